What follows belongs to an exercise in optimizing a design on an open flow for small area; a production flow would make more cautious choices.
In this exercise RTL edits were held to simulation tests only and were not proved equivalent to the original.
Order is by start time. A run may have started before the one above it ended, and the first run may already hold edits.
Some runs may be left out. An edit can pass the tests and still lose a function that they never use.

## flow/config.mk

```make
export PLATFORM = sky130hd
export DESIGN_NAME = LeNet_Conv_C3_top
export DESIGN_NICKNAME = LeNet_Conv_C3_top
export VERILOG_FILES = /design/flow/design.v
export SDC_FILE = /design/flow/constraint.sdc
export NUM_CORES = 4
export LEC_CHECK = 0
export CAP_MARGIN = 20
export CORE_MARGIN = 2
export CORE_UTILIZATION = 40
export PLACE_DENSITY = 0.6
export SLEW_MARGIN = 20
```

## flow/constraint.sdc

```tcl
create_clock -name core_clock -period 8.0 [get_ports {i_sclk}]
set_input_delay 1.6000 -clock core_clock [delete_from_list [all_inputs] [get_ports {i_sclk}]]
set_output_delay 1.6000 -clock core_clock [all_outputs]
set_load 0.01 [all_outputs]
```

## flow/design.v

```verilog
module mult_8bs_4bs(
  input  wire              CLK,
  input  wire signed [7:0] A,
  input  wire signed [3:0] B,
  output reg  signed [11:0] P
);
always @(posedge CLK) P <= A * B;
endmodule
module fifo_3b_16d(
  input  wire       clk,
  input  wire       rst,
  input  wire [2:0] din,
  input  wire       wr_en,
  input  wire       rd_en,
  output reg  [2:0] dout,
  output wire       full,
  output wire       empty
);
reg [2:0] mem [0:15];
reg [3:0] wr_ptr, rd_ptr;
reg [4:0] count;
wire do_wr = wr_en && !full;
wire do_rd = rd_en && !empty;
assign full  = (count == 5'd16);
assign empty = (count == 5'd0);
always @(posedge clk) begin
  if (rst) begin
    wr_ptr <= 4'd0;
    rd_ptr <= 4'd0;
    count  <= 5'd0;
    dout   <= 3'd0;
  end else begin
    if (do_wr) wr_ptr <= wr_ptr + 4'd1;
    if (do_rd) begin
      rd_ptr <= rd_ptr + 4'd1;
      dout   <= mem[rd_ptr];
    end
    count <= count + {4'd0, do_wr} - {4'd0, do_rd};
  end
end
always @(posedge clk)
  if (do_wr) mem[wr_ptr] <= din;
endmodule
`timescale 1ns / 1ps
module Sigmoid#(
	parameter				WI = 16,
	parameter				WO = 1
)(
	input	wire				i_sclk,
	input	wire				i_rstn,
	input	wire				i_valid,
	input	wire signed[WI-1:0]		i_tdata,
	output	reg 				o_valid,
	output	reg [WO-1:0]			o_tdata
);
always@(posedge i_sclk)	o_valid <= i_valid;
always@(posedge i_sclk)
     if(!i_rstn)
     	o_tdata <= 'd0;
     else
	if(i_valid)
	begin
		if(i_tdata<0)	o_tdata <= 'd0;
		else		o_tdata <= 'd1;
	end
	else
	                       o_tdata <= o_tdata;
endmodule
`timescale 1ns / 1ps
module LeNet_Conv_C3#(
	parameter					WD = 3,
	parameter					WW = 8
)(		
	input	wire					i_sclk,
	input	wire					i_rstn,
	input	wire					i_vsync,
	input	wire					i_hsync,
	input	wire					i_valid,
	input	wire[WD-1:0]			        i_tdata,
	input	wire					i_W_en,
	input	wire[WW-1:0]			        i_Weight,
	input	wire[4:0]				i_W_addr,
	output	reg 					o_hsync,
	output	wire					o_valid,
	output	wire signed[WD+WW+5:0]	o_tdata
);
reg [7:0]	cnt_cols,cnt_rows;
reg [WD-1:0]	dat_1;
reg 		wr_en_1;
wire		rd_en_1;
wire[WD-1:0]	dat_2;
reg 		wr_en_2;
wire		rd_en_2;
wire[WD-1:0]	dat_3;
reg 		wr_en_3;
wire		rd_en_3;
wire[WD-1:0]	dat_4;
reg 		wr_en_4;
wire		rd_en_4;
wire[WD-1:0]	dat_5;
reg [WD:0]	dat_1_d1,dat_1_d2,dat_1_d3,dat_1_d4;
reg [WD:0]	dat_2_d1,dat_2_d2,dat_2_d3,dat_2_d4;
reg [WD:0]	dat_3_d1,dat_3_d2,dat_3_d3,dat_3_d4;
reg [WD:0]	dat_4_d1,dat_4_d2,dat_4_d3,dat_4_d4;
reg [WD:0]	dat_5_d1,dat_5_d2,dat_5_d3,dat_5_d4;
reg  signed[WW-1:0]		W_11,W_12,W_13,W_14,W_15;
reg  signed[WW-1:0]		W_21,W_22,W_23,W_24,W_25;
reg  signed[WW-1:0]		W_31,W_32,W_33,W_34,W_35;
reg  signed[WW-1:0]		W_41,W_42,W_43,W_44,W_45;
reg  signed[WW-1:0]		W_51,W_52,W_53,W_54,W_55;
wire signed[WD+WW:0]	M11,M12,M13,M14,M15;
wire signed[WD+WW:0]	M21,M22,M23,M24,M25;
wire signed[WD+WW:0]	M31,M32,M33,M34,M35;
wire signed[WD+WW:0]	M41,M42,M43,M44,M45;
wire signed[WD+WW:0]	M51,M52,M53,M54,M55;
reg [9:0]		sum_flag;
reg  signed[WD+WW+2:0]	sum_11,sum_12;
reg  signed[WD+WW+2:0]	sum_21,sum_22;
reg  signed[WD+WW+2:0]	sum_31,sum_32;
reg  signed[WD+WW+2:0]	sum_41,sum_42;
reg  signed[WD+WW+2:0]	sum_51,sum_52;
reg  signed[WD+WW+3:0]	sum_1,sum_2,sum_3,sum_4,sum_5;
reg  signed[WD+WW+4:0]	sum_t1,sum_t2;
reg  signed[WD+WW+5:0]	sum_5x5;
always@(posedge i_sclk)
	if(i_valid)		cnt_cols <= cnt_cols + 'd1;
	else			cnt_cols <= 'd1;
always@(posedge i_sclk)
	if(!i_rstn)		cnt_rows <= 'd0;
	else
	  if(i_vsync)		cnt_rows <= 'd0;
	  else 
	    if(i_hsync)		cnt_rows <= cnt_rows + 'd1;
	    else			cnt_rows <= cnt_rows;
always@(posedge i_sclk)	wr_en_1 <= i_valid;
always@(posedge i_sclk)	dat_1 <= i_tdata;
assign rd_en_1 = cnt_rows>1 ? i_valid:'d0;
assign rd_en_2 = cnt_rows>2 ? i_valid:'d0;
assign rd_en_3 = cnt_rows>3 ? i_valid:'d0;
assign rd_en_4 = cnt_rows>4 ? i_valid:'d0;
always@(posedge i_sclk)	wr_en_2 <= rd_en_1;
always@(posedge i_sclk)	wr_en_3 <= rd_en_2;
always@(posedge i_sclk)	wr_en_4 <= rd_en_3;
fifo_3b_16d fifo_3b_16d_r1(
  .clk(i_sclk),       
  .rst(i_vsync),       
  .din(dat_1),       
  .wr_en(wr_en_1),   
  .rd_en(rd_en_1),   
  .dout(dat_2),     
  .full(),     
  .empty()   
);
fifo_3b_16d fifo_3b_16d_r2(
  .clk(i_sclk),       
  .rst(i_vsync),       
  .din(dat_2),       
  .wr_en(wr_en_2),   
  .rd_en(rd_en_2),   
  .dout(dat_3),     
  .full(),     
  .empty()   
);
fifo_3b_16d fifo_3b_16d_r3(
  .clk(i_sclk),       
  .rst(i_vsync),       
  .din(dat_3),       
  .wr_en(wr_en_3),   
  .rd_en(rd_en_3),   
  .dout(dat_4),     
  .full(),     
  .empty()   
);
fifo_3b_16d fifo_3b_16d_r4(
  .clk(i_sclk),       
  .rst(i_vsync),       
  .din(dat_4),       
  .wr_en(wr_en_4),   
  .rd_en(rd_en_4),   
  .dout(dat_5),     
  .full(),     
  .empty()   
);
always@(posedge i_sclk)
	begin
		dat_1_d1 <= dat_1;
		dat_2_d1 <= dat_2;
		dat_3_d1 <= dat_3;
		dat_4_d1 <= dat_4;
		dat_5_d1 <= dat_5;
		dat_1_d2 <= dat_1_d1;
		dat_2_d2 <= dat_2_d1;
		dat_3_d2 <= dat_3_d1;
		dat_4_d2 <= dat_4_d1;
		dat_5_d2 <= dat_5_d1;
		dat_1_d3 <= dat_1_d2;
		dat_2_d3 <= dat_2_d2;
		dat_3_d3 <= dat_3_d2;
		dat_4_d3 <= dat_4_d2;
		dat_5_d3 <= dat_5_d2;
		dat_1_d4 <= dat_1_d3;
		dat_2_d4 <= dat_2_d3;
		dat_3_d4 <= dat_3_d3;
		dat_4_d4 <= dat_4_d3;
		dat_5_d4 <= dat_5_d3;
	end
always @(posedge i_sclk)
	if(!i_rstn)
	begin
		W_11 <= 'd0;
		W_12 <= 'd0;
		W_13 <= 'd0;
		W_14 <= 'd0;
		W_15 <= 'd0;
		W_21 <= 'd0;
		W_22 <= 'd0;
		W_23 <= 'd0;
		W_24 <= 'd0;
		W_25 <= 'd0;
		W_31 <= 'd0;
		W_32 <= 'd0;
		W_33 <= 'd0;
		W_34 <= 'd0;
		W_35 <= 'd0;
		W_41 <= 'd0;
		W_42 <= 'd0;
		W_43 <= 'd0;
		W_44 <= 'd0;
		W_45 <= 'd0;
		W_51 <= 'd0;
		W_52 <= 'd0;
		W_53 <= 'd0;
		W_54 <= 'd0;
		W_55 <= 'd0;
	end
	else if(i_W_en)
	begin
		case (i_W_addr)
		0 :	W_11 <= i_Weight;
		1 :     W_12 <= i_Weight;
		2 :     W_13 <= i_Weight;
		3 :     W_14 <= i_Weight;
		4 :     W_15 <= i_Weight;
		5 :     W_21 <= i_Weight;
		6 :     W_22 <= i_Weight;
		7 :     W_23 <= i_Weight;
		8 :     W_24 <= i_Weight;
		9 :     W_25 <= i_Weight;
		10:     W_31 <= i_Weight;
		11:     W_32 <= i_Weight;
		12:     W_33 <= i_Weight;
		13:     W_34 <= i_Weight;
		14:     W_35 <= i_Weight;
		15:     W_41 <= i_Weight;
		16:     W_42 <= i_Weight;
		17:     W_43 <= i_Weight;
		18:     W_44 <= i_Weight;
		19:     W_45 <= i_Weight;
		20:     W_51 <= i_Weight;
		21:     W_52 <= i_Weight;
		22:     W_53 <= i_Weight;
		23:     W_54 <= i_Weight;
		24:     W_55 <= i_Weight;
		endcase
	end
	else
	begin
		W_11 <= W_11;
		W_12 <= W_12;
		W_13 <= W_13;
		W_14 <= W_14;
		W_15 <= W_15;
		W_21 <= W_21;
		W_22 <= W_22;
		W_23 <= W_23;
		W_24 <= W_24;
		W_25 <= W_25;
		W_31 <= W_31;
		W_32 <= W_32;
		W_33 <= W_33;
		W_34 <= W_34;
		W_35 <= W_35;
		W_41 <= W_41;
		W_42 <= W_42;
		W_43 <= W_43;
		W_44 <= W_44;
		W_45 <= W_45;
		W_51 <= W_51;
		W_52 <= W_52;
		W_53 <= W_53;
		W_54 <= W_54;
		W_55 <= W_55;
	end
mult_8bs_4bs mult_8bs_4bs_M11(
  .CLK(i_sclk),   
  .A(W_11),       
  .B(dat_5_d4),       
  .P(M11)       
);
mult_8bs_4bs mult_8bs_4bs_M12(
  .CLK(i_sclk),   
  .A(W_12),       
  .B(dat_5_d3),       
  .P(M12)       
);
mult_8bs_4bs mult_8bs_4bs_M13(
  .CLK(i_sclk),   
  .A(W_13),       
  .B(dat_5_d2),       
  .P(M13)       
);
mult_8bs_4bs mult_8bs_4bs_M14(
  .CLK(i_sclk),   
  .A(W_14),       
  .B(dat_5_d1),       
  .P(M14)       
);
mult_8bs_4bs mult_8bs_4bs_M15(
  .CLK(i_sclk),   
  .A(W_15),       
  .B({1'b0,dat_5}),       
  .P(M15)       
);
mult_8bs_4bs mult_8bs_4bs_M21(
  .CLK(i_sclk),   
  .A(W_21),       
  .B(dat_4_d4),       
  .P(M21)       
);
mult_8bs_4bs mult_8bs_4bs_M22(
  .CLK(i_sclk),   
  .A(W_22),       
  .B(dat_4_d3),       
  .P(M22)       
);
mult_8bs_4bs mult_8bs_4bs_M23(
  .CLK(i_sclk),   
  .A(W_23),       
  .B(dat_4_d2),       
  .P(M23)       
);
mult_8bs_4bs mult_8bs_4bs_M24(
  .CLK(i_sclk),   
  .A(W_24),       
  .B(dat_4_d1),       
  .P(M24)       
);
mult_8bs_4bs mult_8bs_4bs_M25(
  .CLK(i_sclk),   
  .A(W_25),       
  .B({1'b0,dat_4}),       
  .P(M25)       
);
mult_8bs_4bs mult_8bs_4bs_M31(
  .CLK(i_sclk),   
  .A(W_31),       
  .B(dat_3_d4),       
  .P(M31)       
);
mult_8bs_4bs mult_8bs_4bs_M32(
  .CLK(i_sclk),   
  .A(W_32),       
  .B(dat_3_d3),       
  .P(M32)       
);
mult_8bs_4bs mult_8bs_4bs_M33(
  .CLK(i_sclk),   
  .A(W_33),       
  .B(dat_3_d2),       
  .P(M33)       
);
mult_8bs_4bs mult_8bs_4bs_M34(
  .CLK(i_sclk),   
  .A(W_34),       
  .B(dat_3_d1),       
  .P(M34)       
);
mult_8bs_4bs mult_8bs_4bs_M35(
  .CLK(i_sclk),   
  .A(W_35),       
  .B({1'b0,dat_3}),       
  .P(M35)       
);
mult_8bs_4bs mult_8bs_4bs_M41(
  .CLK(i_sclk),   
  .A(W_41),       
  .B(dat_2_d4),       
  .P(M41)       
);
mult_8bs_4bs mult_8bs_4bs_M42(
  .CLK(i_sclk),   
  .A(W_42),       
  .B(dat_2_d3),       
  .P(M42)       
);
mult_8bs_4bs mult_8bs_4bs_M43(
  .CLK(i_sclk),   
  .A(W_43),       
  .B(dat_2_d2),       
  .P(M43)       
);
mult_8bs_4bs mult_8bs_4bs_M44(
  .CLK(i_sclk),   
  .A(W_44),       
  .B(dat_2_d1),       
  .P(M44)       
);
mult_8bs_4bs mult_8bs_4bs_M45(
  .CLK(i_sclk),   
  .A(W_45),       
  .B({1'b0,dat_2}),       
  .P(M45)       
);
mult_8bs_4bs mult_8bs_4bs_M51(
  .CLK(i_sclk),   
  .A(W_51),       
  .B(dat_1_d4),       
  .P(M51)       
);
mult_8bs_4bs mult_8bs_4bs_M52(
  .CLK(i_sclk),   
  .A(W_52),       
  .B(dat_1_d3),       
  .P(M52)       
);
mult_8bs_4bs mult_8bs_4bs_M53(
  .CLK(i_sclk),   
  .A(W_53),       
  .B(dat_1_d2),       
  .P(M53)       
);
mult_8bs_4bs mult_8bs_4bs_M54(
  .CLK(i_sclk),   
  .A(W_54),       
  .B(dat_1_d1),       
  .P(M54)       
);
mult_8bs_4bs mult_8bs_4bs_M55(
  .CLK(i_sclk),   
  .A(W_55),       
  .B({1'b0,dat_1}),       
  .P(M55)       
);
always@(posedge i_sclk)
	if(!i_rstn)	sum_flag <= 'd0;
	else		sum_flag <= {sum_flag[8:0],rd_en_4};
always@(posedge i_sclk)
	if(!i_rstn)
	begin
		sum_11 <= 'd0;
		sum_12 <= 'd0;
		sum_21 <= 'd0;
		sum_22 <= 'd0;
		sum_31 <= 'd0;
		sum_32 <= 'd0;
		sum_41 <= 'd0;
		sum_42 <= 'd0;
		sum_51 <= 'd0;
		sum_52 <= 'd0;
		sum_1 <= 'd0;
		sum_2 <= 'd0;
		sum_3 <= 'd0;
		sum_4 <= 'd0;
		sum_5 <= 'd0;
		sum_t1 <= 'd0;
		sum_t2 <= 'd0;
		sum_5x5 <= 'd0;
	end
	else
	begin
	if(i_vsync)
	begin
		sum_11 <= 'd0;
		sum_12 <= 'd0;
		sum_21 <= 'd0;
		sum_22 <= 'd0;
		sum_31 <= 'd0;
		sum_32 <= 'd0;
		sum_41 <= 'd0;
		sum_42 <= 'd0;
		sum_51 <= 'd0;
		sum_52 <= 'd0;
		sum_1 <= 'd0;
		sum_2 <= 'd0;
		sum_3 <= 'd0;
		sum_4 <= 'd0;
		sum_5 <= 'd0;
		sum_t1 <= 'd0;
		sum_t2 <= 'd0;
		sum_5x5 <= 'd0;
	end
	else
	begin
		if(sum_flag[5])
		begin
			sum_11 <= M11 + M12;
			sum_12 <= M13 + M14 + M15;
			sum_21 <= M21 + M22;
			sum_22 <= M23 + M24 + M25;
			sum_31 <= M31 + M32;
			sum_32 <= M33 + M34 + M35;
			sum_41 <= M41 + M42;
			sum_42 <= M43 + M44 + M45;
			sum_51 <= M51 + M52;
			sum_52 <= M53 + M54 + M55;
		end
		else
		begin
			sum_11 <= sum_11;
			sum_12 <= sum_12;
			sum_21 <= sum_21;
			sum_22 <= sum_22;
			sum_31 <= sum_31;
			sum_32 <= sum_32;
			sum_41 <= sum_41;
			sum_42 <= sum_42;
			sum_51 <= sum_51;
			sum_52 <= sum_52;
		end
		sum_1 <= sum_11 + sum_12;
		sum_2 <= sum_21 + sum_22;
		sum_3 <= sum_31 + sum_32;
		sum_4 <= sum_41 + sum_42;
		sum_5 <= sum_51 + sum_52;
		sum_t1 <= sum_1 + sum_2;
		sum_t2 <= sum_3 + sum_4 + sum_5;
		sum_5x5 <= sum_t1 + sum_t2;
	end
	end
always@(posedge i_sclk)
	if(cnt_rows>3)	o_hsync <= i_hsync;
	else		o_hsync <= 'd0;
assign	o_valid = sum_flag[5]&sum_flag[9];
assign	o_tdata = sum_5x5;
endmodule
`timescale 1ns / 1ps
module LeNet_Conv_C3_top#(
	parameter				WD = 3,
	parameter				WW = 8,
	parameter				GP = 6
)(		
	input	wire				i_sclk,
	input	wire				i_rstn,
	input	wire				i_vsync,
	input	wire				i_hsync,
	input	wire				i_valid,
	input	wire[WD-1:0]			i_tdata_1,
	input	wire[WD-1:0]			i_tdata_2,
	input	wire[WD-1:0]			i_tdata_3,
	input	wire[WD-1:0]			i_tdata_4,
	input	wire[WD-1:0]			i_tdata_5,
	input	wire[WD-1:0]			i_tdata_6,
	input	wire[GP-1:0]			i_W_en,
	input	wire[WW-1:0]			i_Weight_1,
	input	wire[WW-1:0]			i_Weight_2,
	input	wire[WW-1:0]			i_Weight_3,
	input	wire[WW-1:0]			i_Weight_4,
	input	wire[WW-1:0]			i_Weight_5,
	input	wire[WW-1:0]			i_Weight_6,
	input	wire[4:0]			i_W_addr,
	input	wire signed[WW-1:0]		i_Bias,
	output	wire				o_hsync,
	output	wire				o_valid,
	output	wire				o_tdata
);
wire					C3_hsync;
wire					C3_valid;
wire signed[WD+WW+5:0]			C3_tdata[5:0];
reg  signed[WD+WW+8:0]			sum_1,sum_2;
reg 					sum_en;
reg 					C3_dat_en;
reg  signed[WD+WW+8:0]			C3_dat;
wire		C3_sigm_dat_en;
wire		C3_sigm_dat;
assign o_hsync = C3_hsync;
assign o_valid = C3_sigm_dat_en;
assign o_tdata = C3_sigm_dat;
LeNet_Conv_C3#(
	.WD			(WD),
	.WW			(WW)
)LeNet_Conv_C3_1(
	.i_sclk		(i_sclk),
	.i_rstn		(i_rstn),
	.i_vsync		(i_vsync),
	.i_hsync		(i_hsync),
	.i_valid		(i_valid),
	.i_tdata		(i_tdata_1),
	.i_W_en		(i_W_en[0]),
	.i_Weight		(i_Weight_1),
	.i_W_addr		(i_W_addr),
	.o_hsync		(C3_hsync),
	.o_valid		(C3_valid),
	.o_tdata		(C3_tdata[0])
);
LeNet_Conv_C3#(
	.WD			(WD),
	.WW			(WW)
)LeNet_Conv_C3_2(
	.i_sclk		(i_sclk),
	.i_rstn		(i_rstn),
	.i_vsync		(i_vsync),
	.i_hsync		(i_hsync),
	.i_valid		(i_valid),
	.i_tdata		(i_tdata_2),
	.i_W_en		(i_W_en[1]),
	.i_Weight		(i_Weight_2),
	.i_W_addr		(i_W_addr),
	.o_hsync		(),
	.o_valid		(),
	.o_tdata		(C3_tdata[1])
);
LeNet_Conv_C3#(
	.WD			(WD),
	.WW			(WW)
)LeNet_Conv_C3_3(
	.i_sclk		(i_sclk),
	.i_rstn		(i_rstn),
	.i_vsync		(i_vsync),
	.i_hsync		(i_hsync),
	.i_valid		(i_valid),
	.i_tdata		(i_tdata_3),
	.i_W_en		(i_W_en[2]),
	.i_Weight		(i_Weight_3),
	.i_W_addr		(i_W_addr),
	.o_hsync		(),
	.o_valid		(),
	.o_tdata		(C3_tdata[2])
);
LeNet_Conv_C3#(
	.WD			(WD),
	.WW			(WW)
)LeNet_Conv_C3_4(
	.i_sclk		(i_sclk),
	.i_rstn		(i_rstn),
	.i_vsync		(i_vsync),
	.i_hsync		(i_hsync),
	.i_valid		(i_valid),
	.i_tdata		(i_tdata_4),
	.i_W_en		(i_W_en[3]),
	.i_Weight		(i_Weight_4),
	.i_W_addr		(i_W_addr),
	.o_hsync		(),
	.o_valid		(),
	.o_tdata		(C3_tdata[3])
);
LeNet_Conv_C3#(
	.WD			(WD),
	.WW			(WW)
)LeNet_Conv_C3_5(
	.i_sclk		(i_sclk),
	.i_rstn		(i_rstn),
	.i_vsync		(i_vsync),
	.i_hsync		(i_hsync),
	.i_valid		(i_valid),
	.i_tdata		(i_tdata_5),
	.i_W_en		(i_W_en[4]),
	.i_Weight		(i_Weight_5),
	.i_W_addr		(i_W_addr),
	.o_hsync		(),
	.o_valid		(),
	.o_tdata		(C3_tdata[4])
);
LeNet_Conv_C3#(
	.WD			(WD),
	.WW			(WW)
)LeNet_Conv_C3_6(
	.i_sclk		(i_sclk),
	.i_rstn		(i_rstn),
	.i_vsync		(i_vsync),
	.i_hsync		(i_hsync),
	.i_valid		(i_valid),
	.i_tdata		(i_tdata_6),
	.i_W_en		(i_W_en[5]),
	.i_Weight		(i_Weight_6),
	.i_W_addr		(i_W_addr),
	.o_hsync		(),
	.o_valid		(),
	.o_tdata		(C3_tdata[5])
);
always@(posedge i_sclk)
	if(!i_rstn || i_vsync)
	begin
		sum_1 <= 'd0;
		sum_2 <= 'd0;
	end
	else 
	begin
	  if(C3_valid)
	  begin
		sum_1 <= C3_tdata[0] + C3_tdata[1] + C3_tdata[2];
		sum_2 <= C3_tdata[3] + C3_tdata[4] + C3_tdata[5];
	  end
	  else
	  begin
		sum_1 <= sum_1;
		sum_2 <= sum_2;	
	  end
	end
always@(posedge i_sclk)	sum_en <= C3_valid;
always@(posedge i_sclk)	C3_dat_en <= sum_en;
always@(posedge i_sclk)
	if(!i_rstn || i_vsync)	C3_dat <= 'd0;
	else 
	begin
	  if(sum_en)	        C3_dat <= sum_1 + sum_2 + i_Bias;
	  else 		C3_dat <= C3_dat;
	end
Sigmoid#(
	.WI 			(WD+WW+9)
)Sigmoid_C31(
	.i_sclk		(i_sclk),
	.i_rstn                (i_rstn),
	.i_valid		(C3_dat_en),
	.i_tdata		(C3_dat),
	.o_valid		(C3_sigm_dat_en),
	.o_tdata		(C3_sigm_dat)
);
endmodule
```

## flow/run.sh

```bash
#!/bin/bash
# synth_recipe.tcl (not shown) runs the flow's synth.tcl, then flattens the netlist and writes it again
# the make line also repeats each setting of config.mk as NAME=value (left out here)
make -C /OpenROAD-flow-scripts/flow DESIGN_CONFIG=/design/flow/config.mk WORK_HOME=/design/flow/orfs CLKGATE_MAP_FILE= SYNTH_SCRIPT=/design/flow/synth_recipe.tcl finish
```

==> run_results.csv, run 1 <==
group,metric,value,unit
synthesis,synth_compound_area_frac,0.113,
critical_path,endpoint_kind,"flip-flop",
placed_design,place_ws,2.78,ns
routing,wl,1000000,um
sta,setup_tns,0,ns
sta,fin_ws,3.77,ns
synthesis,synth_xor_area_frac,0.0589,
placed_design,port_buffers,92,
floorplanning,chipHeight,1020,um
global_route,grt_overflow,0,
run_status,status,"finished clean",
floorplanning,start_util,0.401,
clock_tree,cts_setup_buffers,0,
routing,dr.max_layer_used,"met5",
critical_path,start_kind,"flip-flop",
routing,wl_met1,465000,um
global_route,track_usage,0.189,
worst_hold_path,min_from,"C3_dat_en",
floorplanning,num_io_pins,93,
routing,drt-initial-drc-count,16300,
worst_hold_path,hold_path_class,"reg -> reg",
floorplanning,core_area,1030000,um2
clock_tree,worstSkewPairLatency,1.15,ns
routing,dr_total_vias,292000,
synthesis,syn_nets,50800,
synthesis,synth_top_family_by_area,"adder cells",
sta,hold_violations,0,
synthesis,synthFlopType,"dfxtp_1",
sta,max_freq,0.236,GHz
global_route,antenna_found_initial,63,
global_route,grt_pass1_wl,1590000,um
clock_tree,cts_root_buf,"clkbuf_16",
clock_tree,cts_buffers,759,
clock_tree,ctsHoldBuffers,0,
cells_and_area,area_growth,10.2,%
floorplanning,rows,372,
clock_tree,cts_tree,"yes",
routing,drc,0,
sta,slew-limit-headroom,0.233,
critical_path,path_max_fanout,3,
critical_path,cp.arrival,5.25,ns
cells_and_area,fin_util,0.442,
sta,slew_viol_final,0,
clock_tree,cts_resized,0,
synthesis,synth_simple_gate_area_frac,0.144,
sta,tightest_slew,1.14,ns
clock_tree,clkTransAtPathRegs,0.06,ns
floorplanning,die-width,1020,um
critical_path,r2r-end,"LeNet_Conv_C3_3.sum_42[12]",
sta,setup_viol,0,
sta,rsz0062_at_grt,"false",
synthesis,synth_edf_count,1152,
global_route,grt_pass1_vias,292000,
job,cap_violations,0,
worst_hold_path,whs_path_depth,0,
routing,routed-wl-met3,43200,um
sta,fin_crit_sh,0.529,
sta,skew,0.0973,ns
placed_design,gp_congestion,0.865,
cells_and_area,final_layout_size_suffix_gt1_frac,0.0455,
global_route,grt_max_degree,150,
synthesis,syn_area,411000,um2
placed_design,dp.final_hpwl,732000,um
critical_path,r2r_setup_slack,3.77,ns
routing,drtPass1Iterations,6,
synthesis,synthCells,43900,
synthesis,synth.area.mux_share,0.0328,
synthesis,syn_avg_cell_area,9.36,um2
floorplanning,die_area,1040000,um2
routing,wl_met2,458000,um
clock_tree,clock_path_buffers,5,
critical_path,worst-endpoint-required,9.02,ns
critical_path,timing.rr.start,"LeNet_Conv_C3_3.mult_8bs_4bs_M43.P[0]",
critical_path,startpoint,"LeNet_Conv_C3_3.mult_8bs_4bs_M43.P[0]",
routing,wl_per_cell,17.2,um
synthesis,seq_area_frac_synth,0.350,
synthesis,synth_fa_ha_area_frac,0.235,
synthesis,ys_ff_latch,6619,
clock_tree,cts_num_sinks,6619,
synthesis,async_reset_ff_frac,0,
synthesis,synth_cell_types,96,
routing,vias_per_cell,5.01,
routing,antenna_left,0,
clock_tree,h-tree-depth,6,
worst_hold_path,min_to,"Sigmoid_C31.o_valid",
cells_and_area,layout.nets,50800,
sta,hold_ws,0.388,ns
synthesis,yosys_warnings,5,
sta,fin_crit,4.23,ns
critical_path,worstRegToRegCells,17,
critical_path,crit_type,"reg -> reg",
[critical path, stage by stage, from the launching register on]
cell	delay, ns
dfxtp_1	0.37
ha_1	0.18
inv_1	0.06
fa_1	0.45
nor2b_1	0.13
o21ai_0	0.10
a21boi_0	0.28
o21ai_0	0.24
a2111oi_0	0.66
o21a_1	0.21
nor2_1	0.05
xnor2_1	0.30
ha_1	0.34
and3_1	0.19
a211oi_1	0.27
xnor2_1	0.11
mux2i_1	0.13
nor2_1	0.05
[worst max path at each step]
| stage | slack, ns | to |
|---|---|---|
| floorplan | 3.99 | LeNet_Conv_C3_5.fifo_3b_16d_r4.count[4] |
| CTS | 3.82 | LeNet_Conv_C3_3.sum_42[12] |
| global route | 3.38 | LeNet_Conv_C3_1.sum_12[12] |
| finish | 3.77 | LeNet_Conv_C3_3.sum_42[12] |
| detailed placement | 2.78 | LeNet_Conv_C3_4.fifo_3b_16d_r1.count[4] |
| global placement | 2.75 | LeNet_Conv_C3_4.fifo_3b_16d_r1.count[4] |
[kinds of logic after synthesis]
family | after synthesis
xor+xnor | 2766
buf+inv | 7231
fa+ha+maj | 6822
compound gates | 7261
simple gates | 12300
mux | 898
flops | 6619
[layout make-up]
class                           instances  area (um2)
Multi-Input combinational cell      30100      240000
Fill cell                           97000      572000
Clock buffer                         1001       21300
Antenna cell                           19        47.5
Timing Repair Buffer                  287        2580
Tap cell                            13700       17100
Sequential cell                      6619      144000
Inverter                             6122       23000
Clock inverter                        390        4980
[per-layer routing]
metal  vias to the layer above  global-route usage
met5                         -                   0
met4                        14              0.0577
met3                      1481              0.0220
li1                     146000                   -
met1                    140000               0.254
met2                      4812               0.318
[metrics by stage]
stage	cells	area (um2)
after floorplan	43900	411000
after global placement	56800	427000
after detailed placement	56800	427000
after CTS	58200	453000
after global routing	58200	453000
final	58200	453000
[synth_stat cells (135+ instances only)]
master,instances,area [um2]
nand4_1,135,845
o21a_1,256,1920
o21ai_0,1154,5780
nand3_1,1472,7370
dfxtp_1,5467,109000
nand2_1,3560,13400
a21boi_0,1257,9440
ha_1,5316,66500
clkbuf_1,956,3590
xnor2_1,1735,15200
a31oi_1,185,1160
and2_1,2693,16800
xor2_1,1031,9030
and3_1,172,1080
fa_1,1506,30100
nor2_1,2859,10700
nor3_1,501,2510
mux2i_1,537,5380
mux4_2,360,8110
nor2b_1,316,1980
edfxtp_1,1152,34600
inv_1,6116,23000
a21o_1,795,5970
nand2b_1,311,1950
a211oi_1,265,1990
a21oi_1,2300,11500
o21bai_1,413,3100
[layout by cell type (no fill, tap or decap), drive strengths merged, types with 316 or more instances in the layout]
cell type,instances
inv,6161
dfxtp,5467
ha,5316
nand2,3560
nor2,2859
and2,2693
a21oi,2303
xnor2,1735
fa,1506
nand3,1472
a21boi,1284
o21ai,1182
edfxtp,1152
xor2,1031
clkbuf,1001
a21o,795
mux2i,537
nor3,505
o21bai,413
mux4,360
nor2b,316
Power of run 1 is not shown: the default activity estimate is doubtful for this run.
## Run 2: large edit since run 1, in outline
flow/design.v: 718 -> 3991 lines; modules unchanged: 0
  c3_fa: new, 4 lines
  c3_ha: new, 4 lines
  c3_dot_ua: new, 1493 lines, not shown
  c3_dot_ub: new, 1495 lines, shown in part
  c3_dot_uf: new, 787 lines, not shown
  LeNet_Conv_C3_top: edited, 182 -> 207 lines
  removed: mult_8bs_4bs, fifo_3b_16d, Sigmoid, LeNet_Conv_C3
  code outside the modules changed too, not shown
==> module c3_fa as of run 2 <==
module c3_fa(input wire a, input wire b, input wire c, output wire s, output wire co);
assign s = a ^ b ^ c;
assign co = (a & b) | (c & (a ^ b));
endmodule
==> module c3_ha as of run 2 <==
module c3_ha(input wire a, input wire b, output wire s, output wire co);
assign s = a ^ b;
assign co = a & b;
endmodule
==> module c3_dot_ub as of run 2, first 9 of 1495 lines <==
module c3_dot_ub(
  input wire [239:0] w,
  input wire [239:0] v,
  input wire sel,
  input wire [89:0] x,
  input wire [17:0] a,
  output wire [17:0] c1,
  output wire [17:0] c2
);
==> module LeNet_Conv_C3_top as of run 2 <==
module LeNet_Conv_C3_top#(
	parameter				WD = 3,
	parameter				WW = 8,
	parameter				GP = 6
)(
	input	wire				i_sclk,
	input	wire				i_rstn,
	input	wire				i_vsync,
	input	wire				i_hsync,
	input	wire				i_valid,
	input	wire[WD-1:0]			i_tdata_1,
	input	wire[WD-1:0]			i_tdata_2,
	input	wire[WD-1:0]			i_tdata_3,
	input	wire[WD-1:0]			i_tdata_4,
	input	wire[WD-1:0]			i_tdata_5,
	input	wire[WD-1:0]			i_tdata_6,
	input	wire[GP-1:0]			i_W_en,
	input	wire[WW-1:0]			i_Weight_1,
	input	wire[WW-1:0]			i_Weight_2,
	input	wire[WW-1:0]			i_Weight_3,
	input	wire[WW-1:0]			i_Weight_4,
	input	wire[WW-1:0]			i_Weight_5,
	input	wire[WW-1:0]			i_Weight_6,
	input	wire[4:0]			i_W_addr,
	input	wire signed[WW-1:0]		i_Bias,
	output	wire				o_hsync,
	output	wire				o_valid,
	output	wire				o_tdata
);
reg [3:0]	rowc;		 
reg [3:0]	colc;		 
reg		hs_q;
always @(posedge i_sclk)
	if (!i_rstn || i_vsync)	rowc <= 4'd0;
	else if (i_hsync)	rowc <= rowc + 4'd1;
always @(posedge i_sclk)
	if (i_valid)	colc <= colc + 4'd1;
	else		colc <= 4'd0;
always @(posedge i_sclk)	hs_q <= i_hsync & (rowc >= 4'd4);
assign o_hsync = hs_q;
wire		trig = i_valid & (colc == 4'd3);	 
reg		mact;		 
reg [3:0]	mk;		 
reg		orow;		 
always @(posedge i_sclk)
	if (!i_rstn)		mact <= 1'b0;
	else if (trig)		mact <= 1'b1;
	else if (mk == 4'd15)	mact <= 1'b0;
always @(posedge i_sclk)
	if (trig)		mk <= 4'd1;
	else if (mact)		mk <= mk + 4'd1;
	else			mk <= 4'd0;
always @(posedge i_sclk)
	if (trig)	orow <= (rowc >= 4'd5);
wire		fpa = trig | (mact & ~mk[0]);		 
wire		fpb = mact & mk[0];			 
wire		fc0 = trig | (mact & (mk == 4'd1));	 
wire [2:0]	fcol = mk[3:1];				 
reg		s1, s2, s3;	 
reg [1:0]	sbi;		 
reg [2:0]	cab;		 
reg [2:0]	wix;		 
always @(posedge i_sclk) begin
	s1 <= fpb;
	s2 <= s1;
	s3 <= s2;
	if (fpb) begin
		sbi <= mk[2:1];
		cab <= mk[3:1];
	end
	wix <= cab;
end
reg		oact;		 
reg [2:0]	oc;		 
always @(posedge i_sclk)
	if (!i_rstn)				oact <= 1'b0;
	else if (mact && mk == 4'd9 && orow)	oact <= 1'b1;
	else if (oc == 3'd7)			oact <= 1'b0;
always @(posedge i_sclk)
	if (oact)	oc <= oc + 3'd1;
	else		oc <= 3'd0;
wire [47:0]	wt_in = {i_Weight_6, i_Weight_5, i_Weight_4, i_Weight_3, i_Weight_2, i_Weight_1};
wire [1199:0]	W;		 
genvar g, a, j;
generate
for (g = 0; g < 6; g = g + 1) begin : KG
	wire [7:0] wd = i_rstn ? wt_in[g*8 +: 8] : 8'd0;
	for (a = 0; a < 25; a = a + 1) begin : KA
		reg [7:0] w;
		wire we = !i_rstn || (i_W_en[g] && i_W_addr == a);
		always @(posedge i_sclk)
			if (we)	w <= wd;
		assign W[(g*25+a)*8 +: 8] = w;
	end
end
endgenerate
wire [17:0]	D0 = {i_tdata_6, i_tdata_5, i_tdata_4, i_tdata_3, i_tdata_2, i_tdata_1};
reg  [17:0]	D1, D2, D3, D4, D5, D6, D7;
always @(posedge i_sclk) begin
	D1 <= D0; D2 <= D1; D3 <= D2; D4 <= D3; D5 <= D4; D6 <= D5; D7 <= D6;
end
reg  [17:0]	tapd;
always @(*)
	case (fcol)
	3'd1: tapd = D1;
	3'd2: tapd = D2;
	3'd3: tapd = D3;
	3'd4: tapd = D4;
	3'd5: tapd = D5;
	3'd6: tapd = D6;
	default: tapd = D7;
	endcase
wire [17:0]	tap = fc0 ? D0 : tapd;
reg  [17:0]	S0, S1, S2, S3, S4;
always @(posedge i_sclk)
	if (fpb) begin
		if (fc0) begin
			S0 <= D4; S1 <= D3; S2 <= D2; S3 <= D1; S4 <= D0;
		end else begin
			S0 <= S1; S1 <= S2; S2 <= S3; S3 <= S4; S4 <= tap;
		end
	end
wire [89:0]	SW = {S4, S3, S2, S1, S0};	 
reg  [127:0]	A1;	 
reg  [135:0]	A2;	 
reg  [143:0]	A3;	 
reg  [143:0]	A4;	 
wire [15:0]	A1h = A1[127 -: 16];
wire [16:0]	A2h = A2[135 -: 17];
wire [17:0]	A3h = A3[143 -: 18];
wire [239:0]	WA1, WA2, WB1, WB2;
wire [89:0]	XAB;
generate
for (g = 0; g < 6; g = g + 1) begin : OPG
	for (j = 0; j < 5; j = j + 1) begin : OPJ
		assign XAB[(g*5+j)*3 +: 3] = SW[j*18 + g*3 +: 3];
		assign WA1[(g*5+j)*8 +: 8] = W[(g*25 +  0 + j)*8 +: 8];	 
		assign WA2[(g*5+j)*8 +: 8] = W[(g*25 + 10 + j)*8 +: 8];	 
		assign WB1[(g*5+j)*8 +: 8] = W[(g*25 +  5 + j)*8 +: 8];	 
		assign WB2[(g*5+j)*8 +: 8] = W[(g*25 + 15 + j)*8 +: 8];	 
	end
end
endgenerate
wire [16:0]	accA = s2 ? A2h : 17'h1ffff;		 
wire [17:0]	accB = s2 ? A3h : {{2{A1h[15]}}, A1h};
wire [17:0]	ca1, ca2, cb1, cb2;
reg  [17:0]	RA1, RA2, RB1, RB2;
c3_dot_ua UA (.w(WA2), .v(WA1), .sel(s2), .x(XAB), .a(accA), .c1(ca1), .c2(ca2));
c3_dot_ub UB (.w(WB2), .v(WB1), .sel(s2), .x(XAB), .a(accB), .c1(cb1), .c2(cb2));
always @(posedge i_sclk) begin
	RA1 <= ca1; RA2 <= ca2;
	RB1 <= cb1; RB2 <= cb2;
end
wire [17:0]	zA = RA1 + RA2 + 18'd1;
wire [17:0]	zB = RB1 + RB2 + 18'd1;
always @(posedge i_sclk) begin
	if (s2) begin
		A1 <= {A1[111:0], zA[15:0]};
		A2 <= {A2[118:0], zB[16:0]};
	end
	if (s3) begin
		A3 <= {A3[125:0], zA};
		A4[wix*18 +: 18] <= zB;
	end
end
localparam [59:0] GA = {4'd5,4'd5,4'd4,4'd4,4'd3,4'd3, 4'd2,4'd2,4'd2, 4'd1,4'd1,4'd1, 4'd0,4'd0,4'd0};
localparam [59:0] JA = {4'd1,4'd0,4'd1,4'd0,4'd1,4'd0, 4'd2,4'd1,4'd0, 4'd2,4'd1,4'd0, 4'd2,4'd1,4'd0};
localparam [59:0] GB = {4'd5,4'd5,4'd4,4'd4,4'd3,4'd3, 4'd5,4'd2,4'd2, 4'd4,4'd1,4'd1, 4'd3,4'd0,4'd0};
localparam [59:0] JB = {4'd4,4'd3,4'd4,4'd3,4'd4,4'd3, 4'd2,4'd4,4'd3, 4'd2,4'd4,4'd3, 4'd2,4'd4,4'd3};
wire [53:0]	XFA = fc0 ? {D1, D2, D3} : {S3, S2, S1};	 
wire [35:0]	XFB = fc0 ? {D1, D2} : {S4, S3};		 
wire [119:0]	WF1, WF2;
wire [44:0]	XF;
genvar m;
generate
for (m = 0; m < 15; m = m + 1) begin : FM
	localparam integer ga = GA[m*4 +: 4];
	localparam integer ja = JA[m*4 +: 4];
	localparam integer gb = GB[m*4 +: 4];
	localparam integer jb = JB[m*4 +: 4];
	assign WF1[m*8 +: 8] = W[(gb*25 + 20 + jb)*8 +: 8];
	assign WF2[m*8 +: 8] = W[(ga*25 + 20 + ja)*8 +: 8];
	if (jb == 4) begin : L
		assign XF[m*3 +: 3] = fpb ? tap[gb*3 +: 3] : XFA[ja*18 + ga*3 +: 3];
	end else begin : E
		assign XF[m*3 +: 3] = fpb ? XFB[(jb-2)*18 + gb*3 +: 3] : XFA[ja*18 + ga*3 +: 3];
	end
end
endgenerate
wire [7:0]	nbias = ~i_Bias;
wire [17:0]	A4r = A4[fcol*18 +: 18];
reg  [18:0]	RF1, RF2;
wire [18:0]	pF = fpb ? RF1 : {A4r[17], A4r};
wire [18:0]	qF = fpb ? RF2 : {{11{nbias[7]}}, nbias};
wire [18:0]	cf1, cf2;
c3_dot_uf UF (.w(WF1), .v(WF2), .sel(fpb), .x(XF), .p(pF), .q(qF), .c1(cf1), .c2(cf2));
always @(posedge i_sclk) begin
	RF1 <= cf1; RF2 <= cf2;
end
wire [18:0]	zF = RF1 + RF2 + 19'd1;		 
wire		sgn = zF[18];			 
reg [3:0]	SB;
always @(posedge i_sclk)
	if (s1)	SB[sbi] <= sgn;
assign o_valid = oact;
assign o_tdata = SB[oc[1:0]];
endmodule
--- a/flow/config.mk
+++ b/flow/config.mk
@@ -7,6 +7,7 @@
 export LEC_CHECK = 0
 export CAP_MARGIN = 20
 export CORE_MARGIN = 2
-export CORE_UTILIZATION = 40
-export PLACE_DENSITY = 0.6
+export CORE_UTILIZATION = 55
+export PLACE_DENSITY = 0.65
 export SLEW_MARGIN = 20
+export SYNTH_HIERARCHICAL = 1
==> run 2 against run 1 <==
  * Final area decreased by 69%
  * Die area decreased by 77%
  * Critical path depth increased by 3
  * Area after synthesis decreased by 69%
  * Sequential share of layout area increased by 11 points
  * Setup slack got worse by 3.4 ns
  * Synthesized cell count decreased by 79%
  * Non-clock buffer count increased by 280
  * Register-to-register slack got worse by 3.3 ns
  * Worst hold slack got worse by 0.043 ns
  * Critical endpoint is now RF1[4]
==> run_results.csv, run 2 <==
group,metric,value,unit
routing,drt-initial-drc-count,11800,
cells_and_area,final_cell_mix,"nand2_1 (2,172), edfxtp_1 (1,850), fa_1 (1,708), buf_4 (446), mux2_4 (380)",
cells_and_area,reg_top3,"KG.KA.w: 1200 flops, A3: 144 flops, A4: 144 flops",
worst_hold_path,whs_path_depth,0,
placed_design,dpl.cell_count,12400,
cells_and_area,largest_register,"KG.KA.w",
synthesis,synthFlopType,"edfxtp_1",
synthesis,yosysMostFrequentCell,"nand2_1",
clock_tree,cts_tree,"yes",
critical_path,endpoint_kind,"flip-flop",
clock_tree,cts_num_sinks,2110,
global_route,grt_max_degree,169,
clock_tree,cts_root_buf,"clkbuf_16",
sta,max_freq,0.130,GHz
sta,slew_viol_final,0,
worst_hold_path,hold_path_class,"reg -> reg",
placed_design,place_ws,-0.480,ns
clock_tree,cts_resized,0,
routing,drtPass1Iterations,7,
floorplanning,start_util,0.554,
synthesis,synth_top_area_frac,0.431,
floorplanning,num_io_pins,93,
placed_design,port_buffers,92,
run_status,status,"finished clean",
routing,vias_per_cell,6.27,
clock_tree,ctsHoldBuffers,0,
sta,hold_violations,0,
routing,wl,479000,um
routing,drc,0,
clock_tree,worstSkewPairLatency,0.93,ns
routing,wl_per_cell,37.2,um
synthesis,synthCells,9257,
sta,fin_crit,7.68,ns
sta,tightest_slew,1.20,ns
synthesis,async_reset_ff_frac,0,
job,cap_violations,0,
routing,dr_total_vias,80700,
placed_design,gp_congestion,1.04,
sta,slew-limit-headroom,0.197,
cells_and_area,final_common_cell,"nand2_1",
sta,hold_ws,0.345,ns
sta,skew,0.0564,ns
cells_and_area,final_layout_size_suffix_gt1_frac,0.163,
clock_tree,h-tree-depth,4,
critical_path,worstRegToRegCells,14,
synthesis,syn_avg_cell_area,13.9,um2
sta,fin_ws,0.325,ns
sta,fin_crit_sh,0.959,
synthesis,synthTopCellsByArea,"edfxtp_1 (43%), fa_1 (28%), nand2_1 (6.4%)",
critical_path,worst-endpoint-required,8.77,ns
synthesis,synth.largest_area_cell,"edfxtp_1",
synthesis,synth_edf_count,1850,
global_route,track_usage,0.407,
sta,setup_viol,0,
cells_and_area,largest_reg_flops,1200,
critical_path,r2r_setup_slack,0.45,ns
synthesis,ys_ff_latch,2110,
floorplanning,die-width,488,um
critical_path,cp.arrival,8.44,ns
critical_path,path_max_fanout,10,
synthesis,seq_area_frac_synth,0.471,
critical_path,crit_type,"in -> reg",
cells_and_area,layout.nets,11500,
cells_and_area,multiInputGateArea,64700,um2
floorplanning,chipHeight,488,um
synthesis,yosys_warnings,7,
cells_and_area,seqCellArea,60800,um2
cells_and_area,area_growth,10.6,%
clock_tree,clkTransAtPathRegs,0.07,ns
placed_design,dp.final_hpwl,386000,um
floorplanning,die_area,238000,um2
sta,rsz0062_at_grt,"false",
floorplanning,core_area,233000,um2
clock_tree,clock_path_buffers,3,
global_route,grt_pass1_vias,83200,
synthesis,syn_nets,11300,
synthesis,synth_cell_types,96,
floorplanning,rows,177,
clock_tree,cts_setup_buffers,0,
cells_and_area,fillCellCount,18000,
global_route,grt_overflow,0,
synthesis,synth_common_cells,"nand2_1 (2,183), edfxtp_1 (1,850), fa_1 (1,776), mux2_4 (380), dfxtp_1 (260)",
cells_and_area,finalNonFillerCells,12900,
global_route,antenna_found_initial,40,
global_route,grt_pass1_wl,655000,um
critical_path,start_kind,"primary input",
clock_tree,cts_buffers,219,
routing,antenna_left,0,
synthesis,syn_area,129000,um2
## run 2: final timing paths
check          start     end
max reg2reg       s2  RA1[9]
min reg2reg    D6[2]   D7[2]
min            D6[2]   D7[2]
max          i_valid  RF1[4]
## run 2: critical path, cell delays in order
cell	delay, ns
clkdlybuf4s50_1	0.47
nand3_1	0.11
buf_4	0.15
and2_2	0.40
buf_4	0.24
nand2_1	0.06
nand2_1	0.15
nor2_1	0.06
a31oi_1	0.20
buf_4	0.21
nand2_1	0.09
fa_1	0.51
fa_1	0.66
fa_1	0.47
fa_1	0.53
fa_1	0.52
fa_1	0.60
fa_1	0.44
fa_1	0.53
fa_1	0.41
## run 2: layout make-up
cell class,instances,share of cell area
Clock buffer,269,0.0408
Sequential cell,2110,0.426
Multi-Input combinational cell,6367,0.454
Tap cell,3132,0.0275
Timing Repair Buffer,567,0.0338
Clock inverter,149,0.0109
Inverter,246,0.00653
Antenna cell,28,0.000491
## run 2: layer usage
| layer | vias to the layer above | track usage | part of all wire | routed length, um |
|---|---|---|---|---|
| met5 | - | 0 | 0.000083 | 40 |
| met4 | 6 | 0.307 | 0.093 | 44700 |
| met3 | 1293 | 0.0749 | 0.093 | 44800 |
| met2 | 5353 | 0.638 | 0.47 | 223000 |
| met1 | 42000 | 0.507 | 0.35 | 167000 |
| li1 | 32100 | - | - | - |
## run 2: metrics by stage
step           TNS, ns  utilization  area (um2)
2_1_floorplan    -1.95            -      129000
3_3_place_gp     -5.50        0.580      135000
3_5_place_dp     -5.29        0.580      135000
4_1_cts              0        0.612      142000
5_1_grt              0        0.612      143000
6_report             0        0.613      143000
## run 2: cell families (layout without fill, tap and decap cells)
family | count (synthesis) | count (layout) | share of synthesized area
buffers and inverters | 780 | 1231 | 0.0294
other | 2 | 30 | 0.0000583
AO/OA/AOI/OAI | 807 | 807 | 0.0415
flip-flops | 2110 | 2110 | 0.471
multiplexers | 675 | 675 | 0.0702
adder cells (fa/ha/maj) | 1915 | 1915 | 0.289
XOR/XNOR | 35 | 35 | 0.00250
AND/OR/NAND/NOR | 2933 | 2933 | 0.0955
## run 2: Yosys stat by module (local to each module, per instance)
module	flops+latches	cells inside	area, um2
c3_dot_ub	0	1193	7740
c3_dot_uf	0	625	3700
LeNet_Conv_C3_top	2110	4462	74100
c3_fa	0	1	20.0
c3_ha	0	1	12.5
c3_dot_ua	0	1194	7740
Power of run 2 is not shown: the default activity estimate is doubtful for this run.
## Run 3: large edit since run 2, in outline
flow/design.v: 3991 -> 5215 lines; modules unchanged: 2
  c3_mxi: new, 3 lines
  c3_dot_ua: edited, 1493 -> 1973 lines, not shown
  c3_dot_ub: edited, 1495 -> 1975 lines, shown in part
  c3_dot_uf: edited, 787 -> 1027 lines, not shown
  LeNet_Conv_C3_top: edited, 207 -> 228 lines
==> module c3_mxi as of run 3 <==
module c3_mxi(input wire a, input wire b, input wire s, output wire y);
assign y = ~(s ? a : b);
endmodule
==> module c3_dot_ub as of run 3, first 9 of 1975 lines <==
module c3_dot_ub(
  input wire [239:0] w,
  input wire [239:0] v,
  input wire sel,
  input wire [89:0] x,
  input wire [17:0] a,
  output wire [17:0] c1,
  output wire [17:0] c2
);
==> module LeNet_Conv_C3_top, changes in run 3 <==
@@ -38,10 +38,13 @@
 	else		colc <= 4'd0;
 always @(posedge i_sclk)	hs_q <= i_hsync & (rowc >= 4'd4);
 assign o_hsync = hs_q;
-wire		trig = i_valid & (colc == 4'd3);	 
+reg		trig;		 
 reg		mact;		 
 reg [3:0]	mk;		 
 reg		orow;		 
+always @(posedge i_sclk)
+	if (!i_rstn)	trig <= 1'b0;
+	else		trig <= i_valid & (colc == 4'd2);
 always @(posedge i_sclk)
 	if (!i_rstn)		mact <= 1'b0;
 	else if (trig)		mact <= 1'b1;
@@ -84,7 +87,7 @@
 genvar g, a, j;
 generate
 for (g = 0; g < 6; g = g + 1) begin : KG
-	wire [7:0] wd = i_rstn ? wt_in[g*8 +: 8] : 8'd0;
+	wire [7:0] wd = i_rstn ? ~wt_in[g*8 +: 8] : 8'hff;
 	for (a = 0; a < 25; a = a + 1) begin : KA
 		reg [7:0] w;
 		wire we = !i_rstn || (i_W_en[g] && i_W_addr == a);
@@ -124,7 +127,6 @@
 reg  [127:0]	A1;	 
 reg  [135:0]	A2;	 
 reg  [143:0]	A3;	 
-reg  [143:0]	A4;	 
 wire [15:0]	A1h = A1[127 -: 16];
 wire [16:0]	A2h = A2[135 -: 17];
 wire [17:0]	A3h = A3[143 -: 18];
@@ -158,11 +160,19 @@
 		A1 <= {A1[111:0], zA[15:0]};
 		A2 <= {A2[118:0], zB[16:0]};
 	end
-	if (s3) begin
+	if (s3)
 		A3 <= {A3[125:0], zA};
-		A4[wix*18 +: 18] <= zB;
-	end
-end
+end
+wire [143:0]	A4;
+genvar c;
+generate
+for (c = 0; c < 8; c = c + 1) begin : A4G
+	reg [17:0] r;
+	always @(posedge i_sclk)
+		if (s3 && wix == c)	r <= zB;
+	assign A4[c*18 +: 18] = r;
+end
+endgenerate
 localparam [59:0] GA = {4'd5,4'd5,4'd4,4'd4,4'd3,4'd3, 4'd2,4'd2,4'd2, 4'd1,4'd1,4'd1, 4'd0,4'd0,4'd0};
 localparam [59:0] JA = {4'd1,4'd0,4'd1,4'd0,4'd1,4'd0, 4'd2,4'd1,4'd0, 4'd2,4'd1,4'd0, 4'd2,4'd1,4'd0};
 localparam [59:0] GB = {4'd5,4'd5,4'd4,4'd4,4'd3,4'd3, 4'd5,4'd2,4'd2, 4'd4,4'd1,4'd1, 4'd3,4'd0,4'd0};
@@ -188,7 +198,18 @@
 end
 endgenerate
 wire [7:0]	nbias = ~i_Bias;
-wire [17:0]	A4r = A4[fcol*18 +: 18];
+reg  [17:0]	A4r;
+always @(*)
+	case (fcol)
+	3'd0: A4r = A4[  0 +: 18];
+	3'd1: A4r = A4[ 18 +: 18];
+	3'd2: A4r = A4[ 36 +: 18];
+	3'd3: A4r = A4[ 54 +: 18];
+	3'd4: A4r = A4[ 72 +: 18];
+	3'd5: A4r = A4[ 90 +: 18];
+	3'd6: A4r = A4[108 +: 18];
+	default: A4r = A4[126 +: 18];
+	endcase
 reg  [18:0]	RF1, RF2;
 wire [18:0]	pF = fpb ? RF1 : {A4r[17], A4r};
 wire [18:0]	qF = fpb ? RF2 : {{11{nbias[7]}}, nbias};
==> run 3 against run 2 <==
  * Synthesized cell count is 12% lower
  * Sequential share of layout area increased by 2.7 points
  * Critical path depth down 2
  * Register-to-register slack better by 0.19 ns
  * Utilization is 0.057 points lower
  * Via count down 12%
==> run_results.csv, run 3 <==
group,metric,value,unit
global_route,grt_pass1_vias,74200,
synthesis,seq_area_frac_synth,0.502,
sta,max_freq,0.136,GHz
synthesis,ys_ff_latch,2111,
placed_design,gp_congestion,1.08,
synthesis,synth_cell_types,71,
clock_tree,cts_num_sinks,2111,
cells_and_area,layout.nets,10500,
floorplanning,die_area,224000,um2
routing,wl_met1,149000,um
clock_tree,cts_tree,"yes",
critical_path,path_max_fanout,44,
floorplanning,core_area,219000,um2
cells_and_area,seqCellArea,60800,um2
sta,fin_crit_sh,0.920,
synthesis,syn_area,121000,um2
global_route,antenna_found_initial,36,
sta,hold_ws,0.336,ns
synthesis,synth_edf_count,1850,
clock_tree,worstSkewPairLatency,0.93,ns
clock_tree,clkTransAtPathRegs,0.06,ns
critical_path,start_kind,"flip-flop",
synthesis,syn_avg_cell_area,14.9,um2
routing,drt-initial-drc-count,9539,
routing,drtPass1Iterations,6,
clock_tree,h-tree-depth,4,
cells_and_area,final_cell_mix,"nand2_1 (1,996), edfxtp_1 (1,850), fa_1 (1,621), mux2i_1 (638), and2_1 (277)",
placed_design,port_buffers,92,
sta,tightest_slew,1.21,ns
worst_hold_path,hold_path_class,"reg -> reg",
synthesis,async_reset_ff_frac,0,
sta,hold_violations,0,
cells_and_area,multiInputGateArea,58500,um2
run_status,status,"finished clean",
global_route,grt_overflow,0,
routing,dr.max_layer_used,"met4",
sta,slew-limit-headroom,0.192,
global_route,track_usage,0.399,
clock_tree,cts_buffers,215,
synthesis,synth_top_area_frac,0.459,
routing,wl_per_cell,37.8,um
global_route,grt_max_degree,100,
routing,antenna_left,0,
synthesis,synth.largest_area_cell,"edfxtp_1",
synthesis,yosys_warnings,7,
cells_and_area,fin_util,0.612,
floorplanning,start_util,0.552,
floorplanning,chipHeight,473,um
floorplanning,rows,172,
floorplanning,num_io_pins,93,
critical_path,crit_type,"reg -> reg",
synthesis,synthCells,8139,
routing,routed-wl-met3,35000,um
sta,setup_tns,0,ns
global_route,grt_pass1_wl,595000,um
floorplanning,die-width,473,um
cells_and_area,area_growth,10.9,%
critical_path,endpoint_kind,"flip-flop",
critical_path,cp.arrival,8.11,ns
sta,slew_viol_final,0,
cells_and_area,reg_top3,"KG.KA.w: 1200 flops, A3: 144 flops, A4G.r: 144 flops",
synthesis,synth_common_cells,"nand2_1 (2,020), edfxtp_1 (1,850), fa_1 (1,776), mux2i_1 (638), and2_1 (277)",
clock_tree,cts_resized,0,
routing,wl_met2,207000,um
cells_and_area,largest_reg_flops,1200,
sta,setup_viol,0,
routing,vias_per_cell,6.18,
cells_and_area,final_common_cell,"nand2_1",
clock_tree,cts_root_buf,"clkbuf_16",
clock_tree,ctsHoldBuffers,0,
synthesis,synthFlopType,"edfxtp_1",
routing,drc,0,
cells_and_area,final_layout_size_suffix_gt1_frac,0.0988,
placed_design,dp.final_hpwl,355000,um
clock_tree,clock_path_buffers,3,
job,cap_violations,0,
sta,fin_crit,7.36,ns
cells_and_area,largest_register,"KG.KA.w",
sta,skew,0.0851,ns
sta,rsz0062_at_grt,"false",
clock_tree,cts_setup_buffers,0,
routing,wl,436000,um
synthesis,yosysMostFrequentCell,"nand2_1",
cells_and_area,fillCellCount,16500,
routing,dr_total_vias,71300,
synthesis,synthTopCellsByArea,"edfxtp_1 (46%), fa_1 (29%), nand2_1 (6.3%)",
synthesis,syn_nets,10100,
critical_path,worst-endpoint-required,8.75,ns
## run 3: per-module statistics from Yosys (local to each module, per instance)
| module | cells | flip-flops and latches |
|---|---|---|
| LeNet_Conv_C3_top | 3581 | 2111 |
| c3_dot_ub | 854 | 0 |
| c3_dot_ua | 854 | 0 |
| c3_dot_uf | 467 | 0 |
| c3_fa | 1 | 0 |
| c3_ha | 1 | 0 |
| c3_mxi | 1 | 0 |
## run 3: critical path: stages (launching register included)
cell      delay, ns
dfxtp_4        0.58
nand3b_1       0.29
o21ba_4        0.40
buf_12         0.26
buf_4          0.27
nand2_1        0.07
nand2_1        0.09
nor2_1         0.05
a31oi_1        0.29
buf_4          0.28
and2_1         0.17
fa_1           0.52
fa_1           0.74
fa_1           0.52
fa_1           0.59
fa_1           0.46
fa_1           0.61
fa_1           0.45
fa_1           0.46
## run 3: logic make-up after synthesis
logic type / after synthesis / share of synthesized area
and+or+nand+nor: 2509 / 0.0859
DFF: 2111 / 0.502
adders and majority gates: 1911 / 0.308
muxes: 691 / 0.0607
buffers and inverters: 461 / 0.0186
AOI/OAI and AO/OA: 415 / 0.0220
xor gates and xnor gates: 39 / 0.00282
other: 2 / 0.0000621
## run 3: metal layers
layer | up-vias | global-route usage
met1 | 37500 | 0.486
met5 | - | 0
met4 | 0 | 0.332
met3 | 1083 | 0.0625
li1 | 28400 | -
met2 | 4318 | 0.634
## run 3: per-stage QoR
step,area [um2],std cells,worst slack (ns)
floorplan,121000,8139,-4.65
global placement,127000,11100,0.522
detailed placement,127000,11100,0.523
CTS,134000,11500,0.656
global route,134000,11500,0.432
finish,134000,11500,0.644
## run 3: final cells by class
type | instances | share of cell area
multi-input cells | 5567 | 0.436
clock buffers | 266 | 0.0423
flip-flops and latches | 2111 | 0.453
well taps | 2871 | 0.0268
clock inverters | 137 | 0.0126
diodes | 15 | 0.000280
repair buffers | 345 | 0.0225
inverters | 227 | 0.00640
## run 3: worst paths after layout
| kind | start | to | slack (ns) | cells past startpoint |
|---|---|---|---|---|
| setup / recovery | mk[2] | RF1[8] | 0.64 | 18 |
| hold / removal | D6[17] | D7[17] | 0.34 | 0 |
| setup reg to reg | mk[2] | RF1[8] | 0.64 | 18 |
| hold reg to reg | D6[17] | D7[17] | 0.34 | 0 |
Power of run 3 is not shown: the default activity estimate is doubtful for this run.
==> run 4: changes to the inputs <==
==> flow/config.mk (replaced) <==
export PLATFORM = sky130hd
export DESIGN_NAME = LeNet_Conv_C3_top
export DESIGN_NICKNAME = LeNet_Conv_C3_top
export VERILOG_FILES = /design/flow/design.v
export SDC_FILE = /design/flow/constraint.sdc
export NUM_CORES = 4
export LEC_CHECK = 0
export CAP_MARGIN = 10
export CORE_MARGIN = 2
export CORE_UTILIZATION = 60
export CTS_CLUSTER_SIZE = 20
export PLACE_DENSITY = 0.7
export SLEW_MARGIN = 10
export SYNTH_HIERARCHICAL = 1
==> run 4 against run 3 <==
  * Die area shrank 8.3%
  * Critical path type unchanged
  * Flip-flop and latch count is the same
  * Critical path depth shrank 3
  * Via count grew 0.96%
  * Clock skew shrank 0.024 ns
  * Still clean
  * Sequential share of layout area grew 0.27 points
  * Setup slack lost 0.095 ns
  * Final area shrank 0.60%
  * Wire length shrank 3.9%
  * First-iteration DRC count grew 1.4%
  * Cell count shrank 2.0%
  * Maximum frequency shrank 1.3%
==> run_results.csv, run 4 <==
group,metric,value,unit
sta,slew_viol_final,0,
sta,fin_crit_sh,0.931,
global_route,met1_usage,0.521,
sta,skew,0.0609,ns
synthesis,synth_fa_ha_area_frac,0.308,
cells_and_area,final_layout_size_suffix_gt1_frac,0.0943,
synthesis,synthTopCellsByArea,"edfxtp_1 (46%), fa_1 (29%), nand2_1 (6.3%)",
sta,setup_viol,0,
clock_tree,cts_tree,"yes",
synthesis,synth.area.mux_share,0.0607,
sta,rsz0062_at_grt,"false",
clock_tree,ctsHoldBuffers,0,
run_status,status,"finished clean",
clock_tree,cts_root_buf,"clkbuf_16",
synthesis,seq_area_frac_synth,0.502,
sta,hold_violations,0,
sta,max_freq,0.134,GHz
synthesis,async_reset_ff_frac,0,
critical_path,worstPathCellList,"buf_4, mux4_2, a221oi_1, o21ai_1, nand2_1, o21ai_0, and2_1, fa_1, fa_1, fa_1, fa_1, fa_1, fa_1, fa_1, fa_1",
critical_path,timing.rr.start,"mk[2]",
floorplanning,chipHeight,453,um
synthesis,yosys_warnings,7,
critical_path,start_kind,"flip-flop",
global_route,grt_use_met2,0.651,
clock_tree,cts_num_sinks,2111,
global_route,top_usage_layer,"met2",
critical_path,path_max_fanout,54,
clock_tree,h-tree-depth,4,
critical_path,endpoint_kind,"flip-flop",
placed_design,dp.final_hpwl,338000,um
synthesis,syn_nets,10100,
routing,wl,419000,um
critical_path,cpPeakStageDelay,0.65,ns
cells_and_area,layout.nets,10500,
global_route,use_met3,0.0746,
global_route,track_usage,0.420,
routing,wl_per_cell,37.1,um
clock_tree,cts_buffers,212,
clock_tree,cts_setup_buffers,0,
floorplanning,start_util,0.605,
synthesis,syn_area,121000,um2
routing,dr_total_vias,72000,
clock_tree,cts_resized,0,
synthesis,syn_avg_cell_area,14.9,um2
critical_path,cpMostUsedCell,"fa_1",
critical_path,worstRegToRegCells,15,
global_route,grt_pass1_wl,579000,um
cells_and_area,fillCellCount,14100,
synthesis,synth_simple_gate_area_frac,0.0859,
routing,drc,0,
critical_path,r2r_setup_slack,0.55,ns
clock_tree,clkTransAtPathRegs,0.06,ns
placed_design,port_buffers,92,
global_route,grt_overflow,0,
floorplanning,num_io_pins,93,
synthesis,ys_ff_latch,2111,
critical_path,crit_type,"reg -> reg",
critical_path,slowest_stage,"buf_4",
clock_tree,clock_path_buffers,3,
synthesis,synthFlopType,"edfxtp_1",
synthesis,yosysMostFrequentCell,"nand2_1",
sta,hold_ws,0.332,ns
critical_path,cp.arrival,8.21,ns
floorplanning,die_area,205000,um2
placed_design,post_dp_cell_area,126000,um2
worst_hold_path,whs_path_depth,0,
worst_hold_path,hold_path_class,"reg -> reg",
critical_path,worst-endpoint-required,8.76,ns
routing,drtPass1Iterations,6,
synthesis,synth_top_area_frac,0.459,
routing,drt-initial-drc-count,9676,
cells_and_area,final_common_cell,"nand2_1",
job,cap_violations,0,
synthesis,synth_edf_count,1850,
sta,slew-limit-headroom,0.126,
placed_design,gp_congestion,1.10,
synthesis,synthCells,8139,
global_route,antenna_found_initial,32,
cells_and_area,final_cell_mix,"nand2_1 (1,998), edfxtp_1 (1,850), fa_1 (1,621), mux2i_1 (638), and2_1 (277)",
worst_hold_path,min_from,"D6[15]",
floorplanning,rows,164,
worst_hold_path,min_to,"D7[15]",
synthesis,synth.largest_area_cell,"edfxtp_1",
synthesis,synth_compound_area_frac,0.0220,
sta,tightest_slew,1.30,ns
synthesis,synth_cell_types,71,
cells_and_area,area_growth,10.2,%
floorplanning,die-width,453,um
critical_path,r2r-end,"RF1[7]",
sta,fin_crit,7.45,ns
cells_and_area,fin_area,133000,um2
synthesis,synth_xor_area_frac,0.00282,
synthesis,synth_common_cells,"nand2_1 (2,020), edfxtp_1 (1,850), fa_1 (1,776), mux2i_1 (638), and2_1 (277)",
cells_and_area,largest_reg_flops,1200,
routing,antenna_left,0,
floorplanning,core_area,200000,um2
routing,vias_per_cell,6.37,
clock_tree,worstSkewPairLatency,0.88,ns
global_route,grt_pass1_vias,74800,
synthesis,synth_top_family_by_area,"adder cells",
global_route,grt_max_degree,118,
cells_and_area,largest_register,"KG.KA.w",
cells_and_area,reg_top3,"KG.KA.w: 1200 flops, A3: 144 flops, A4G.r: 144 flops",
[run 4: kinds of logic after synthesis]
family | after synthesis
and+or+nand+nor | 2509
DFF | 2111
adders and majority gates | 1911
muxes | 691
buffers and inverters | 461
AOI/OAI and AO/OA | 415
xor gates and xnor gates | 39
other | 2
[run 4: how the worst max path moves through the flow]
stage	to	start	cells after the start
2_1_floorplan	RA1[7]	s2	13
3_3_place_gp	RF1[7]	i_tdata_5[1]	14
3_5_place_dp	RF1[7]	mk[2]	15
4_1_cts	RF1[7]	mk[2]	15
5_1_grt	RF1[7]	mk[2]	15
6_report	RF1[7]	mk[2]	15
[run 4: Yosys stat by module, one instance, submodules excluded]
module             cell area [um2]  times used
c3_ha                         12.5           9
c3_dot_uf                     2180           1
c3_mxi                        10.0         600
LeNet_Conv_C3_top            69600           1
c3_fa                         20.0        1774
c3_dot_ua                     3800           1
c3_dot_ub                     3800           1
[run 4: layer usage]
layer  wire length, um  vias up
met5                12        -
met4             45700        2
met3             38700     1311
met2            194000     4747
met1            141000    37600
li1                  -    28400
[run 4: per-stage QoR]
| step | util | worst slack, ns | TNS, ns | instances |
|---|---|---|---|---|
| floorplan | - | -4.65 | -274.69 | 8139 |
| global placement | 0.632 | 0.540 | 0 | 10900 |
| detailed placement | 0.632 | 0.596 | 0 | 10900 |
| CTS | 0.666 | 0.575 | 0 | 11300 |
| global route | 0.667 | 0.321 | 0 | 11300 |
| finish | 0.667 | 0.549 | 0 | 11300 |
[run 4: cell type report]
| type | instances | area (um2) | share of cell area |
|---|---|---|---|
| tap | 2656 | 3320 | 0.0249 |
| inverter | 227 | 860 | 0.00644 |
| antenna | 14 | 35.0 | 0.000263 |
| sequential | 2111 | 60800 | 0.456 |
| clock inverter | 119 | 1270 | 0.00953 |
| clock buffer | 278 | 5690 | 0.0426 |
| timing repair buffer | 338 | 2950 | 0.0221 |
| multi-input combinational | 5567 | 58500 | 0.438 |
[run 4: critical path, delay by kind of cell (launching register included)]
kind	cells	cell delay, ns
flops	1	0.62
compound gates	3	1.00
mux	1	0.41
simple gates	2	0.50
fa+ha+maj	8	4.06
buf+inv	1	0.65
Power of run 4 is not shown: the default activity estimate is doubtful for this run.
==> run 5: changes to the inputs <==
--- a/flow/config.mk
+++ b/flow/config.mk
@@ -7,8 +7,7 @@
 export LEC_CHECK = 0
 export CAP_MARGIN = 10
 export CORE_MARGIN = 2
-export CORE_UTILIZATION = 60
-export CTS_CLUSTER_SIZE = 20
-export PLACE_DENSITY = 0.7
+export CORE_UTILIZATION = 65
+export PLACE_DENSITY = 0.75
 export SLEW_MARGIN = 10
 export SYNTH_HIERARCHICAL = 1
==> run 5 against run 4 <==
  * Global-route usage rose by 4.1 points
  * Flip-flop and latch count did not move
  * Maximum frequency fell by 1.0%
  * Non-clock buffer count fell by 2
  * Critical path depth fell by 1
  * Count of clock-buffer cells in the layout fell by 18
==> run_results.csv, run 5 <==
group,metric,value,unit
routing,drt-initial-drc-count,11200,
placed_design,gp_congestion,1.09,
clock_tree,clock_path_buffers,3,
cells_and_area,seqCellArea,60800,um2
placed_design,port_buffers,92,
cells_and_area,fillCellCount,11800,
synthesis,synthFlopType,"edfxtp_1",
global_route,grt_use_met2,0.715,
critical_path,endpoint_kind,"flip-flop",
sta,skew,0.0551,ns
critical_path,worst-path-buf-inv,2,
synthesis,synth.largest_area_cell,"edfxtp_1",
synthesis,ys_ff_latch,2111,
routing,antenna_left,0,
cells_and_area,final_cell_mix,"nand2_1 (2,001), edfxtp_1 (1,850), fa_1 (1,621), mux2i_1 (638), and2_1 (277)",
sta,setup_viol,0,
critical_path,path_max_fanout,30,
synthesis,synth_common_cells,"nand2_1 (2,020), edfxtp_1 (1,850), fa_1 (1,776), mux2i_1 (638), and2_1 (277)",
synthesis,synthTopCellsByArea,"edfxtp_1 (46%), fa_1 (29%), nand2_1 (6.3%)",
floorplanning,rows,158,
global_route,antenna_found_initial,27,
sta,hold_violations,0,
global_route,grt_pass1_vias,77700,
clock_tree,cts_buffers,203,
cells_and_area,largest_register,"KG.KA.w",
clock_tree,cts_tree,"yes",
synthesis,synth_top_area_frac,0.459,
global_route,met1_usage,0.537,
floorplanning,num_io_pins,93,
sta,slew-limit-headroom,0.121,
synthesis,synth_cell_types,71,
floorplanning,die-width,436,um
cells_and_area,final_common_cell,"nand2_1",
sta,rsz0062_at_grt,"false",
worst_hold_path,hold_path_class,"reg -> reg",
sta,fin_crit_sh,0.941,
clock_tree,clkTransAtPathRegs,0.07,ns
routing,dr_total_vias,73600,
cells_and_area,reg_top3,"KG.KA.w: 1200 flops, A3: 144 flops, A4G.r: 144 flops",
sta,setup_tns,0,ns
global_route,grt_overflow,0,
critical_path,path_delay_family,"adder cells",
clock_tree,worstSkewPairLatency,0.88,ns
clock_tree,cts_resized,0,
synthesis,async_reset_ff_frac,0,
critical_path,slowest_stage,"fa_1",
critical_path,cpPeakStageDelay,0.97,ns
critical_path,worst-endpoint-required,8.70,ns
synthesis,yosysMostFrequentCell,"nand2_1",
floorplanning,die_area,190000,um2
critical_path,start_kind,"flip-flop",
routing,wl,427000,um
cells_and_area,final_layout_size_suffix_gt1_frac,0.0944,
routing,drtPass1Iterations,7,
synthesis,syn_avg_cell_area,14.9,um2
global_route,top_usage_layer,"met2",
job,cap_violations,0,
synthesis,syn_area,121000,um2
sta,tightest_slew,1.30,ns
critical_path,cpMostUsedCell,"fa_1",
global_route,grt_pass1_wl,591000,um
run_status,status,"finished clean",
cells_and_area,fin_util,0.719,
placed_design,dp.final_hpwl,337000,um
synthesis,seq_area_frac_synth,0.502,
clock_tree,cts_setup_buffers,0,
routing,vias_per_cell,6.62,
cells_and_area,layout.nets,10400,
floorplanning,chipHeight,436,um
cells_and_area,multiInputGateArea,58500,um2
clock_tree,h-tree-depth,4,
critical_path,crit_type,"reg -> reg",
clock_tree,cts_num_sinks,2111,
floorplanning,core_area,185000,um2
sta,max_freq,0.133,GHz
sta,fin_crit,7.53,ns
synthesis,synth_edf_count,1850,
clock_tree,cts_root_buf,"clkbuf_16",
synthesis,syn_nets,10100,
cells_and_area,largest_reg_flops,1200,
routing,wl_per_cell,38.4,um
cells_and_area,area_growth,10.1,%
global_route,grt_max_degree,85,
synthesis,yosys_warnings,7,
critical_path,cp.arrival,8.23,ns
synthesis,synthCells,8139,
placed_design,dpl.cell_count,10700,
sta,slew_viol_final,0,
critical_path,worstPathCellList,"buf_12, buf_12, mux2i_1, nand2_1, fa_1, fa_1, fa_2, fa_1, fa_1, fa_1, fa_1, fa_1, fa_1, fa_1",
global_route,track_usage,0.461,
floorplanning,start_util,0.653,
routing,drc,0,
global_route,use_met3,0.108,
clock_tree,ctsHoldBuffers,0,
cells_and_area,finalNonFillerCells,11100,
## run 5: cell counts after synthesis
No cell type changed its count.
## run 5: cells by family (layout without fill, tap and decap cells)
group                    after synthesis  count (layout)  share of synthesized area
XOR/XNOR                              39              39                    0.00282
flip-flops                          2111            2111                      0.502
AO/OA/AOI/OAI                        415             415                     0.0220
buffers and inverters                461             949                     0.0186
AND/OR/NAND/NOR                     2509            2509                     0.0859
other                                  2              17                  0.0000621
adder cells (fa/ha/maj)             1911            1911                      0.308
multiplexers                         691             691                     0.0607
## run 5: modules after synthesis (local to each module, per instance)
module / cells / flip-flops and latches
LeNet_Conv_C3_top: 3581 / 2111
c3_dot_ub: 854 / 0
c3_dot_ua: 854 / 0
c3_dot_uf: 467 / 0
c3_fa: 1 / 0
c3_ha: 1 / 0
c3_mxi: 1 / 0
## run 5: worst paths after layout
check	slack, ns	cells after the start	start	end
hold / removal	0.33	0	D6[5]	D7[5]
setup reg to reg	0.47	14	s2	RA1[6]
hold reg to reg	0.33	0	D6[5]	D7[5]
setup / recovery	0.47	14	s2	RA1[6]
## run 5: cell type report
type / count / share of cell area
sequential: 2111 / 0.456
timing repair buffer: 336 / 0.0221
clock buffer: 260 / 0.0413
antenna: 15 / 0.000282
tap: 2480 / 0.0233
multi-input combinational: 5567 / 0.439
clock inverter: 126 / 0.0115
inverter: 227 / 0.00645
## run 5: worst register-to-register path, stage by stage, from the launching register on
cell     delay, ns
dfxtp_4       0.55
buf_12        0.27
buf_12        0.32
mux2i_1       0.61
nand2_1       0.16
fa_1          0.50
fa_1          0.97
fa_2          0.58
fa_1          0.40
fa_1          0.50
fa_1          0.41
fa_1          0.57
fa_1          0.46
fa_1          0.55
fa_1          0.49
## run 5: stage by stage
step | hold WS [ns] | cell area, um2 | setup slack [ns]
final | 0.327 | 133000 | 0.470
after global routing | 0.331 | 133000 | 0.437
after floorplan | 0.323 | 121000 | -4.65
after global placement | 0.330 | 126000 | 0.555
after detailed placement | 0.336 | 126000 | 0.516
after CTS | 0.322 | 133000 | 0.614
## run 5: metal layers
metal / vias to the layer above / wire length, um
li1: 28300 / -
met1: 37900 / 130000
met2: 5863 / 197000
met3: 1555 / 47700
met4: 8 / 51100
met5: - / 58
Power of run 5 is not shown: the default activity estimate is doubtful for this run.
==> run 6: changes to the inputs <==
--- a/flow/config.mk
+++ b/flow/config.mk
@@ -5,9 +5,11 @@
 export SDC_FILE = /design/flow/constraint.sdc
 export NUM_CORES = 4
 export LEC_CHECK = 0
-export CAP_MARGIN = 10
+export CAP_MARGIN = 5
 export CORE_MARGIN = 2
 export CORE_UTILIZATION = 65
+export CTS_CLUSTER_DIAMETER = 150
+export CTS_CLUSTER_SIZE = 20
 export PLACE_DENSITY = 0.75
-export SLEW_MARGIN = 10
+export SLEW_MARGIN = 5
 export SYNTH_HIERARCHICAL = 1
==> run 6 against run 5 <==
  * Largest cell class unchanged
  * Still clean on timing, DRC and antenna
  * Final area shrank 2.8%
  * Area after synthesis did not move
  * Via count decreased by 1.9%
  * Flip-flop and latch count unchanged
  * Maximum frequency up 1.9%
==> run_results.csv, run 6 <==
group,metric,value,unit
floorplanning,num_io_pins,93,
critical_path,cpMostUsedCell,"fa_1",
floorplanning,die_area,190000,um2
synthesis,seq_area_frac_synth,0.502,
global_route,antenna_found_initial,24,
critical_path,worstPathCellList,"buf_12, buf_12, mux2i_1, nand2_1, fa_1, fa_1, fa_1, fa_1, fa_1, fa_1, fa_1, fa_1, fa_1, fa_1",
synthesis,synth_top_family_by_area,"adder cells",
routing,wl_met2,193000,um
synthesis,synth_fa_ha_area_frac,0.308,
critical_path,cp.depth,14,
sta,rsz0062_at_grt,"false",
placed_design,post_dp_cell_area,126000,um2
synthesis,synth_xor_area_frac,0.00282,
critical_path,worstRegToRegCells,14,
routing,dr_total_vias,72300,
floorplanning,die-width,436,um
routing,wl,418000,um
floorplanning,start_util,0.653,
global_route,track_usage,0.452,
synthesis,synth_compound_area_frac,0.0220,
floorplanning,rows,158,
worst_hold_path,hold_path_class,"reg -> reg",
run_status,status,"finished clean",
critical_path,r2r_setup_slack,0.61,ns
critical_path,endpoint_kind,"flip-flop",
synthesis,synth.largest_area_cell,"edfxtp_1",
synthesis,synth.area.mux_share,0.0607,
clock_tree,worstSkewPairLatency,0.84,ns
cells_and_area,final_cell_mix,"nand2_1 (2,001), edfxtp_1 (1,850), fa_1 (1,621), mux2i_1 (638), and2_1 (277)",
critical_path,endpoint,"RA1[6]",
synthesis,synth_edf_count,1850,
routing,antenna_left,0,
sta,hold_violations,0,
cells_and_area,final_common_cell,"nand2_1",
placed_design,gp_congestion,1.09,
sta,slew-limit-headroom,0.0671,
global_route,grt_pass1_vias,76000,
clock_tree,cts_buffers,115,
critical_path,startpoint,"s2",
clock_tree,cts_root_buf,"clkbuf_16",
synthesis,syn_avg_cell_area,14.9,um2
critical_path,path_max_fanout,55,
cells_and_area,fin_util,0.699,
worst_hold_path,min_from,"D6[9]",
sta,max_freq,0.135,GHz
synthesis,syn_area,121000,um2
critical_path,timing.rr.start,"s2",
synthesis,synth_common_cells,"nand2_1 (2,020), edfxtp_1 (1,850), fa_1 (1,776), mux2i_1 (638), and2_1 (277)",
routing,routed-wl-met3,45100,um
critical_path,slowest_stage,"fa_1",
clock_tree,cts_num_sinks,2111,
routing,wl_met1,129000,um
cells_and_area,fin_area,129000,um2
global_route,grt_pass1_wl,579000,um
routing,vias_per_cell,6.61,
cells_and_area,largest_register,"KG.KA.w",
clock_tree,h-tree-depth,3,
critical_path,r2r-end,"RA1[6]",
global_route,grt_overflow,0,
synthesis,synthCells,8139,
clock_tree,clock_path_buffers,3,
placed_design,dp.final_hpwl,337000,um
cells_and_area,final_layout_size_suffix_gt1_frac,0.0732,
floorplanning,chipHeight,436,um
cells_and_area,area_growth,6.97,%
clock_tree,cts_tree,"yes",
critical_path,path_delay_family,"adder cells",
critical_path,cp.arrival,8.04,ns
synthesis,synth_cell_types,71,
routing,drtPass1Iterations,9,
routing,wl_per_cell,38.2,um
synthesis,async_reset_ff_frac,0,
routing,drc,0,
critical_path,worst-endpoint-required,8.65,ns
global_route,grt_max_degree,85,
synthesis,yosys_warnings,7,
cells_and_area,reg_top3,"KG.KA.w: 1200 flops, A3: 144 flops, A4G.r: 144 flops",
sta,skew,0.0568,ns
critical_path,cpPeakStageDelay,0.62,ns
clock_tree,cts_resized,0,
placed_design,port_buffers,92,
sta,setup_viol,0,
cells_and_area,fillCellCount,12400,
clock_tree,cts_setup_buffers,0,
sta,fin_crit_sh,0.923,
floorplanning,core_area,185000,um2
job,cap_violations,0,
synthesis,synth_simple_gate_area_frac,0.0859,
routing,dr.max_layer_used,"met5",
clock_tree,ctsHoldBuffers,0,
clock_tree,clkTransAtPathRegs,0.09,ns
critical_path,worst-path-buf-inv,2,
routing,drt-initial-drc-count,10800,
cells_and_area,layout.nets,10400,
critical_path,start_kind,"flip-flop",
synthesis,synthTopCellsByArea,"edfxtp_1 (46%), fa_1 (29%), nand2_1 (6.3%)",
synthesis,ys_ff_latch,2111,
synthesis,syn_nets,10100,
cells_and_area,largest_reg_flops,1200,
worst_hold_path,whs_path_depth,0,
synthesis,yosysMostFrequentCell,"nand2_1",
sta,slew_viol_final,0,
critical_path,crit_type,"reg -> reg",
synthesis,synthFlopType,"edfxtp_1",
sta,tightest_slew,1.38,ns
synthesis,synth_top_area_frac,0.459,
sta,fin_crit,7.39,ns
==> run 6: cell counts after synthesis <==
Identical to the previous run, type by type.
==> run 6: worst register-to-register path, delay by kind of cell, from the launching register on <==
kind / cells / cell delay (ns)
adders and majority gates: 10 / 5.26
buffers and inverters: 2 / 0.68
DFF: 1 / 0.57
muxes: 1 / 0.55
and+or+nand+nor: 1 / 0.18
==> run 6: how the worst min path moves through the flow <==
stage,slack [ns],to
2_1_floorplan,0.32,wix[2]
3_3_place_gp,0.33,wix[2]
3_5_place_dp,0.34,D6[11]
4_1_cts,0.35,D7[12]
5_1_grt,0.35,D6[4]
6_report,0.35,D7[9]
==> run 6: cell type report <==
| cell class | instances | area (um2) | area share |
|---|---|---|---|
| Antenna cell | 25 | 62.6 | 0.000483 |
| Clock buffer | 190 | 3160 | 0.0244 |
| Tap cell | 2480 | 3100 | 0.0240 |
| Inverter | 227 | 860 | 0.00664 |
| Sequential cell | 2111 | 60800 | 0.470 |
| Clock inverter | 6 | 78.8 | 0.000609 |
| Timing Repair Buffer | 333 | 2930 | 0.0226 |
| Multi-Input combinational cell | 5567 | 58500 | 0.452 |
==> run 6: metal layers <==
layer / vias to the layer above / global-route usage
met2: 5499 / 0.700
met5: - / 0
li1: 28000 / -
met4: 4 / 0.410
met1: 37300 / 0.538
met3: 1427 / 0.0939
==> run 6: per-stage QoR <==
step	setup TNS, ns	worst slack, ns	hold slack, ns	cells
final	0	0.613	0.355	10900
after CTS	0	0.661	0.353	10900
after global placement	0	0.555	0.330	10700
after global routing	0	0.504	0.352	10900
after detailed placement	0	0.537	0.336	10700
after floorplan	-274.69	-4.65	0.323	8139
==> run 6: modules after synthesis (local to each module, per instance) <==
module             times used  flops+latches
c3_dot_uf                   1              0
c3_mxi                    600              0
LeNet_Conv_C3_top           1           2111
c3_fa                    1774              0
c3_ha                       9              0
c3_dot_ub                   1              0
c3_dot_ua                   1              0
==> run 6: cell families after synthesis <==
kind of cell | Yosys count
simple gates | 2509
flops | 2111
fa+ha+maj | 1911
mux | 691
buf+inv | 461
compound gates | 415
xor+xnor | 39
other cells | 2
Power of run 6 is not shown: the default activity estimate is doubtful for this run.
==> run 7: changes to the inputs <==
==> flow/config.mk (replaced) <==
export PLATFORM = sky130hd
export DESIGN_NAME = LeNet_Conv_C3_top
export DESIGN_NICKNAME = LeNet_Conv_C3_top
export VERILOG_FILES = /design/flow/design.v
export SDC_FILE = /design/flow/constraint.sdc
export NUM_CORES = 4
export LEC_CHECK = 0
export CAP_MARGIN = 10
export CORE_MARGIN = 2
export CORE_UTILIZATION = 60
export CTS_CLUSTER_DIAMETER = 150
export CTS_CLUSTER_SIZE = 16
export PLACE_DENSITY = 0.7
export SLEW_MARGIN = 10
export SYNTH_HIERARCHICAL = 1
==> run 7 against run 6 <==
  * Still clean
  * Final area increased by 1.1%
  * Wire length about the same
  * Worst hold slack got worse by 0.024 ns
  * Die area increased by 8.3%
  * Via count decreased by 1.2%
  * Flip-flop and latch count unchanged
  * Setup slack got worse by 0.10 ns
  * Critical path type unchanged
  * Critical endpoint is now RF1[7]
==> run_results.csv, run 7 <==
group,metric,value,unit
run_status,status,"finished clean",
floorplanning,die_area,205000,um2
placed_design,dp.final_hpwl,338000,um
sta,setup_viol,0,
critical_path,path_max_fanout,54,
clock_tree,ctsHoldBuffers,0,
routing,wl,418000,um
sta,fin_crit,7.49,ns
critical_path,endpoint,"RF1[7]",
sta,tightest_slew,1.32,ns
cells_and_area,fin_area,131000,um2
floorplanning,num_io_pins,93,
critical_path,r2r_setup_slack,0.51,ns
critical_path,worstPathCellList,"buf_4, mux4_2, a221oi_1, o21ai_1, nand2_1, o21ai_0, and2_1, fa_1, fa_1, fa_1, fa_1, fa_1, fa_1, fa_1, fa_1",
critical_path,r2r-end,"RF1[7]",
sta,skew,0.0440,ns
floorplanning,core_area,200000,um2
synthesis,synth_fa_ha_area_frac,0.308,
routing,drc,0,
clock_tree,cts_root_buf,"clkbuf_16",
routing,wl_per_cell,37.4,um
synthesis,syn_nets,10100,
synthesis,synth.largest_area_cell,"edfxtp_1",
synthesis,synth_top_area_frac,0.459,
global_route,grt_pass1_wl,577000,um
critical_path,cpPeakStageDelay,0.65,ns
clock_tree,clkTransAtPathRegs,0.08,ns
global_route,grt_overflow,0,
clock_tree,clock_path_buffers,3,
critical_path,cpMostUsedCell,"fa_1",
synthesis,synthFlopType,"edfxtp_1",
worst_hold_path,hold_path_class,"reg -> reg",
synthesis,synth_xor_area_frac,0.00282,
synthesis,ys_ff_latch,2111,
synthesis,syn_area,121000,um2
routing,dr_total_vias,71400,
synthesis,synthTopCellsByArea,"edfxtp_1 (46%), fa_1 (29%), nand2_1 (6.3%)",
cells_and_area,final_common_cell,"nand2_1",
cells_and_area,area_growth,8.17,%
critical_path,endpoint_kind,"flip-flop",
floorplanning,chipHeight,453,um
sta,rsz0062_at_grt,"false",
critical_path,crit_type,"reg -> reg",
cells_and_area,final_layout_size_suffix_gt1_frac,0.0791,
cells_and_area,multiInputGateArea,58500,um2
synthesis,async_reset_ff_frac,0,
synthesis,yosysMostFrequentCell,"nand2_1",
critical_path,slowest_stage,"buf_4",
cells_and_area,largest_reg_flops,1200,
clock_tree,h-tree-depth,4,
cells_and_area,reg_top3,"KG.KA.w: 1200 flops, A3: 144 flops, A4G.r: 144 flops",
critical_path,startpoint,"mk[2]",
placed_design,post_dp_cell_area,126000,um2
critical_path,worst-endpoint-required,8.74,ns
clock_tree,cts_tree,"yes",
placed_design,gp_congestion,1.10,
cells_and_area,largest_register,"KG.KA.w",
sta,slew-limit-headroom,0.108,
global_route,grt_max_degree,118,
cells_and_area,fin_util,0.654,
sta,hold_violations,0,
clock_tree,cts_buffers,150,
floorplanning,rows,164,
routing,vias_per_cell,6.39,
critical_path,timing.rr.start,"mk[2]",
synthesis,synthCells,8139,
critical_path,cp.arrival,8.23,ns
sta,fin_crit_sh,0.936,
synthesis,seq_area_frac_synth,0.502,
synthesis,synth_cell_types,71,
cells_and_area,final_cell_mix,"nand2_1 (1,998), edfxtp_1 (1,850), fa_1 (1,621), mux2i_1 (638), and2_1 (277)",
synthesis,synth_compound_area_frac,0.0220,
clock_tree,cts_setup_buffers,0,
cells_and_area,layout.nets,10400,
synthesis,synth_edf_count,1850,
synthesis,synth_simple_gate_area_frac,0.0859,
job,cap_violations,0,
critical_path,start_kind,"flip-flop",
clock_tree,cts_num_sinks,2111,
clock_tree,cts_resized,0,
synthesis,yosys_warnings,7,
synthesis,synth_common_cells,"nand2_1 (2,020), edfxtp_1 (1,850), fa_1 (1,776), mux2i_1 (638), and2_1 (277)",
synthesis,synth.area.mux_share,0.0607,
routing,drt-initial-drc-count,9724,
placed_design,port_buffers,92,
global_route,track_usage,0.420,
global_route,antenna_found_initial,31,
worst_hold_path,min_from,"D6[9]",
global_route,grt_pass1_vias,74200,
routing,antenna_left,0,
synthesis,synth_top_family_by_area,"adder cells",
clock_tree,worstSkewPairLatency,0.87,ns
synthesis,syn_avg_cell_area,14.9,um2
sta,slew_viol_final,0,
critical_path,worstRegToRegCells,15,
routing,drtPass1Iterations,9,
floorplanning,start_util,0.605,
sta,max_freq,0.133,GHz
cells_and_area,fillCellCount,14400,
cells_and_area,seqCellArea,60800,um2
floorplanning,die-width,453,um
-- run 7: cell types whose count changed in the layout (fill, tap and decap cells not counted), moves of 2 or more --
cell,before,now
clkbuf_1,75,81
nand2_1,2001,1998
clkbuf_2,0,3
clkinv_2,0,2
buf_12,16,14
buf_2,1,4
nand2_2,18,21
clkinv_16,0,10
inv_6,3,1
buf_4,224,226
clkbuf_16,115,150
-- run 7: worst min-delay path by stage --
stage                     endpoint  slack [ns]  cells after the start
final                        D7[9]        0.33                      0
after CTS                    D7[9]        0.33                      0
after detailed placement    wix[2]        0.33                      0
after global routing         D7[9]        0.34                      0
after global placement      wix[2]        0.33                      0
after floorplan             wix[2]        0.32                      0
-- run 7: cell families after synthesis --
kind of cell	count (synthesis)
buffers and inverters	461
flip-flops	2111
adder cells (fa/ha/maj)	1911
other	2
AO/OA/AOI/OAI	415
XOR/XNOR	39
AND/OR/NAND/NOR	2509
multiplexers	691
-- run 7: worst max-delay path: cells and delay by family, from the launching register on --
family                   cells  cell delay (ns)
AND/OR/NAND/NOR              2             0.51
adder cells (fa/ha/maj)      8             4.04
AO/OA/AOI/OAI                3             1.01
multiplexers                 1             0.41
flip-flops                   1             0.62
buffers and inverters        1             0.65
-- run 7: area by class of cell --
type	count	share of cell area
Clock buffer	231	0.0310
Sequential cell	2111	0.464
Inverter	227	0.00657
Clock inverter	17	0.00296
Antenna cell	25	0.000478
Tap cell	2656	0.0254
Multi-Input combinational cell	5567	0.447
Timing Repair Buffer	339	0.0224
-- run 7: per-module statistics from Yosys (local to each module, per instance) --
module             cell area, um2  times used  cells inside  flops+latches
c3_ha                        12.5           9             1              0
c3_dot_ub                    3800           1           854              0
LeNet_Conv_C3_top           69600           1          3581           2111
c3_dot_ua                    3800           1           854              0
c3_fa                        20.0        1774             1              0
c3_dot_uf                    2180           1           467              0
c3_mxi                       10.0         600             1              0
-- run 7: routing by layer --
layer  vias up  part of all wire  global-route usage
met3      1224             0.091              0.0725
met4         4              0.11               0.355
li1      28100                 -                   -
met5         -          0.000062                   0
met1     37300              0.34               0.522
met2      4730              0.46               0.648
-- run 7: through the flow --
stage                     TNS, ns  std cells  hold WS [ns]  setup WS [ns]
after floorplan           -274.69       8139         0.323          -4.65
after global placement          0      10900         0.328          0.540
after detailed placement        0      10900         0.327          0.596
after CTS                       0      11100         0.325          0.567
after global routing            0      11200         0.343          0.304
final                           0      11200         0.331          0.508
Power of run 7 is not shown: the default activity estimate is doubtful for this run.
==> run 8: changes to the inputs <==
==> flow/config.mk (replaced) <==
export PLATFORM = sky130hd
export DESIGN_NAME = LeNet_Conv_C3_top
export DESIGN_NICKNAME = LeNet_Conv_C3_top
export VERILOG_FILES = /design/flow/design.v
export SDC_FILE = /design/flow/constraint.sdc
export NUM_CORES = 4
export LEC_CHECK = 0
export CAP_MARGIN = 5
export CORE_MARGIN = 2
export CORE_UTILIZATION = 65
export CTS_CLUSTER_DIAMETER = 150
export CTS_CLUSTER_SIZE = 24
export PLACE_DENSITY = 0.75
export SLEW_MARGIN = 5
export SYNTH_HIERARCHICAL = 1
==> run 8 against run 7 <==
  * Utilization is 4.3 points higher
  * Critical endpoint is now RA2[10]
  * Critical path depth is 1 lower
  * Largest cell class unchanged
  * Count of clock-buffer cells in the layout is 67 lower
==> run_results.csv, run 8 <==
group,metric,value,unit
run_status,status,"finished clean",
clock_tree,h-tree-depth,3,
critical_path,path_max_fanout,42,
clock_tree,clock_path_buffers,3,
global_route,grt_overflow,0,
sta,slew_viol_final,0,
synthesis,async_reset_ff_frac,0,
synthesis,synth_top_area_frac,0.459,
sta,max_freq,0.134,GHz
synthesis,synthFlopType,"edfxtp_1",
cells_and_area,area_growth,6.66,%
routing,antenna_left,0,
cells_and_area,fin_util,0.697,
critical_path,slowest_stage,"fa_1",
clock_tree,cts_resized,0,
sta,hold_ws,0.351,ns
placed_design,port_buffers,92,
floorplanning,rows,158,
routing,dr_total_vias,71800,
global_route,antenna_found_initial,26,
cells_and_area,largest_reg_flops,1200,
cells_and_area,largest_register,"KG.KA.w",
cells_and_area,multiInputGateArea,58500,um2
synthesis,syn_nets,10100,
routing,wl_per_cell,38.1,um
placed_design,post_dp_cell_area,126000,um2
floorplanning,core_area,185000,um2
clock_tree,worstSkewPairLatency,0.82,ns
synthesis,yosys_warnings,7,
clock_tree,ctsHoldBuffers,0,
cells_and_area,final_cell_mix,"nand2_1 (2,001), edfxtp_1 (1,850), fa_1 (1,621), mux2i_1 (638), and2_1 (277)",
clock_tree,cts_root_buf,"clkbuf_16",
job,cap_violations,0,
clock_tree,cts_setup_buffers,0,
routing,vias_per_cell,6.59,
synthesis,syn_area,121000,um2
sta,tightest_slew,1.35,ns
critical_path,worstPathCellList,"buf_12, buf_12, mux2i_1, nand2_1, fa_1, fa_1, fa_2, fa_1, fa_2, fa_1, fa_2, fa_1, fa_1, fa_1",
global_route,grt_pass1_vias,75600,
floorplanning,start_util,0.653,
synthesis,synth.largest_area_cell,"edfxtp_1",
synthesis,synthTopCellsByArea,"edfxtp_1 (46%), fa_1 (29%), nand2_1 (6.3%)",
floorplanning,die_area,190000,um2
sta,skew,0.0577,ns
critical_path,endpoint_kind,"flip-flop",
critical_path,crit_type,"reg -> reg",
synthesis,seq_area_frac_synth,0.502,
placed_design,dp.final_hpwl,337000,um
sta,hold_violations,0,
sta,fin_crit_sh,0.932,
synthesis,synthCells,8139,
floorplanning,die-width,436,um
floorplanning,num_io_pins,93,
cells_and_area,final_common_cell,"nand2_1",
clock_tree,cts_buffers,98,
cells_and_area,fillCellCount,12400,
synthesis,synth_common_cells,"nand2_1 (2,020), edfxtp_1 (1,850), fa_1 (1,776), mux2i_1 (638), and2_1 (277)",
routing,drtPass1Iterations,10,
critical_path,cp.arrival,8.07,ns
sta,setup_viol,0,
synthesis,synth_cell_types,71,
cells_and_area,layout.nets,10300,
placed_design,gp_congestion,1.09,
cells_and_area,seqCellArea,60800,um2
clock_tree,cts_tree,"yes",
synthesis,ys_ff_latch,2111,
routing,drc,0,
synthesis,yosysMostFrequentCell,"nand2_1",
routing,drt-initial-drc-count,10500,
critical_path,worst-path-buf-inv,2,
global_route,track_usage,0.449,
sta,fin_ws,0.544,ns
routing,wl,415000,um
critical_path,path_delay_family,"adder cells",
sta,rsz0062_at_grt,"false",
clock_tree,cts_num_sinks,2111,
synthesis,synth_edf_count,1850,
global_route,grt_pass1_wl,575000,um
cells_and_area,reg_top3,"KG.KA.w: 1200 flops, A3: 144 flops, A4G.r: 144 flops",
critical_path,start_kind,"flip-flop",
global_route,grt_max_degree,85,
placed_design,place_ws,0.537,ns
critical_path,cpPeakStageDelay,0.89,ns
critical_path,cpMostUsedCell,"fa_1",
cells_and_area,final_layout_size_suffix_gt1_frac,0.0719,
cells_and_area,fin_area,129000,um2
sta,fin_crit,7.46,ns
synthesis,syn_avg_cell_area,14.9,um2
floorplanning,chipHeight,436,um
clock_tree,clkTransAtPathRegs,0.10,ns
sta,slew-limit-headroom,0.0930,
worst_hold_path,hold_path_class,"reg -> reg",
critical_path,worst-endpoint-required,8.61,ns
run 8: cell counts after synthesis:
Identical to the previous run, type by type.
run 8: metrics by stage:
stage               setup TNS [ns]  cells
floorplan                  -274.69   8139
global placement                 0  10700
detailed placement               0  10700
CTS                              0  10900
global route                     0  10900
finish                           0  10900
run 8: layer usage:
layer / GRT usage / vias to the layer above / routed length [um]
li1: - / 28000 / -
met1: 0.533 / 37100 / 129000
met2: 0.695 / 5419 / 192000
met3: 0.0918 / 1354 / 43800
met4: 0.413 / 6 / 50400
met5: 0 / - / 45
run 8: final timing paths:
path                from      end  slack [ns]  depth (start not counted)
setup / recovery      s2  RA2[10]        0.54                         14
hold / removal    cab[2]   wix[2]        0.35                          0
setup reg to reg      s2  RA2[10]        0.54                         14
hold reg to reg   cab[2]   wix[2]        0.35                          0
run 8: per-module statistics from Yosys, one instance, submodules excluded:
module             copies in the design  flip-flops and latches  cells
LeNet_Conv_C3_top                     1                    2111   3581
c3_dot_ub                             1                       0    854
c3_dot_ua                             1                       0    854
c3_dot_uf                             1                       0    467
c3_fa                              1774                       0      1
c3_ha                                 9                       0      1
c3_mxi                              600                       0      1
run 8: kinds of logic after synthesis:
kind of cell,Yosys count,synth area share
DFF,2111,0.502
other,2,0.0000621
xor gates and xnor gates,39,0.00282
muxes,691,0.0607
buffers and inverters,461,0.0186
AOI/OAI and AO/OA,415,0.0220
adders and majority gates,1911,0.308
and+or+nand+nor,2509,0.0859
run 8: layout make-up:
type / instances / share of cell area
Antenna cell: 13 / 0.000252
Clock buffer: 164 / 0.0216
Clock inverter: 6 / 0.000717
Inverter: 227 / 0.00666
Multi-Input combinational cell: 5567 / 0.453
Sequential cell: 2111 / 0.471
Tap cell: 2480 / 0.0240
Timing Repair Buffer: 334 / 0.0227
Power of run 8 is not shown: the default activity estimate is doubtful for this run.

==> afterwards: timing with drivers on the ports <==
The results above use ideal ports. As a check the final layouts listed here were re-extracted and re-timed, cells and wires unchanged.
Step 1 assumes that a clkbuf_16 drives the clock port and a buf_2 every other input.
Step 2 times the ports against the registers' clock, not the clock port: input delays grow and output delays shrink by t, the midpoint of the rising clock arrivals with the driver on.
Slacks: ideal / step 1 / step 2; pairs: ideal / step 1.
run | t (ns) | setup slack, ns | worst setup path after step 2
run 1 | 1.252 | 3.767 / 3.767 / 2.691 | input to register
run 2 | 0.986 | 0.325 / 0.388 / -0.598 | input to register
run 3 | 0.991 | 0.644 / 0.644 / 0.416 | input to register
run 4 | 0.952 | 0.549 / 0.549 / 0.520 | input to register
run 5 | 0.953 | 0.470 / 0.470 / 0.363 | input to register
run 6 | 0.911 | 0.613 / 0.613 / 0.478 | input to register
run 7 | 0.949 | 0.508 / 0.508 / 0.485 | input to register
run 8 | 0.887 | 0.544 / 0.544 / 0.476 | input to register
Met with ideal ports but missed after step 2: setup timing in run 2. The setup slack of run 1, which loses most, moves by 0.000 ns with the drivers and by -1.076 ns with both steps.
